From an optimization exercise on the open Yosys and OpenROAD flow, aimed at small area, a short achievable clock period and few clock cycles; shortcuts taken in it are not production practice. Function was checked by simulation only, so behaviour that the tests miss may differ from the original. The runs stand in the order in which they began. Some may have run side by side, so a run need not build on the results above it, and the first need not be the original design. Some runs may be left out. An edit can pass the tests and still lose a function that they never use. No activity file was given, so power comes from the tool's default toggle rates.

$ cat config.mk
export PLATFORM = sky130hd
export DESIGN_NAME = cpu
export DESIGN_NICKNAME = cpu
export VERILOG_FILES = /design/flow/design.v
export SDC_FILE = /design/flow/constraint.sdc
export NUM_CORES = 4
export LEC_CHECK = 0
export CAP_MARGIN = 20
export CORE_MARGIN = 2
export CORE_UTILIZATION = 40
export SLEW_MARGIN = 20
$ cat constraint.sdc
create_clock -name core_clock -period 10.0 [get_ports {clk}]
set_input_delay 2.0000 -clock core_clock [delete_from_list [all_inputs] [get_ports {clk}]]
set_output_delay 2.0000 -clock core_clock [all_outputs]
set_load 0.01 [all_outputs]
$ cat design.v
module alu(
    input wire [31:0]   opA,
                        opB,
    input wire [3:0]    S,     
    input wire          M,     
                        Cin,
    output reg [31:0]  DO,     
    output reg          C,     
                        V,     
                        N,     
                        Z      
);
    wire [5:0] control = {S, Cin, M};
    parameter   SET_ZERO = 6'b000010,
                NOR      = 6'b000110,
                NOTAND   = 6'b001010,
                NOT_A    = 6'b001110,
                ANDNOT   = 6'b010010,
                NOT_B    = 6'b010110,
                XOR      = 6'b011010,
                NAND     = 6'b011110,
                AND      = 6'b100010,
                XNOR     = 6'b100110,
                PASS_B   = 6'b101010,
                NOTOR    = 6'b101110,
                PASS_A   = 6'b110010,
                ORNOT    = 6'b110110,
                OR       = 6'b111010,
                SET_ONE  = 6'b111110,
                ADD      = 6'b100101,
                SUB      = 6'b011011;
    always @(*) begin
        case(control)
            SET_ZERO: {C,DO} = {1'b0, {32{1'b0}}};
            NOR:      {C,DO} = {1'b0, ~opA & ~opB};
            NOTAND:   {C,DO} = {1'b0, ~opA & opB};
            NOT_A:    {C,DO} = {1'b0, ~opA};
            ANDNOT:   {C,DO} = {1'b0, opA & ~opB};
            NOT_B:    {C,DO} = {1'b0, ~opB};
            XOR:      {C,DO} = {1'b0, opA ^ opB};
            NAND:     {C,DO} = {1'b0, ~(opA & opB)};
            AND:      {C,DO} = {1'b0, opA & opB};
            XNOR:     {C,DO} = {1'b0, ~(opA ^ opB)};
            PASS_B:   {C,DO} = {1'b0, opB};
            NOTOR:    {C,DO} = {1'b0, ~opA | opB};
            PASS_A:   {C,DO} = {1'b0, opA};
            ORNOT:    {C,DO} = {1'b0, opA | ~opB};
            OR:       {C,DO} = {1'b0, opA | opB};
            SET_ONE:  {C,DO} = {1'b0, {32{1'b1}}};
            ADD:      {C,DO} = opA + opB + Cin;
            SUB:      {C,DO} = opA + ~opB + Cin;
            default:  {C,DO} = {1'b0, {32{1'b0}}};
        endcase
    end
    always @(*) begin
        N = DO[31];
        Z = (DO == {32{1'b0}}) ? 1'b1 : 1'b0;
        V = {opA[31], opB[31], DO[31], M} == 4'b0010 || 
            {opA[31], opB[31], DO[31], M} == 4'b1100 ? 1'b1 : 1'b0;
    end
endmodule
module barrel_shifter (
    input  wire [31:0] data_in,
    input  wire [2:0]  shift_op,
    input  wire [4:0]  shift_cnt,
    output wire [31:0] data_out
);
    wire [31:0] lsr, lsl, ror, asr, asl;
    assign lsr = data_in >> shift_cnt;
    assign lsl = data_in << shift_cnt;
    assign ror = ((data_in >> shift_cnt) | (data_in << (6'd32 - shift_cnt)));
    assign asr = $signed(data_in) >>> shift_cnt;
    assign asl = lsl;
    assign data_out = (shift_op == 3'b000) ? data_in :
                      (shift_op == 3'b001) ? lsr     :
                      (shift_op == 3'b010) ? lsl     :
                      (shift_op == 3'b011) ? ror     :
                      (shift_op == 3'b100) ? asr     :
                      (shift_op == 3'b101) ? asl     :
                                             32'bx;
endmodule
module bubble(
    input wire         need_bubble_id,
    input wire         need_bubble_ex,
    output wire        bubble_en,
    output wire [31:0] bubble_instrn
);
    assign bubble_en = need_bubble_id | need_bubble_ex;
    assign bubble_instrn = 32'b000000000000_000_000_000_0010011;  
endmodule
module comparator(
    input  wire [31:0] A,
    input  wire [31:0] B,
    input  wire [2:0]  mode,    
    output reg  [31:0] result 
);
    localparam LT  = 3'b000;
    localparam LTU = 3'b001;
    localparam GE  = 3'b010;
    localparam GEU = 3'b011;
    localparam EQ  = 3'b100;
    localparam NEQ = 3'b101;
    wire lt_signed   = ($signed(A) < $signed(B));
    wire ge_signed   = ($signed(A) >= $signed(B));
    wire lt_unsigned = (A < B);
    wire ge_unsigned = (A >= B);
    wire eq          = (A == B);
    always @(*) begin
        case (mode)
            LT:   result = {31'b0, lt_signed};
            LTU:  result = {31'b0, lt_unsigned};
            GE:   result = {31'b0, ge_signed};
            GEU:  result = {31'b0, ge_unsigned};
            EQ:   result = {31'b0, eq};
            NEQ:  result = {31'b0, ~eq};
            default:  result = 32'b0;
        endcase
    end
endmodule
module forwarding(
    input wire [4:0]  rs1_addr_id,
    input wire [4:0]  rs2_addr_id,
    input wire [4:0]  rd_addr_ex,
    input wire [4:0]  rd_addr_mem,
    input wire        reg_write_en_ex,
    input wire        reg_write_en_mem,
    input wire [31:0] cal_result_ex,
    input wire [31:0] wb_data_mem,
    output reg [31:0] rs1_data_id,
    output reg [31:0] rs2_data_id,
    output reg        rs1_forward_en,
    output reg        rs2_forward_en
);
    wire [1:0] need_forward_rs1;
    wire [1:0] need_forward_rs2;
    wire rs1_match_ex  = reg_write_en_ex  && (rs1_addr_id != 5'd0) && (rd_addr_ex  != 5'd0) && (rs1_addr_id == rd_addr_ex);
    wire rs1_match_mem = reg_write_en_mem && (rs1_addr_id != 5'd0) && (rd_addr_mem != 5'd0) && (rs1_addr_id == rd_addr_mem);
    assign need_forward_rs1 = {rs1_match_mem, rs1_match_ex};
    wire rs2_match_ex  = reg_write_en_ex  && (rs2_addr_id != 5'd0) && (rd_addr_ex  != 5'd0) && (rs2_addr_id == rd_addr_ex);
    wire rs2_match_mem = reg_write_en_mem && (rs2_addr_id != 5'd0) && (rd_addr_mem != 5'd0) && (rs2_addr_id == rd_addr_mem);
    assign need_forward_rs2 = {rs2_match_mem, rs2_match_ex};
    always @(*) begin
        case (need_forward_rs1)
            2'b01: begin rs1_data_id = cal_result_ex; rs1_forward_en = 1'b1; end
            2'b10: begin rs1_data_id = wb_data_mem;   rs1_forward_en = 1'b1; end
            2'b11: begin rs1_data_id = cal_result_ex; rs1_forward_en = 1'b1; end
            default: begin rs1_data_id = 32'b0; rs1_forward_en = 1'b0; end
        endcase
    end
    always @(*) begin
        case (need_forward_rs2)
            2'b01: begin rs2_data_id = cal_result_ex; rs2_forward_en = 1'b1; end
            2'b10: begin rs2_data_id = wb_data_mem;   rs2_forward_en = 1'b1; end
            2'b11: begin rs2_data_id = cal_result_ex; rs2_forward_en = 1'b1; end
            default: begin rs2_data_id = 32'b0; rs2_forward_en = 1'b0; end
        endcase
    end
endmodule
module froze(
    input  wire        ex_is_load,
    input  wire [4:0]  rd_addr_ex,
    input  wire [4:0]  rs1_addr_id,
    input  wire [4:0]  rs2_addr_id,
    output wire        froze_if,
    output wire        froze_id,
    output wire        flush_en,
    output wire [31:0] nop_instr
);
    wire need_froze = ex_is_load && (rd_addr_ex != 5'd0) &&
                       ((rd_addr_ex == rs1_addr_id) || (rd_addr_ex == rs2_addr_id));
    assign froze_if   = need_froze;
    assign froze_id   = need_froze;
    assign flush_en = need_froze;
    assign nop_instr = 32'h00000013;
endmodule
module instruction_decoder(
    input  wire [31:0]  instruction,
    input  wire [31:0]  pc_count,
    output wire [4:0]   rd_addr,
    output wire [4:0]   rs1_addr,
    output wire [4:0]   rs2_addr,
    output reg  [31:0]  imm_value,
    output reg          use_alu,
    output reg          use_shifter,
    output reg          use_comparator,
    output reg          alu_src1,           
    output reg          alu_src2,           
    output reg  [5:0]   alu_mode,
    output reg  [2:0]   shifter_mode,
    output reg  [2:0]   comparator_mode,
    output reg          reg_write_en,
    output reg          mem_read_en,
    output reg          mem_write_en,
    output reg  [1:0]   mem_access_mode,    
    output reg          mem_read_signed,    
    output reg          is_bj               
);
wire [6:0] opcode = instruction[6:0];
wire [2:0] funct3 = instruction[14:12];
wire [6:0] funct7 = instruction[31:25];
wire [4:0] rd  = instruction[11:7];
wire [4:0] rs1 = instruction[19:15];
wire [4:0] rs2 = instruction[24:20];
wire [31:0] imm_i = {{20{instruction[31]}}, instruction[31:20]};
wire [31:0] imm_s = {{20{instruction[31]}}, instruction[31:25], instruction[11:7]};
wire [31:0] imm_b = {{19{instruction[31]}}, instruction[31], instruction[7], instruction[30:25], instruction[11:8], 1'b0};
wire [31:0] imm_u = {instruction[31:12], 12'b0};
wire [31:0] imm_j = {{11{instruction[31]}}, instruction[31], instruction[19:12], instruction[20], instruction[30:21], 1'b0};
wire R_TYPE      = (opcode == 7'b0110011);
wire I_TYPE_CALC = (opcode == 7'b0010011);
wire I_TYPE_LOAD = (opcode == 7'b0000011);
wire I_TYPE_JUMP = (opcode == 7'b1100111) && (funct3 == 3'b000);
wire I_TYPE_SYNC = (opcode == 7'b1110011);
wire I_TYPE_ENV  = (opcode == 7'b1110010) && instruction[31:20] != 12'b000000000000;
wire I_TYPE_CSR  = (opcode == 7'b1110011);
wire S_TYPE      = (opcode == 7'b0100011);
wire B_TYPE      = (opcode == 7'b1100011);
wire U_TYPE      = (opcode == 7'b0110111) || (opcode == 7'b0010111);
wire J_TYPE      = (opcode == 7'b1101111);
parameter ADD  = 10'b0000000000,   
          SUB  = 10'b0100000000,   
          OR   = 10'b0000000110,   
          AND  = 10'b0000000111,   
          XOR  = 10'b0000000100,   
          SLL  = 10'b0000000001,   
          SRL  = 10'b0000000101,   
          SRA  = 10'b0100000101,   
          SLT  = 10'b0000000010,   
          SLTU = 10'b0000000011;   
parameter ADDI = 3'b000,   
          ORI   = 3'b110,   
          ANDI  = 3'b111,   
          XORI  = 3'b100,   
          SLLI  = 7'b0000001,   
          SRLI  = 7'b0000101,   
          SRAI  = 7'b0100101,   
          SLTI  = 3'b010,   
          SLTIU = 3'b011,   
          LB   = 3'b000,   
          LH   = 3'b001,   
          LW   = 3'b010,   
          LBU  = 3'b100,   
          LHU  = 3'b101,   
          JALR  = 7'b0000000,   
          ECALL = 12'b000000000000,   
          EBREAK= 12'b000000000001,   
          FENCE = 3'b000,     
          FENCE_I = 3'b001,   
          CSRRW  = 3'b001,   
          CSRRS  = 3'b010,   
          CSRRC  = 3'b011,   
          CSRRWI = 3'b101,   
          CSRRSI = 3'b110,   
          CSRRCI = 3'b111;   
parameter SB  = 3'b000,   
          SH  = 3'b001,   
          SW  = 3'b010;   
parameter BEQ  = 3'b000,   
          BNE  = 3'b001,   
          BLT  = 3'b100,   
          BGE  = 3'b101,   
          BLTU = 3'b110,   
          BGEU = 3'b111;   
parameter LUI  = 7'b0110111,   
          AUIPC= 7'b0010111;   
parameter JAL  = 7'b1101111;   
assign rd_addr  = rd;
assign rs1_addr = rs1;
assign rs2_addr = rs2;
parameter   ALU_SET_ZERO = 6'b000010,
            ALU_NOR      = 6'b000110,
            ALU_NOTAND   = 6'b001010,
            ALU_NOT_A    = 6'b001110,
            ALU_ANDNOT   = 6'b010010,
            ALU_NOT_B    = 6'b010110,
            ALU_XOR      = 6'b011010,
            ALU_NAND     = 6'b011110,
            ALU_AND      = 6'b100010,
            ALU_XNOR     = 6'b100110,
            ALU_PASS_B   = 6'b101010,
            ALU_NOTOR    = 6'b101110,
            ALU_PASS_A   = 6'b110010,
            ALU_ORNOT    = 6'b110110,
            ALU_OR       = 6'b111010,
            ALU_SET_ONE  = 6'b111110,
            ALU_ADD      = 6'b100101,
            ALU_SUB      = 6'b011011;
parameter SHIFT_NOP = 3'b000,
          SHIFT_LSR = 3'b001,
          SHIFT_LSL = 3'b010,
          SHIFT_ROR = 3'b011,
          SHIFT_ASR = 3'b100,
          SHIFT_ASL = 3'b101;
parameter CMP_LT  = 3'b000,
          CMP_LTU = 3'b001,
          CMP_GE  = 3'b010,
          CMP_GEU = 3'b011,
          CMP_EQ  = 3'b100,
          CMP_NEQ = 3'b101;
always @(*) begin
    imm_value <= 32'b0;
    use_alu   <= 1'b0;
    use_shifter <= 1'b0;
    use_comparator <= 1'b0;
    alu_src1   <= 1'b0;
    alu_src2   <= 1'b0;
    alu_mode  <= ALU_SET_ZERO;
    shifter_mode <= SHIFT_NOP;
    comparator_mode <= 3'b000;
    reg_write_en <= 1'b0;
    mem_read_en  <= 1'b0;
    mem_write_en <= 1'b0;
    mem_access_mode <= 2'b00;
    mem_read_signed <= 1'b1;
    is_bj <= 1'b0;
    if(R_TYPE) begin
        reg_write_en <= 1'b1;
        alu_src2 <= 1'b0;  
        case({funct7, funct3})
            ADD: begin
                alu_mode <= ALU_ADD;
                use_alu  <= 1'b1;
            end 
            SUB: begin
                alu_mode <= ALU_SUB;
                use_alu  <= 1'b1;
            end
            OR: begin
                alu_mode <= ALU_OR;
                use_alu  <= 1'b1;
            end
            AND: begin
                alu_mode <= ALU_AND;
                use_alu  <= 1'b1;
            end
            XOR: begin
                alu_mode <= ALU_XOR;
                use_alu  <= 1'b1;
            end
            SLL: begin
                shifter_mode <= SHIFT_LSL;
                use_shifter  <= 1'b1;
            end
            SRL: begin
                shifter_mode <= SHIFT_LSR;
                use_shifter  <= 1'b1;
            end
            SRA: begin
                shifter_mode <= SHIFT_ASR;
                use_shifter  <= 1'b1;
            end
            SLT: begin
                comparator_mode <= CMP_LT;
                use_comparator <= 1'b1;
            end
            SLTU: begin
                comparator_mode <= CMP_LTU;
                use_comparator <= 1'b1;
            end
            default: ;
        endcase
    end else if(I_TYPE_CALC) begin
        reg_write_en <= 1'b1;
        alu_src2 <= 1'b1;  
        imm_value <= imm_i;
        case(funct3)
            ADDI: begin
                alu_mode <= ALU_ADD;
                use_alu  <= 1'b1;
            end
            ORI: begin
                alu_mode <= ALU_OR;
                use_alu  <= 1'b1;
            end
            ANDI: begin
                alu_mode <= ALU_AND;
                use_alu  <= 1'b1;
            end
            XORI: begin
                alu_mode <= ALU_XOR;
                use_alu  <= 1'b1;
            end
            SLTI: begin
                comparator_mode <= CMP_LT;
                use_comparator <= 1'b1;
            end
            SLTIU: begin
                comparator_mode <= CMP_LTU;
                use_comparator <= 1'b1;
            end
            3'b001: begin
                if({funct7, funct3} == {7'b0000000, 3'b001}) begin
                    shifter_mode <= SHIFT_LSL;
                    use_shifter  <= 1'b1;
                end
            end
            3'b101: begin
                if({funct7, funct3} == {7'b0000000, 3'b101}) begin
                    shifter_mode <= SHIFT_LSR;
                    use_shifter  <= 1'b1;
                end else if({funct7, funct3} == {7'b0100000, 3'b101}) begin
                    shifter_mode <= SHIFT_ASR;
                    use_shifter  <= 1'b1;
                end
            end
            default: ;
        endcase
    end else if(S_TYPE) begin
        use_alu <= 1'b1;
        alu_src2 <= 1'b1;  
        imm_value <= imm_s;
        alu_mode <= ALU_ADD;
        mem_write_en <= 1'b1;
        case(funct3)
            SB: mem_access_mode <= 2'b00;  
            SH: mem_access_mode <= 2'b01;  
            SW: mem_access_mode <= 2'b10;  
            default: ;
        endcase
    end else if(I_TYPE_LOAD) begin
        use_alu <= 1'b1;
        alu_src2 <= 1'b1;  
        imm_value <= imm_i;
        alu_mode <= ALU_ADD;
        mem_read_en <= 1'b1;
        reg_write_en <= 1'b1;
        case(funct3)
            LB: mem_access_mode <= 2'b00;
            LH: mem_access_mode <= 2'b01;
            LW: mem_access_mode <= 2'b10;
            LBU: begin
                mem_access_mode <= 2'b00;
                mem_read_signed <= 1'b0;
            end
            LHU: begin
                mem_access_mode <= 2'b01;
                mem_read_signed <= 1'b0;
            end
            default: ;
        endcase
    end else if(U_TYPE) begin
        case(opcode)
            LUI: begin
                reg_write_en <= 1'b1;
                imm_value <= imm_u;
                alu_src2 <= 1'b1;  
                alu_mode <= ALU_PASS_B;
                use_alu <= 1'b1;
            end
            AUIPC: begin
                reg_write_en <= 1'b1;
                imm_value <= imm_u;
                alu_src1 <= 1'b1;  
                alu_src2 <= 1'b1;  
                alu_mode <= ALU_ADD;
                use_alu <= 1'b1;
            end
            default: ; 
        endcase 
    end else if(J_TYPE) begin
        reg_write_en <= 1'b1;
        imm_value <= 32'd4;
        alu_src1 <= 1'b1;  
        alu_src2 <= 1'b1;  
        alu_mode <= ALU_ADD;
        use_alu <= 1'b1;
        is_bj <= 1'b1;
    end else if(I_TYPE_JUMP) begin
        reg_write_en <= 1'b1;
        imm_value <= 32'd4;
        alu_src1 <= 1'b1;  
        alu_src2 <= 1'b1;  
        alu_mode <= ALU_ADD;
        use_alu <= 1'b1;
        is_bj <= 1'b1;
    end else if(B_TYPE) begin
        use_comparator <= 1'b1;
        imm_value <= imm_b;
        is_bj <= 1'b1;
        case(funct3)
            BEQ: begin
                comparator_mode <= CMP_EQ;
            end
            BNE: begin
                comparator_mode <= CMP_NEQ;
            end
            BLT: begin
                comparator_mode <= CMP_LT;
            end
            BGE: begin
                comparator_mode <= CMP_GE;
            end
            BLTU: begin
                comparator_mode <= CMP_LTU;
            end
            BGEU: begin
                comparator_mode <= CMP_GEU;
            end
            default: ;
        endcase
    end
end
endmodule
module program_counter (
    input  wire         clk,
    input  wire         rstn,
    input  wire [1:0]   pc_src,   
    input  wire [31:0]  rs1,
    input  wire [31:0]  offset,
    output reg  [31:0]  pc_cnt
);
    always @(posedge clk or negedge rstn) begin
        if (!rstn) begin
            pc_cnt <= 32'b0;
        end else begin
            case (pc_src)
                2'b00: pc_cnt <= pc_cnt + 4;
                2'b01: pc_cnt <= pc_cnt + offset;
                2'b10: pc_cnt <= (rs1 + offset) & ~32'b1;
                default: pc_cnt <= pc_cnt + 4;
            endcase
        end
    end
endmodule
module reg_file(
    input  wire        clk,
    input  wire        rstn,
    input  wire        write_en,
    input  wire [4:0]  write_addr,
    input  wire [31:0] write_data,
    input  wire [4:0]  rd1_addr,
    input  wire [4:0]  rd2_addr,
    output wire [31:0] rd1_data,
    output wire [31:0] rd2_data
);
    wire [32*32-1:0] q_all;
    wire [31:0]      v_all;
    assign q_all[31:0] = 32'b0;
    assign v_all[0]    = 1'b0;
    genvar i;
    generate
        for (i = 1; i < 32; i = i + 1) begin : g_reg
            reg        valid;
            reg [31:0] q;
            wire       we = write_en && (write_addr == i);
            always @(posedge clk or negedge rstn)
                if (!rstn)
                    valid <= 1'b0;
                else if (we)
                    valid <= 1'b1;
            always @(posedge clk)
                if (we)
                    q <= write_data;
            assign q_all[32*i +: 32] = q;
            assign v_all[i] = valid;
        end
    endgenerate
    reg [31:0] r1, r2;
    integer k;
    always @(*) begin
        r1 = 32'b0;
        r2 = 32'b0;
        for (k = 1; k < 32; k = k + 1) begin
            r1 = r1 | ({32{v_all[k] & (rd1_addr == k)}} & q_all[32*k +: 32]);
            r2 = r2 | ({32{v_all[k] & (rd2_addr == k)}} & q_all[32*k +: 32]);
        end
    end
    assign rd1_data = r1;
    assign rd2_data = r2;
endmodule
module cpu(
    input  wire         clk,
    input  wire         rstn,
    output wire [31:0]  imem_addr,
    input  wire [31:0]  imem_rdata,
    output wire [31:0]  dmem_addr,
    output wire         dmem_we,
    output wire [1:0]   dmem_mode,    
    output wire [31:0]  dmem_wdata,
    input  wire [31:0]  dmem_rdata
);
    reg  [31:2] pc;
    reg         id_v;
    reg  [31:0] id_ir;
    reg  [31:2] id_pc;
    reg         ex_v;
    reg  [31:0] ex_a, ex_b, ex_sd;
    reg  [31:2] ex_alt;
    reg  [4:0]  ex_rd;
    reg         ex_wr, ex_load, ex_store, ex_br, ex_jalr, ex_pred;
    reg  [2:0]  ex_f3;
    reg         ex_fa, ex_fb, ex_fs;
    reg         ex_sub, ex_sel_sum, ex_sel_lt, ex_sel_xor, ex_sel_or, ex_sel_and;
    reg         ex_sel_sll, ex_sel_sr, ex_sra, ex_link;
    reg  [31:0] mem_res, mem_sd;
    reg  [4:0]  mem_rd;
    reg         mem_wr, mem_load, mem_store;
    reg  [2:0]  mem_f3;
    reg  [31:0] wb_raw;
    reg  [1:0]  wb_lo;
    reg  [2:0]  wb_f3;
    reg  [4:0]  wb_rd;
    reg         wb_wr;
    assign imem_addr = {pc, 2'b00};
    reg [31:0] wb_val;
    always @(*) begin : align
        reg [7:0]  by;
        reg [15:0] hw;
        case (wb_lo)
            2'b00:   by = wb_raw[7:0];
            2'b01:   by = wb_raw[15:8];
            2'b10:   by = wb_raw[23:16];
            default: by = wb_raw[31:24];
        endcase
        hw = wb_lo[1] ? wb_raw[31:16] : wb_raw[15:0];
        case (wb_f3[1:0])
            2'b00:   wb_val = {{24{~wb_f3[2] & by[7]}}, by};
            2'b01:   wb_val = {{16{~wb_f3[2] & hw[15]}}, hw};
            default: wb_val = wb_raw;
        endcase
    end
    wire [4:0] rs1 = id_ir[19:15];
    wire [4:0] rs2 = id_ir[24:20];
    wire [4:0] rd  = id_ir[11:7];
    wire [2:0] f3  = id_ir[14:12];
    wire d_jal   = id_ir[3];
    wire d_jalr  = id_ir[6] & ~id_ir[3] &  id_ir[2];
    wire d_br    = id_ir[6] & ~id_ir[2];
    wire d_u     = ~id_ir[6] & id_ir[2];
    wire d_lui   = d_u &  id_ir[5];
    wire d_auipc = d_u & ~id_ir[5];
    wire d_load  = ~id_ir[6] & ~id_ir[5] & ~id_ir[4];
    wire d_store = ~id_ir[6] &  id_ir[5] & ~id_ir[4] & ~id_ir[2];
    wire d_alu   = ~id_ir[6] &  id_ir[4] & ~id_ir[2];       
    wire d_op    = d_alu & id_ir[5];
    wire use_rs1 = ~d_u & ~d_jal;
    wire use_rs2 = d_br | d_store | d_op;
    wire reg_we  = ~d_br & ~d_store & (rd != 5'd0);
    wire [31:0] imm_i = {{20{id_ir[31]}}, id_ir[31:20]};
    wire [31:0] imm_s = {{20{id_ir[31]}}, id_ir[31:25], id_ir[11:7]};
    wire [31:0] imm_b = {{19{id_ir[31]}}, id_ir[31], id_ir[7], id_ir[30:25], id_ir[11:8], 1'b0};
    wire [31:0] imm_u = {id_ir[31:12], 12'b0};
    wire [31:0] imm_j = {{11{id_ir[31]}}, id_ir[31], id_ir[19:12], id_ir[20], id_ir[30:21], 1'b0};
    wire [31:2] id_target = id_pc + (d_jal ? imm_j[31:2] : imm_b[31:2]);
    wire        id_pred   = d_br & id_ir[31];                  
    wire [31:0] rf1, rf2;
    reg_file u_rf(
        .clk(clk), .rstn(rstn),
        .write_en(wb_wr), .write_addr(wb_rd), .write_data(wb_val),
        .rd1_addr(rs1), .rd2_addr(rs2),
        .rd1_data(rf1), .rd2_data(rf2)
    );
    wire m1 = mem_wr & (mem_rd == rs1);
    wire m2 = mem_wr & (mem_rd == rs2);
    wire w1 = wb_wr  & (wb_rd  == rs1);
    wire w2 = wb_wr  & (wb_rd  == rs2);
    wire [31:0] rv1 = m1 ? mem_res : w1 ? wb_val : rf1;
    wire [31:0] rv2 = m2 ? mem_res : w2 ? wb_val : rf2;
    wire e1 = ex_v & ex_wr & (ex_rd == rs1);
    wire e2 = ex_v & ex_wr & (ex_rd == rs2);
    wire stall = id_v & ((use_rs1 & ((e1 & ex_load) | (m1 & mem_load))) |
                         (use_rs2 & ((e2 & ex_load) | (m2 & mem_load))));
    wire [31:0] A = ex_fa ? mem_res : ex_a;
    wire [31:0] B = ex_fb ? mem_res : ex_b;
    wire [31:0] S = ex_fs ? mem_res : ex_sd;
    wire [31:0] Bx = B ^ {32{ex_sub}};
    wire [32:0] sum33 = {1'b0, A} + {1'b0, Bx} + {32'b0, ex_sub};
    wire [31:0] sum = sum33[31:0];
    wire        ltu = ~sum33[32];
    wire        lt  = (A[31] ^ B[31]) ? A[31] : sum[31];
    wire        eq  = (A == B);
    wire [31:0] a_rev;
    genvar gi;
    generate
        for (gi = 0; gi < 32; gi = gi + 1) begin : g_rev
            assign a_rev[gi] = A[31-gi];
        end
    endgenerate
    wire [31:0] sh_in = ex_sel_sll ? a_rev : A;
    wire [32:0] sh_x  = {ex_sra & A[31], sh_in};
    wire [32:0] sh_r  = $signed(sh_x) >>> B[4:0];
    wire [31:0] sh_o  = sh_r[31:0];
    wire [31:0] sh_rev;
    generate
        for (gi = 0; gi < 32; gi = gi + 1) begin : g_rev2
            assign sh_rev[gi] = sh_o[31-gi];
        end
    endgenerate
    wire [31:0] ex_res = ({32{ex_sel_sum}} & sum) |
                         ({32{ex_sel_lt}}  & {31'b0, ex_f3[0] ? ltu : lt}) |
                         ({32{ex_sel_xor}} & (A ^ B)) |
                         ({32{ex_sel_or}}  & (A | B)) |
                         ({32{ex_sel_and}} & (A & B)) |
                         ({32{ex_sel_sll}} & sh_rev) |
                         ({32{ex_sel_sr}}  & sh_o) |
                         ({32{ex_link}}    & {ex_alt, 2'b00});
    wire br_cond  = ex_f3[2] ? (ex_f3[1] ? ltu : lt) : eq;
    wire br_taken = br_cond ^ ex_f3[0];
    wire ex_redirect = ex_v & (ex_jalr | (ex_br & (br_taken ^ ex_pred)));
    wire [31:2] ex_target = ex_jalr ? sum[31:2] : ex_alt;
    wire id_redirect = id_v & (d_jal | id_pred);
    always @(posedge clk or negedge rstn) begin
        if (!rstn)
            pc <= 30'b0;
        else if (ex_redirect)
            pc <= ex_target;
        else if (stall)
            pc <= pc;
        else if (id_redirect)
            pc <= id_target;
        else
            pc <= pc + 30'd1;
    end
    always @(posedge clk or negedge rstn) begin
        if (!rstn)
            id_v <= 1'b0;
        else if (ex_redirect)
            id_v <= 1'b0;
        else if (!stall)
            id_v <= ~id_redirect;
    end
    always @(posedge clk) begin
        if (!stall) begin
            id_ir <= imem_rdata;
            id_pc <= pc;
        end
    end
    always @(posedge clk or negedge rstn) begin
        if (!rstn)
            ex_v <= 1'b0;
        else
            ex_v <= id_v & ~stall & ~ex_redirect;
    end
    wire alu_f3_0 = d_alu & (f3 == 3'b000);
    always @(posedge clk) begin
        ex_a     <= d_lui ? 32'b0 : d_auipc ? {id_pc, 2'b00} : rv1;
        ex_b     <= (d_op | d_br) ? rv2 : d_store ? imm_s : d_u ? imm_u : imm_i;
        ex_sd    <= rv2;
        ex_alt   <= (d_jal | d_jalr | id_pred) ? pc : id_target;
        ex_rd    <= rd;
        ex_wr    <= reg_we;
        ex_load  <= d_load;
        ex_store <= d_store;
        ex_br    <= d_br;
        ex_jalr  <= d_jalr;
        ex_pred  <= id_pred;
        ex_f3    <= f3;
        ex_fa    <= e1 & ~d_u;
        ex_fb    <= e2 & (d_op | d_br);
        ex_fs    <= e2;
        ex_sub   <= (d_op & id_ir[30] & (f3 == 3'b000)) | (d_alu & (f3[2:1] == 2'b01)) | d_br;
        ex_sel_sum <= alu_f3_0 | d_load | d_store | d_u;
        ex_sel_lt  <= d_alu & (f3[2:1] == 2'b01);
        ex_sel_xor <= d_alu & (f3 == 3'b100);
        ex_sel_or  <= d_alu & (f3 == 3'b110);
        ex_sel_and <= d_alu & (f3 == 3'b111);
        ex_sel_sll <= d_alu & (f3 == 3'b001);
        ex_sel_sr  <= d_alu & (f3 == 3'b101);
        ex_sra     <= id_ir[30];
        ex_link    <= d_jal | d_jalr;
    end
    always @(posedge clk or negedge rstn) begin
        if (!rstn) begin
            mem_wr    <= 1'b0;
            mem_store <= 1'b0;
        end else begin
            mem_wr    <= ex_v & ex_wr;
            mem_store <= ex_v & ex_store;
        end
    end
    always @(posedge clk) begin
        mem_res  <= ex_res;
        mem_sd   <= S;
        mem_rd   <= ex_rd;
        mem_load <= ex_load;
        mem_f3   <= ex_f3;
    end
    assign dmem_addr  = mem_res;
    assign dmem_we    = mem_store;
    assign dmem_mode  = mem_f3[1:0];
    assign dmem_wdata = mem_sd;
    always @(posedge clk or negedge rstn) begin
        if (!rstn)
            wb_wr <= 1'b0;
        else
            wb_wr <= mem_wr;
    end
    always @(posedge clk) begin
        wb_raw <= mem_load ? dmem_rdata : mem_res;
        wb_lo  <= mem_res[1:0];
        wb_f3  <= mem_load ? mem_f3 : 3'b010;
        wb_rd  <= mem_rd;
    end
endmodule
$ cat run.sh
#!/bin/bash
# synth_recipe.tcl (not shown) runs the flow's synth.tcl, then flattens the netlist and writes it again
# the make line also repeats each setting of config.mk as NAME=value (left out here)
make -C /OpenROAD-flow-scripts/flow DESIGN_CONFIG=/design/flow/config.mk WORK_HOME=/design/flow/orfs CLKGATE_MAP_FILE= SYNTH_SCRIPT=/design/flow/synth_recipe.tcl finish
==> summary.txt, run 1 <==
CP arrival - 7.12 ns
DRC - 0
first-pass GRT wire length - 437,000 um
postcts setup bufs - 0
final core utilization - 0.462
Slew headroom - 0.115
Final min period - 6.42 ns
Routed Antenna Nets - 0
Seq pwr share - 0.444
DIE WIDTH - 407 um
RSZ-0062 raised after global routing - no
ys async rst share - 0.0476
I/O Buffers - 160
CTS buffer count - 149
routed wire length - 332,000 um
Worst-path clk slew - 0.06 ns
largest net degree at the start of global routing - 68
Mapped Cells - 5,186
P_sw - 6.35 mW
Post-synth EDFFs - 1,052
Setup crit start kind - register
pins over their slew limit - 0
register bit count reported by yosys - 1,386
combinational share of power - 0.247
crit path kind - reg2reg
FILL cells - 14,400
num ports - 165
Max Fclk - 156 MHz
Core Area - 0.161 mm^2
Clock Skew - 0.0573 ns
antenna violations before repair - 21
Sink Count - 1,386
worst hold path type - reg2reg
WP data required - 10.70 ns
clk latency of the worst-skew pair - 0.83 ns
Synth Flop Type - edfxtp_1
die area - 0.165 mm^2
clock root cell - clkbuf_16
final period utilization - 0.642
Crit. End Element - register
Site Rows - 147
CTS H-tree lvls - 4
YS warnings - 2
DP Cell Count - 7,242
Cell Area, Synth - 0.0649 mm^2
crit-path max FO - 31
vias in the first global route - 51,200
CTS Hold Bufs - 0
post-route setup TNS - 0 ns
DR iter-0 viols - 12,500
Final nets - 5,427
Non-Filler Instances - 7,527
Vias/cell - 7.42
Pwr Total - 18.3 mW
clock power share - 0.309
TritonCTS clock tree - yes
CTS resizes - 0
die height - 407 um
Clock Path Buffers - 3
switching share of power - 0.348
total track usage - 0.389
area overhead of the layout relative to synthesis - 14.5%
worst slew pin tran - 1.32 ns
RePlAce Congestion - 1.05
status - complete, no violations
cell-internal power - 11.9 mW
drt pass-1 iters - 13
post-synthesis sequential area ratio - 0.595
synth unique cells - 82
Mean Syn Cell Area - 12.5 um^2
max_cap viols - 0
maximum VDD drop - 0.000241 V
routed length per instance - 44.1 um
Hold Fails Final Rpt - 0
# setup viols final - 0
total grt overflow - 0
Starting Density - 0.403
DP Wirelength - 198,000 um
DR vias - 55,800
LEAKAGE - 26.0 nW
layout cell share with drive strength beyond 1 - 0.133
Power Dens Cells - 246 mW/mm^2
## power groups by stage
| stage | logic (mW) | clock network (mW) | registers [mW] |
|---|---|---|---|
| floorplan | 2.35 | 0 | 7.72 |
| global placement | 4.28 | 0 | 8.17 |
| detailed placement | 4.30 | 0 | 8.16 |
| CTS | 4.32 | 5.63 | 8.06 |
| global route | 4.69 | 5.84 | 8.10 |
| finish | 4.51 | 5.64 | 8.11 |
## routing by layer
metal  share of wire  wire length, um  track usage  up-vias
li1                -                -            -    21000
met1            0.33           109000        0.450    27000
met2            0.41           136000        0.561     5907
met3            0.16            51700        0.172     1875
met4            0.10            34400        0.299       26
met5          0.0015              495      0.00743        -
## layout make-up
class / instances / area (um^2) / area share
clock buffers: 192 / 3950 / 0.0532
clock inverters: 79 / 930 / 0.0125
diodes: 13 / 32.5 / 0.000438
flip-flops and latches: 1386 / 38600 / 0.520
multi-input cells: 3243 / 24700 / 0.332
well taps: 2160 / 2700 / 0.0364
inverters: 121 / 458 / 0.00616
repair buffers: 333 / 2910 / 0.0392
## sequential cells by signal (all words and copies together), names as in the netlist, 2 cells and up
signal,cells
wb_raw,32
wb_f3,3
ex_rd,5
u_rf.g.valid,31
mem_sd,32
id_ir,30
pc,30
ex_alt,30
ex_a,32
ex_sd,32
wb_lo,2
ex_f3,3
id_pc,30
mem_res,32
wb_rd,5
u_rf.g.q,992
mem_f3,3
ex_b,32
mem_rd,5
## metrics by stage
stage,setup slack (ns),area (um^2),hold slack [ns]
3_5_place_dp,3.67,69300,0.377
4_1_cts,3.64,74200,0.390
6_report,3.58,74300,0.394
3_3_place_gp,3.65,69300,0.372
2_1_floorplan,4.94,64900,0.346
5_1_grt,3.44,74300,0.400
## cells by family (layout without fill, tap and decap cells)
kind of cell | Yosys count | count (layout) | synth area share
simple gates | 1026 | 1026 | 0.0806
flops | 1386 | 1386 | 0.595
compound gates | 1661 | 1661 | 0.195
fa+ha+maj | 127 | 127 | 0.0247
mux | 310 | 310 | 0.0564
buf+inv | 558 | 725 | 0.0331
xor+xnor | 117 | 117 | 0.0158
other cells | 1 | 15 | 0.0000578
## cells in the final DEF (no fill, tap or decap), types with 63 or more instances in the layout
master | Yosys | final
edfxtp_1 | 1052 | 1052
a221oi_1 | 362 | 362
a22o_1 | 357 | 357
dfxtp_1 | 268 | 256
nand2_1 | 238 | 238
a22oi_1 | 234 | 234
a21oi_1 | 216 | 216
buf_4 | 4 | 173
o21ai_0 | 180 | 164
mux2i_1 | 164 | 160
clkdlybuf4s50_1 | 0 | 159
nor2_1 | 183 | 152
clkbuf_16 | 0 | 149
nand4_1 | 145 | 145
ha_1 | 125 | 125
inv_1 | 118 | 116
mux2_2 | 113 | 113
nand3_1 | 86 | 85
nor3_1 | 99 | 85
xnor2_1 | 72 | 72
dfrtp_1 | 66 | 66
a222oi_1 | 64 | 64
and3_2 | 0 | 63
## path summary, 6_finish.rpt
path,startpoint,end,slack [ns],cells after the start
max reg2reg,ex_fb,pc[20],3.58,17
min reg2reg,ex_load,mem_load,0.39,0
max,ex_fb,pc[20],3.58,17
max in group asynchronous,rstn,u_rf.g_reg[23].valid,7.86,2
min in group asynchronous,rstn,pc[27],0.98,1
min,ex_load,mem_load,0.39,0
## worst max-delay path, stage by stage, from the launching register on
cell	delay [ns]
dfxtp_2	0.94
buf_4	0.48
mux2i_4	0.28
buf_4	0.35
nand2_1	0.08
and3_1	0.21
fa_1	0.47
nor2b_1	0.31
o31a_1	0.22
o31ai_1	0.14
a2111oi_0	0.93
nor3_1	0.15
nor3_1	0.24
o31ai_1	0.20
mux2i_1	0.22
nor2_4	0.14
buf_4	0.47
mux2_2	0.40
## synth_stat cells, drive strengths merged, types with 64 or more instances
cell       n  area share
nand4    145       0.014
xnor2     72      0.0097
nand3     86      0.0066
buf       67      0.0047
dfrtp     66       0.025
ha       125       0.024
a21oi    217       0.017
mux2     115       0.020
nand2    238       0.014
mux2i    165       0.026
a22o     357       0.048
clkbuf   370       0.021
dfxtp    268       0.083
nor3      99      0.0076
inv      119      0.0069
nor2     184       0.011
a221oi   362       0.049
o21ai    181       0.014
edfxtp  1052        0.49
a222oi    64      0.0099
a22oi    234       0.027
and3      88      0.0085
Testbench counts, summed over its fixed seeds: cycles 45,361.
==> run 2, diff against run 1 <==
--- a/design.v
+++ b/design.v
@@ -591,3 +591,2 @@
     reg  [2:0]  ex_f3;
-    reg         ex_fa, ex_fb, ex_fs;
     reg         ex_sub, ex_sel_sum, ex_sel_lt, ex_sel_xor, ex_sel_or, ex_sel_and;
@@ -662,5 +661,5 @@
                          (use_rs2 & ((e2 & ex_load) | (m2 & mem_load))));
-    wire [31:0] A = ex_fa ? mem_res : ex_a;
-    wire [31:0] B = ex_fb ? mem_res : ex_b;
-    wire [31:0] S = ex_fs ? mem_res : ex_sd;
+    wire [31:0] A = ex_a;
+    wire [31:0] B = ex_b;
+    wire [31:0] S = ex_sd;
     wire [31:0] Bx = B ^ {32{ex_sub}};
@@ -735,5 +734,6 @@
     always @(posedge clk) begin
-        ex_a     <= d_lui ? 32'b0 : d_auipc ? {id_pc, 2'b00} : rv1;
-        ex_b     <= (d_op | d_br) ? rv2 : d_store ? imm_s : d_u ? imm_u : imm_i;
-        ex_sd    <= rv2;
+        ex_a     <= (e1 & ~d_u) ? ex_res : d_lui ? 32'b0 : d_auipc ? {id_pc, 2'b00} : rv1;
+        ex_b     <= (e2 & (d_op | d_br)) ? ex_res :
+                    (d_op | d_br) ? rv2 : d_store ? imm_s : d_u ? imm_u : imm_i;
+        ex_sd    <= e2 ? ex_res : rv2;
         ex_alt   <= (d_jal | d_jalr | id_pred) ? pc : id_target;
@@ -747,5 +747,2 @@
         ex_f3    <= f3;
-        ex_fa    <= e1 & ~d_u;
-        ex_fb    <= e2 & (d_op | d_br);
-        ex_fs    <= e2;
         ex_sub   <= (d_op & id_ir[30] & (f3 == 3'b000)) | (d_alu & (f3[2:1] == 2'b01)) | d_br;
--- a/config.mk
+++ b/config.mk
@@ -9,3 +9,4 @@
 export CORE_MARGIN = 2
-export CORE_UTILIZATION = 40
+export CORE_UTILIZATION = 60
+export SETUP_SLACK_MARGIN = 5
 export SLEW_MARGIN = 20
==> summary.txt, run 2 <==
status - complete, no violations (unchanged)
worst hold stages - 0 (unchanged)
cell taking the most area after synthesis - edfxtp_1 (unchanged)
Sink Count - 1,383 (was 1,386)
hold endpoint - mem_sd[30] (was mem_load)
DP Wirelength - 188,000 um (was 198,000 um)
Vias/cell - 8.37 (was 7.42)
Setup crit start kind - register (unchanged)
pins over their slew limit - 0 (unchanged)
TritonCTS clock tree - yes (unchanged)
antenna violations before repair - 33 (was 21)
final core utilization - 0.685 (was 0.462)
crit path buf inv count - 1 (was 3)
maximum VDD drop - 0.000248 V (was 0.000241 V)
Routed Antenna Nets - 0 (unchanged)
Cell Area, Synth - 0.0653 mm^2 (was 0.0649 mm^2)
clk latency of the worst-skew pair - 0.82 ns (was 0.83 ns)
Mean Syn Cell Area - 12.2 um^2 (was 12.5 um^2)
synth unique cells - 84 (was 82)
max reg flops - 992 (unchanged)
DRC - 0 (unchanged)
Commonest cells post-synth - edfxtp_1 (1,052), a22oi_1 (504), clkbuf_1 (376) (was edfxtp_1 (1,052), clkbuf_1 (370), a221oi_1 (362))
register bit count reported by yosys - 1,383 (was 1,386)
register area - 0.0386 mm^2 (about the same)
Post-synth EDFFs - 1,052 (unchanged)
Max Fclk - 191 MHz (was 156 MHz)
Starting Density - 0.607 (was 0.403)
DR vias - 58,300 (was 55,800)
DIE WIDTH - 334 um (was 407 um)
Worst-path clk slew - 0.06 ns (about the same)
DP Worst Slack - 4.33 ns (was 3.67 ns)
drt pass-1 iters - 15 (was 13)
final period utilization - 0.524 (was 0.642)
LEAKAGE - 25.9 nW (was 26.0 nW)
Most flops, register - u_rf.g.q (unchanged)
WP data required - 10.60 ns (was 10.70 ns)
footprint of the multi-input gates - 0.0250 mm^2 (was 0.0247 mm^2)
num ports - 165 (unchanged)
Clock Path Buffers - 3 (unchanged)
Synth Flop Type - edfxtp_1 (unchanged)
FF-to-FF End - ex_b[16] (was pc[20])
YS warnings - 2 (unchanged)
Core Area - 0.108 mm^2 (was 0.161 mm^2)
Final min period - 5.24 ns (was 6.42 ns)
most frequent cells in the layout - edfxtp_1 (1,052), a22oi_1 (504), nand2_1 (288) (was edfxtp_1 (1,052), a221oi_1 (362), a22o_1 (357))
total track usage - 0.547 (was 0.389)
CP arrival - 5.84 ns (was 7.12 ns)
Reg2Reg Depth - 10 (was 17)
crit path kind - reg2reg (unchanged)
slowest stage delay, CP - 0.91 ns (was 0.94 ns)
layout cell share with drive strength beyond 1 - 0.130 (was 0.133)
largest net degree at the start of global routing - 86 (was 68)
slowest cell on the critical path - and3_2 (was dfxtp_2)
clock root cell - clkbuf_16 (unchanged)
die area - 0.111 mm^2 (was 0.165 mm^2)
CTS H-tree lvls - 4 (unchanged)
I/O Buffers - 160 (unchanged)
crit path cell chain - nor3b_1 > and3_2 > buf_4 > a221oi_1 > nand3_1 > nor3_1 > a31oi_1 > mux2i_1 > o21a_1 > o32ai_1 (was buf_4 > mux2i_4 > buf_4 > nand2_1 > and3_1 > fa_1 > nor2b_1 > o31a_1 > o31ai_1 > a2111oi_0 > nor3_1 > nor3_1 > o31ai_1 > mux2i_1 > nor2_4 > buf_4 > mux2_2)
Slew headroom - 0.0981 (was 0.115)
Clock Skew - 0.0429 ns (was 0.0573 ns)
FILL cells - 7,876 (was 14,400)
RSZ-0062 raised after global routing - no (unchanged)
critical hold path startpoint - ex_sd[30] (was ex_load)
first-pass GRT wire length - 422,000 um (was 437,000 um)
routed wire length - 312,000 um (was 332,000 um)
RePlAce Congestion - 1.10 (was 1.05)
post-route setup TNS - 0 ns (unchanged)
Mapped Cells - 5,367 (was 5,186)
r2r setup slk - 4.76 ns (was 3.58 ns)
ys async rst share - 0.0477 (was 0.0476)
Hold Fails Final Rpt - 0 (unchanged)
max_cap viols - 0 (unchanged)
routed length per instance - 44.8 um (was 44.1 um)
setup ws final - 4.76 ns (was 3.58 ns)
cell family with most CP delay - compound AO/OA/AOI/OAI gates (unchanged)
Crit. End Element - register (unchanged)
Yosys top cell area share - 0.484 (was 0.487)
post-synthesis sequential area ratio - 0.591 (was 0.595)
Site Rows - 120 (was 147)
area overhead of the layout relative to synthesis - 12.8% (was 14.5%)
die height - 334 um (was 407 um)
worst hold path type - reg2reg (unchanged)
most common cell after layout, fill and taps aside - edfxtp_1 (unchanged)
# setup viols final - 0 (unchanged)
total grt overflow - 0 (unchanged)
r2r startpoint - id_ir[20] (was ex_fb)
DR iter-0 viols - 13,700 (was 12,500)
crit-path max FO - 18 (was 31)
Area contributors post-synth - edfxtp_1 (48%), dfxtp_1 (8.1%), a22oi_1 (5.8%) (was edfxtp_1 (49%), dfxtp_1 (8.3%), a221oi_1 (4.9%))
worst slew pin tran - 1.35 ns (was 1.32 ns)
vias in the first global route - 53,900 (was 51,200)
CTS buffer count - 143 (was 149)
Power Dens Cells - 248 mW/mm^2 (was 246 mW/mm^2)
count leader, synth - edfxtp_1 (unchanged)
Final nets - 5,614 (was 5,427)
## run 2: changes by cell type after synthesis, moves of 20 or more
cell      change
a221oi_1    -124
a222oi_1     -21
a22o_1      -124
a22oi_1     +270
inv_1        +22
mux2_2       -37
mux2i_1      -78
mux4_2       +20
nand2_1      +50
nand3_1      +65
nand3b_1     -28
nor2_1       +29
o21a_1       +35
## run 2: worst max-delay path by stage
stage | from | to | slack, ns | depth (start not counted)
3_5_place_dp | ex_sub | pc[21] | 4.33 | 14
2_1_floorplan | id_ir[21] | pc[18] | 5.54 | 13
5_1_grt | id_ir[20] | ex_b[16] | 4.98 | 10
6_report | id_ir[20] | ex_b[16] | 4.76 | 10
4_1_cts | ex_sub | pc[21] | 5.06 | 14
3_3_place_gp | ex_sub | pc[21] | 4.34 | 14
## run 2: stage by stage
stage | power [mW] | cells | area, um^2 | hold WS, ns
2_1_floorplan | 10.2 | 5368 | 65300 | 0.310
3_3_place_gp | 12.5 | 6667 | 68800 | 0.313
3_5_place_dp | 12.6 | 6668 | 68800 | 0.312
4_1_cts | 17.8 | 6927 | 73400 | 0.326
5_1_grt | 18.5 | 6940 | 73600 | 0.331
6_report | 18.2 | 6961 | 73600 | 0.326
## run 2: where the power goes
group | leakage, nW | internal [mW] | total (mW) | switching (mW)
clock network | 2.25 | 3.00 | 5.39 | 2.40
registers | 12.6 | 7.21 | 8.13 | 0.922
logic | 11.1 | 1.63 | 4.70 | 3.07
## run 2: cells by family after synthesis
family | after synthesis | synth area share
AO/OA/AOI/OAI | 1777 | 0.203
XOR/XNOR | 115 | 0.0154
adder cells (fa/ha/maj) | 127 | 0.0246
buffers and inverters | 590 | 0.0345
flip-flops | 1383 | 0.591
multiplexers | 209 | 0.0424
other | 1 | 0.0000575
AND/OR/NAND/NOR | 1165 | 0.0891
## run 2: timing repair
item | CTS | global route
hold buffers | 0 | 0
resized for setup | 6 | 3
endpoints found under the setup margin | 26 | 4
setup buffers | 0 | 10
pin swaps | 1 | 0
gates cloned | 0 | 0
## run 2: metal layers
metal	vias up	GRT usage	part of all wire	wire length, um
li1	21600	-	-	-
met1	27300	0.620	0.30	93600
met2	6956	0.748	0.39	122000
met3	2394	0.285	0.18	56900
met4	37	0.482	0.12	38800
met5	-	0.0126	0.0019	596
## run 2: area by class of cell
class / count / share of cell area
repair buffers: 353 / 0.0416
flip-flops and latches: 1383 / 0.524
multi-input cells: 3395 / 0.340
well taps: 1403 / 0.0238
diodes: 23 / 0.000782
clock buffers: 181 / 0.0514
inverters: 145 / 0.00741
clock inverters: 78 / 0.0116
Testbench counts for the RTL of run 2, summed over its fixed seeds: cycles 45,361.
==> run 3, diff against run 2 <==
--- a/design.v
+++ b/design.v
@@ -81,10 +81,18 @@
 endmodule
-module bubble(
-    input wire         need_bubble_id,
-    input wire         need_bubble_ex,
-    output wire        bubble_en,
-    output wire [31:0] bubble_instrn
+module sel3(
+    input  wire sa, a,
+    input  wire sb, b,
+    input  wire sc, c,
+    output wire y
 );
-    assign bubble_en = need_bubble_id | need_bubble_ex;
-    assign bubble_instrn = 32'b000000000000_000_000_000_0010011;  
+    assign y = (sa & a) | (sb & b) | (sc & c);
+endmodule
+module sel4(
+    input  wire sa, a,
+    input  wire sb, b,
+    input  wire sc, c,
+    input  wire sd, d,
+    output wire y
+);
+    assign y = (sa & a) | (sb & b) | (sc & c) | (sd & d);
 endmodule
@@ -524,2 +532,26 @@
 endmodule
+module rf_aoi222(input wire [2:0] s, input wire [2:0] d, output wire y_n);
+    assign y_n = ~|(s & d);
+endmodule
+module rf_rdbit(input wire [31:1] sel, input wire [31:1] d, output wire y);
+    wire [10:0] n;
+    genvar j;
+    generate
+        for (j = 0; j < 10; j = j + 1) begin : g_a
+            rf_aoi222 u(.s(sel[3*j+3:3*j+1]), .d(d[3*j+3:3*j+1]), .y_n(n[j]));
+        end
+    endgenerate
+    assign n[10] = ~(sel[31] & d[31]);
+    wire [2:0] g;
+    rf_nand4 u_g0(.a(n[3:0]),  .y(g[0]));
+    rf_nand4 u_g1(.a(n[7:4]),  .y(g[1]));
+    rf_nand4 u_g2(.a({1'b1, n[10:8]}), .y(g[2]));
+    rf_or3   u_o(.a(g), .y(y));
+endmodule
+module rf_nand4(input wire [3:0] a, output wire y);
+    assign y = ~&a;
+endmodule
+module rf_or3(input wire [2:0] a, output wire y);
+    assign y = |a;
+endmodule
 module reg_file(
@@ -557,14 +589,18 @@
     endgenerate
-    reg [31:0] r1, r2;
-    integer k;
-    always @(*) begin
-        r1 = 32'b0;
-        r2 = 32'b0;
-        for (k = 1; k < 32; k = k + 1) begin
-            r1 = r1 | ({32{v_all[k] & (rd1_addr == k)}} & q_all[32*k +: 32]);
-            r2 = r2 | ({32{v_all[k] & (rd2_addr == k)}} & q_all[32*k +: 32]);
+    wire [31:1] sel1, sel2;
+    genvar b;
+    generate
+        for (i = 1; i < 32; i = i + 1) begin : g_sel
+            assign sel1[i] = v_all[i] & (rd1_addr == i);
+            assign sel2[i] = v_all[i] & (rd2_addr == i);
         end
-    end
-    assign rd1_data = r1;
-    assign rd2_data = r2;
+        for (b = 0; b < 32; b = b + 1) begin : g_bit
+            wire [31:1] col;
+            for (i = 1; i < 32; i = i + 1) begin : g_col
+                assign col[i] = q_all[32*i + b];
+            end
+            rf_rdbit u_r1(.sel(sel1), .d(col), .y(rd1_data[b]));
+            rf_rdbit u_r2(.sel(sel2), .d(col), .y(rd2_data[b]));
+        end
+    endgenerate
 endmodule
@@ -581,6 +617,10 @@
 );
-    reg  [31:2] pc;
+    reg  [11:2] fpc;         
     reg         id_v;
     reg  [31:0] id_ir;
-    reg  [31:2] id_pc;
+    reg  [31:2] id_pc;       
+    reg         id_pred;     
+    reg  [11:2] id_tlo;      
+    reg         id_tc;       
+    reg  [7:0]  id_offh;     
     reg         ex_v;
@@ -602,3 +642,3 @@
     reg         wb_wr;
-    assign imem_addr = {pc, 2'b00};
+    assign imem_addr = {20'b0, fpc, 2'b00};
     reg [31:0] wb_val;
@@ -642,4 +682,2 @@
     wire [31:0] imm_j = {{11{id_ir[31]}}, id_ir[31], id_ir[19:12], id_ir[20], id_ir[30:21], 1'b0};
-    wire [31:2] id_target = id_pc + (d_jal ? imm_j[31:2] : imm_b[31:2]);
-    wire        id_pred   = d_br & id_ir[31];                  
     wire [31:0] rf1, rf2;
@@ -655,4 +693,2 @@
     wire w2 = wb_wr  & (wb_rd  == rs2);
-    wire [31:0] rv1 = m1 ? mem_res : w1 ? wb_val : rf1;
-    wire [31:0] rv2 = m2 ? mem_res : w2 ? wb_val : rf2;
     wire e1 = ex_v & ex_wr & (ex_rd == rs1);
@@ -665,6 +701,6 @@
     wire [31:0] Bx = B ^ {32{ex_sub}};
-    wire [32:0] sum33 = {1'b0, A} + {1'b0, Bx} + {32'b0, ex_sub};
-    wire [31:0] sum = sum33[31:0];
-    wire        ltu = ~sum33[32];
-    wire        lt  = (A[31] ^ B[31]) ? A[31] : sum[31];
+    wire [32:0] sum33 = {A, 1'b1} + {Bx, ex_sub};
+    wire [31:0] sum = sum33[32:1];
+    wire        ltu = A < B;
+    wire        lt  = $signed(A) < $signed(B);
     wire        eq  = (A == B);
@@ -687,4 +723,3 @@
     endgenerate
-    wire [31:0] ex_res = ({32{ex_sel_sum}} & sum) |
-                         ({32{ex_sel_lt}}  & {31'b0, ex_f3[0] ? ltu : lt}) |
+    wire [31:0] ex_oth = ({32{ex_sel_lt}}  & {31'b0, ex_f3[0] ? ltu : lt}) |
                          ({32{ex_sel_xor}} & (A ^ B)) |
@@ -695,2 +730,3 @@
                          ({32{ex_link}}    & {ex_alt, 2'b00});
+    wire [31:0] ex_res = ({32{ex_sel_sum}} & sum) | ex_oth;
     wire br_cond  = ex_f3[2] ? (ex_f3[1] ? ltu : lt) : eq;
@@ -698,15 +734,44 @@
     wire ex_redirect = ex_v & (ex_jalr | (ex_br & (br_taken ^ ex_pred)));
-    wire [31:2] ex_target = ex_jalr ? sum[31:2] : ex_alt;
-    wire id_redirect = id_v & (d_jal | id_pred);
+    reg  r_redir, r_jalr;
+    always @(posedge clk or negedge rstn) begin
+        if (!rstn)
+            r_redir <= 1'b0;
+        else
+            r_redir <= ex_redirect;
+    end
+    always @(posedge clk)
+        r_jalr <= ex_jalr;
+    wire [31:2] r_target = r_jalr ? mem_sd[31:2] : mem_res[31:2];
+    wire [11:0] jalr_lo = ex_a[11:0] + ex_b[11:0];
+    wire [11:2] ex_ftarget = ex_jalr ? jalr_lo[11:2] : ex_alt[11:2];
+    wire [31:0] f_ir    = imem_rdata;
+    wire        f_jal   = f_ir[3];
+    wire        f_br    = f_ir[6] & ~f_ir[2];
+    wire        f_pred  = f_jal | (f_br & f_ir[31]);        
+    wire [10:0] f_tb    = {1'b0, fpc} + {1'b0, f_ir[7], f_ir[30:25], f_ir[11:9]};
+    wire [10:0] f_tj    = {1'b0, fpc} + {1'b0, f_ir[20], f_ir[30:22]};
+    wire [10:0] f_t     = f_jal ? f_tj : f_tb;
     always @(posedge clk or negedge rstn) begin
         if (!rstn)
-            pc <= 30'b0;
+            fpc <= 10'b0;
         else if (ex_redirect)
-            pc <= ex_target;
+            fpc <= ex_ftarget;
         else if (stall)
-            pc <= pc;
-        else if (id_redirect)
-            pc <= id_target;
+            fpc <= fpc;
+        else if (f_pred)
+            fpc <= f_t[9:0];
         else
-            pc <= pc + 30'd1;
+            fpc <= fpc + 10'd1;
+    end
+    wire [31:2] id_link = id_pc + 30'd1;
+    wire [20:0] id_thi  = {id_pc[31:12], 1'b1} + {{12{id_ir[31]}}, id_offh, id_tc};
+    wire [31:2] id_tgt  = {id_thi[20:1], id_tlo};
+    wire        id_taken = d_jal | id_pred;
+    always @(posedge clk or negedge rstn) begin
+        if (!rstn)
+            id_pc <= 30'b0;
+        else if (r_redir)
+            id_pc <= r_target;
+        else if (id_v & ~stall)
+            id_pc <= id_taken ? id_tgt : id_link;
     end
@@ -718,3 +783,3 @@
         else if (!stall)
-            id_v <= ~id_redirect;
+            id_v <= 1'b1;
     end
@@ -722,4 +787,7 @@
         if (!stall) begin
-            id_ir <= imem_rdata;
-            id_pc <= pc;
+            id_ir   <= imem_rdata;
+            id_pred <= f_br & f_pred;
+            id_tlo  <= f_t[9:0];
+            id_tc   <= f_t[10];
+            id_offh <= f_jal ? f_ir[19:12] : {8{f_ir[31]}};
         end
@@ -732,9 +800,35 @@
     end
+    wire        a_rs  = ~d_u;
+    wire        b_rs  = d_op | d_br;
+    wire        a_ex  = e1 & a_rs;
+    wire        a_rf  = ~e1 & a_rs & ~m1 & ~w1;
+    wire        a_o   = ~a_ex & ~a_rf;
+    wire [31:0] a_oth = (a_rs & m1) ? mem_res : (a_rs & w1) ? wb_val :
+                        d_auipc ? {id_pc, 2'b00} : 32'b0;
+    wire        b_ex  = e2 & b_rs;
+    wire        b_rf  = ~e2 & b_rs & ~m2 & ~w2;
+    wire        b_o   = ~b_ex & ~b_rf;
+    wire [31:0] b_oth = (b_rs & m2) ? mem_res : (b_rs & w2) ? wb_val :
+                        d_store ? imm_s : d_u ? imm_u : imm_i;
+    wire        s_rf  = ~e2 & ~m2 & ~w2;
+    wire        s_o   = ~e2 & ~s_rf;
+    wire [31:0] s_oth = m2 ? mem_res : wb_val;
+    wire [31:0] ex_a_d, ex_b_d, ex_sd_d;
+    genvar gk;
+    generate
+        for (gk = 0; gk < 32; gk = gk + 1) begin : g_opsel
+            sel4 u_a(.sa(a_ex & ex_sel_sum), .a(sum[gk]), .sb(a_ex), .b(ex_oth[gk]),
+                     .sc(a_rf), .c(rf1[gk]), .sd(a_o), .d(a_oth[gk]), .y(ex_a_d[gk]));
+            sel4 u_b(.sa(b_ex & ex_sel_sum), .a(sum[gk]), .sb(b_ex), .b(ex_oth[gk]),
+                     .sc(b_rf), .c(rf2[gk]), .sd(b_o), .d(b_oth[gk]), .y(ex_b_d[gk]));
+            sel4 u_s(.sa(e2 & ex_sel_sum),   .a(sum[gk]), .sb(e2),   .b(ex_oth[gk]),
+                     .sc(s_rf), .c(rf2[gk]), .sd(s_o), .d(s_oth[gk]), .y(ex_sd_d[gk]));
+        end
+    endgenerate
     wire alu_f3_0 = d_alu & (f3 == 3'b000);
     always @(posedge clk) begin
-        ex_a     <= (e1 & ~d_u) ? ex_res : d_lui ? 32'b0 : d_auipc ? {id_pc, 2'b00} : rv1;
-        ex_b     <= (e2 & (d_op | d_br)) ? ex_res :
-                    (d_op | d_br) ? rv2 : d_store ? imm_s : d_u ? imm_u : imm_i;
-        ex_sd    <= e2 ? ex_res : rv2;
-        ex_alt   <= (d_jal | d_jalr | id_pred) ? pc : id_target;
+        ex_a     <= ex_a_d;
+        ex_b     <= ex_b_d;
+        ex_sd    <= ex_sd_d;
+        ex_alt   <= (d_br & ~id_pred) ? id_tgt : id_link;
         ex_rd    <= rd;
@@ -756,3 +850,3 @@
         ex_sra     <= id_ir[30];
-        ex_link    <= d_jal | d_jalr;
+        ex_link    <= d_jal | d_jalr | d_br;      
     end
@@ -769,3 +863,3 @@
         mem_res  <= ex_res;
-        mem_sd   <= S;
+        mem_sd   <= ex_jalr ? {sum[31:2], 2'b00} : S;
         mem_rd   <= ex_rd;
==> flow/run.sh (new file) <==
#!/bin/bash
# The standard layout (standard.sh, unchanged synthesis), with a stronger
# setup repair: repair_timing aims for 6.5 ns of slack at the design's 10 ns
# clock and may resize cells across footprints. Ports get buf_2 buffers.
# Each ORFS step writes its own log under orfs/logs/; make's output goes to flow.log.
set -o pipefail
bash standard.sh SETUP_SLACK_MARGIN=6.5 MATCH_CELL_FOOTPRINT=0 \
    "BUFFER_PORTS_ARGS=-buffer_cell sky130_fd_sc_hd__buf_2" finish > flow.log 2>&1
==> standard.sh (new file) <==
#!/bin/bash
# synth_recipe.tcl (not shown) runs the flow's synth.tcl, then flattens the netlist and writes it again
# the make line also repeats each setting of config.mk as NAME=value (left out here)
make -C /OpenROAD-flow-scripts/flow DESIGN_CONFIG=/design/flow/config.mk WORK_HOME=/design/flow/orfs CLKGATE_MAP_FILE= SYNTH_SCRIPT=/design/flow/synth_recipe.tcl "${@:-finish}"
--- a/config.mk
+++ b/config.mk
@@ -9,4 +9,6 @@
 export CORE_MARGIN = 2
-export CORE_UTILIZATION = 60
+export CORE_UTILIZATION = 55
 export SETUP_SLACK_MARGIN = 5
 export SLEW_MARGIN = 20
+export SYNTH_HIERARCHICAL = 1
+export SYNTH_MINIMUM_KEEP_SIZE = 0
removed: run.sh
==> summary.txt, run 3 <==
status - complete, no violations (unchanged)
CTS buffer count - 147 (was 143)
highest metal used - met5 (unchanged)
post-route cell area - 0.0757 mm^2 (was 0.0736 mm^2)
cell taking the most area after synthesis - edfxtp_1 (unchanged)
Cell Area, Synth - 0.0655 mm^2 (was 0.0653 mm^2)
Clock Skew - 0.0270 ns (was 0.0429 ns)
placed cell areas - 0.0690 mm^2 (was 0.0688 mm^2)
r2r setup slk - 6.38 ns (was 4.76 ns)
max reg flops - 992 (unchanged)
Pwr Total - 19.0 mW (was 18.2 mW)
count leader, synth - edfxtp_1 (unchanged)
clk latency of the worst-skew pair - 0.82 ns (about the same)
Most flops, register - u_rf.g.q (unchanged)
drt pass-1 iters - 13 (was 15)
combinational share of power - 0.272 (was 0.258)
# setup viols final - 0 (unchanged)
Starting Density - 0.554 (was 0.607)
crit path kind - in2reg (was reg2reg)
Power Dens Cells - 251 mW/mm^2 (was 248 mW/mm^2)
Met2 Routed Length - 121,000 um (was 122,000 um)
DR vias - 55,400 (was 58,300)
Synth Flop Type - edfxtp_1 (unchanged)
Yosys top cell area share - 0.478 (was 0.484)
Hold Slack - 0.390 ns (was 0.326 ns)
Crit. End Element - register (unchanged)
DP Wirelength - 180,000 um (was 188,000 um)
synth unique cells - 93 (was 84)
DRC - 0 (unchanged)
Commonest cells post-synth - edfxtp_1 (1,042), a222oi_1 (652), nand2_1 (457) (was edfxtp_1 (1,052), a22oi_1 (504), clkbuf_1 (376))
Core Area - 0.118 mm^2 (was 0.108 mm^2)
vias in the first global route - 50,800 (was 53,900)
Sink Count - 1,385 (was 1,383)
Mean Syn Cell Area - 12.6 um^2 (was 12.2 um^2)
Seq pwr share - 0.442 (was 0.446)
clock power share - 0.286 (was 0.296)
area overhead of the layout relative to synthesis - 15.6% (was 12.8%)
RePlAce Congestion - 1.08 (was 1.10)
Setup crit start kind - input port (was register)
max_cap viols - 0 (unchanged)
Vias/cell - 7.68 (was 8.37)
DR iter-0 viols - 11,500 (was 13,700)
Slew headroom - 0.213 (was 0.0981)
antenna violations before repair - 21 (was 33)
Hold Fails Final Rpt - 0 (unchanged)
total grt overflow - 0 (unchanged)
crit-path max FO - 5 (was 18)
layout cell share with drive strength beyond 1 - 0.186 (was 0.130)
YS warnings - 8 (was 2)
Post-Route M1 WL - 94,200 um (was 93,600 um)
Clock Path Buffers - 3 (unchanged)
num ports - 165 (unchanged)
worst slew pin tran - 1.18 ns (was 1.35 ns)
post-route setup TNS - 0 ns (unchanged)
Post-synth EDFFs - 1,042 (was 1,052)
CTS H-tree lvls - 4 (unchanged)
post-synthesis sequential area ratio - 0.589 (was 0.591)
ys async rst share - 0.0556 (was 0.0477)
RSZ-0062 raised after global routing - yes (was no)
clock root cell - clkbuf_16 (unchanged)
final period utilization - 0.367 (was 0.524)
register bit count reported by yosys - 1,385 (was 1,383)
routed length per instance - 39.9 um (was 44.8 um)
die height - 349 um (was 334 um)
die area - 0.122 mm^2 (was 0.111 mm^2)
pins over their slew limit - 0 (unchanged)
P_sw - 6.93 mW (was 6.39 mW)
CP arrival - 4.38 ns (was 5.84 ns)
Final nets - 5,783 (was 5,614)
Max Fclk - 272 MHz (was 191 MHz)
Site Rows - 126 (was 120)
Routed Antenna Nets - 0 (unchanged)
cell-internal power - 12.1 mW (was 11.8 mW)
worst hold path type - reg2reg (unchanged)
most frequent cells in the layout - edfxtp_1 (1,042), a222oi_1 (652), nand2_1 (455) (was edfxtp_1 (1,052), a22oi_1 (504), nand2_1 (288))
Met3 Routed Length - 42,700 um (was 56,900 um)
LEAKAGE - 26.8 nW (was 25.9 nW)
maximum VDD drop - 0.000182 V (was 0.000248 V)
Mapped Cells - 5,192 (was 5,367)
WP data required - 10.71 ns (was 10.60 ns)
most common cell after layout, fill and taps aside - edfxtp_1 (unchanged)
TritonCTS clock tree - yes (unchanged)
switching share of power - 0.364 (was 0.350)
first-pass GRT wire length - 388,000 um (was 422,000 um)
final core utilization - 0.641 (was 0.685)
routed wire length - 288,000 um (was 312,000 um)
DIE WIDTH - 349 um (was 334 um)
largest net degree at the start of global routing - 68 (was 86)
Area contributors post-synth - edfxtp_1 (48%), a222oi_1 (10%), dfxtp_1 (8.1%) (was edfxtp_1 (48%), dfxtp_1 (8.1%), a22oi_1 (5.8%))
Worst-path clk slew - 0.07 ns (was 0.06 ns)
Final min period - 3.67 ns (was 5.24 ns)
I/O Buffers - 140 (was 160)
total track usage - 0.459 (was 0.547)
-- run 3: cell types whose count changed in the layout (fill, tap and decap cells not counted), moves of 66 or more --
cell / change
a22o_1: -230
nand2_1: +167
nor3_1: -66
conb_1: +84
nand4_1: +68
nand3_1: -114
a221oi_1: -226
a22oi_1: -297
buf_2: +136
clkdlybuf4s50_1: -159
a222oi_1: +609
-- run 3: final timing paths --
check	start	to	cells after the start
max	imem_rdata[3]	fpc[11]	13
min	ex_load	mem_load	0
max reg2reg	id_ir[20]	ex_b[3]	9
min reg2reg	ex_load	mem_load	0
max in group asynchronous	rstn	u_rf.g_reg[24].valid	2
min in group asynchronous	rstn	id_pc[30]	1
-- run 3: cells by family after synthesis --
logic type,synth area share
AO/OA/AOI/OAI,0.199
XOR/XNOR,0.0206
adder cells (fa/ha/maj),0.0308
buffers and inverters,0.0219
flip-flops,0.589
multiplexers,0.0383
other,0.00373
AND/OR/NAND/NOR,0.0964
-- run 3: layout make-up --
type | instances | area (um^2)
sequential | 1385 | 38700
clock buffer | 184 | 3890
timing repair inverter | 4 | 20.0
fill | 9162 | 42400
antenna | 2 | 5.00
inverter | 145 | 569
timing repair buffer | 384 | 2910
multi-input combinational | 3490 | 26800
tap | 1536 | 1920
clock inverter | 84 | 821
-- run 3: power by group through the flow --
stage / Sequential, mW / Clock [mW] / Combinational, mW
after floorplan: 7.81 / 0 / 2.71
after global placement: 8.38 / 0 / 4.50
after detailed placement: 8.38 / 0 / 4.56
after CTS: 8.29 / 5.43 / 4.74
after global routing: 8.36 / 5.66 / 5.36
final: 8.41 / 5.43 / 5.17
-- run 3: modules after synthesis (local to each module, per instance) --
module     flip-flops and latches  times used  area, um^2  cells
rf_rdbit                        0          64        7.51      2
rf_nand4                        0         192        6.26      1
cpu                           362           1       23400   2672
sel4                            0          96        18.8      3
reg_file                     1023           1       31700   1208
rf_or3                          0          64        6.26      1
rf_aoi222                       0         640        10.0      1
-- run 3: critical path, cell delays in order --
cell and delay [ns]:
buf_12 0.10, mux2i_4 0.33, inv_2 0.09, ha_4 0.23
a21oi_4 0.15, o211ai_1 0.16, o41ai_2 0.40, o21ai_1 0.14
xor2_1 0.22, nor2_1 0.06, a31oi_1 0.16, o22ai_1 0.10
a221oi_2 0.24
-- run 3: stage by stage --
stage | std cells | setup WS [ns]
floorplan | 5213 | 5.83
global placement | 6855 | 5.13
detailed placement | 6855 | 5.08
CTS | 7172 | 6.41
global route | 7212 | 6.19
finish | 7214 | 6.33
-- run 3: per-layer routing --
layer,vias up,global-route usage
li1,22400,-
met1,27000,0.555
met2,4914,0.661
met3,1098,0.159
met4,16,0.378
met5,-,0.00920
-- run 3: timing repair --
action | 4_1_cts | 5_1_grt
setup endpoints to repair | 316 | 280
setup buffers | 45 | 31
pin swaps | 21 | 55
gates resized for setup | 154 | 173
cloned | 4 | 7
hold buffers | 0 | 0
Testbench counts for the RTL of run 3, summed over its fixed seeds: cycles 42,196.
==> run 4, diff against run 3 <==
==> flow/run.sh (replaced) <==
#!/bin/bash
# The standard layout (standard.sh, unchanged synthesis), with:
# - buf_2 port buffers;
# - clock tree sink clusters of up to 30 flip-flops within 60 um, and no
#   dummy loads.
# Each ORFS step writes its own log under orfs/logs/; make's output goes to flow.log.
set -o pipefail
bash standard.sh SETUP_SLACK_MARGIN=6.5 MATCH_CELL_FOOTPRINT=0 \
    "BUFFER_PORTS_ARGS=-buffer_cell sky130_fd_sc_hd__buf_2" \
    "CTS_ARGS=-sink_clustering_enable -repair_clock_nets -sink_clustering_size 30 -sink_clustering_max_diameter 60 -dont_use_dummy_load" \
    finish > flow.log 2>&1
==> summary.txt, run 4 <==
status - complete, no violations (unchanged)
largest net degree at the start of global routing - 68 (unchanged)
Synth Flop Type - edfxtp_1 (unchanged)
most frequent cells in the layout - edfxtp_1 (1,042), a222oi_1 (652), nand2_1 (455) (unchanged)
Area contributors post-synth - edfxtp_1 (48%), a222oi_1 (10%), dfxtp_1 (8.1%) (unchanged)
post-synthesis sequential area ratio - 0.589 (unchanged)
LEAKAGE - 25.9 nW (was 26.8 nW)
first-pass GRT wire length - 387,000 um (was 388,000 um)
I/O Buffers - 140 (unchanged)
Sink Count - 1,385 (unchanged)
# setup viols final - 0 (unchanged)
routed wire length - 289,000 um (was 288,000 um)
FILL cells - 9,314 (was 9,162)
Post-synth EDFFs - 1,042 (unchanged)
total track usage - 0.457 (was 0.459)
clk latency of the worst-skew pair - 0.79 ns (was 0.82 ns)
CP arrival - 4.37 ns (was 4.38 ns)
maximum VDD drop - 0.000186 V (was 0.000182 V)
Core Area - 0.118 mm^2 (unchanged)
Yosys top cell area share - 0.478 (unchanged)
Power Dens Cells - 236 mW/mm^2 (was 251 mW/mm^2)
Most flops, register - u_rf.g.q (unchanged)
Clock Skew - 0.128 ns (was 0.0270 ns)
CTS Hold Bufs - 0 (unchanged)
synth unique cells - 93 (unchanged)
die area - 0.122 mm^2 (unchanged)
Routed Antenna Nets - 0 (unchanged)
CTS H-tree lvls - 3 (was 4)
Starting Density - 0.554 (unchanged)
WP data required - 10.65 ns (was 10.71 ns)
pins over their slew limit - 0 (unchanged)
RSZ-0062 raised after global routing - yes (unchanged)
total grt overflow - 0 (unchanged)
Site Rows - 126 (unchanged)
Final nets - 5,748 (was 5,783)
Vias/cell - 7.83 (was 7.68)
DP Wirelength - 180,000 um (unchanged)
Mapped Cells - 5,192 (unchanged)
crit-path max FO - 5 (unchanged)
register area - 0.0387 mm^2 (about the same)
footprint of the multi-input gates - 0.0269 mm^2 (was 0.0268 mm^2)
ys async rst share - 0.0556 (unchanged)
clock root cell - clkbuf_16 (unchanged)
TritonCTS clock tree - yes (unchanged)
DIE WIDTH - 349 um (unchanged)
YS warnings - 8 (unchanged)
drt pass-1 iters - 14 (was 13)
Slew headroom - 0.193 (was 0.213)
Hold Fails Final Rpt - 0 (unchanged)
max_cap viols - 0 (unchanged)
worst hold path type - reg2reg (unchanged)
Crit. End Element - register (unchanged)
post-route cell area - 0.0739 mm^2 (was 0.0757 mm^2)
final core utilization - 0.626 (was 0.641)
worst slew pin tran - 1.21 ns (was 1.18 ns)
DP Worst Slack - 5.08 ns (unchanged)
layout cell share with drive strength beyond 1 - 0.174 (was 0.186)
most common cell after layout, fill and taps aside - edfxtp_1 (unchanged)
Max Fclk - 269 MHz (was 272 MHz)
area overhead of the layout relative to synthesis - 12.9% (was 15.6%)
num ports - 165 (unchanged)
Hold Slack - 0.320 ns (was 0.390 ns)
DR iter-0 viols - 11,500 (about the same)
die height - 349 um (unchanged)
antenna violations before repair - 16 (was 21)
final period utilization - 0.372 (was 0.367)
cell taking the most area after synthesis - edfxtp_1 (unchanged)
Final min period - 3.72 ns (was 3.67 ns)
Setup crit start kind - input port (unchanged)
Mean Syn Cell Area - 12.6 um^2 (unchanged)
Clock Path Buffers - 3 (unchanged)
post-route setup TNS - 0 ns (unchanged)
DR vias - 55,400 (about the same)
count leader, synth - edfxtp_1 (unchanged)
Non-Filler Instances - 7,069 (was 7,214)
vias in the first global route - 50,500 (was 50,800)
CTS buffer count - 109 (was 147)
register bit count reported by yosys - 1,385 (unchanged)
max reg flops - 992 (unchanged)
Commonest cells post-synth - edfxtp_1 (1,042), a222oi_1 (652), nand2_1 (457) (unchanged)
routed length per instance - 40.9 um (was 39.9 um)
crit path kind - in2reg (unchanged)
Pwr Total - 17.4 mW (was 19.0 mW)
placed cell areas - 0.0690 mm^2 (unchanged)
DRC - 0 (unchanged)
setup ws final - 6.28 ns (was 6.33 ns)
Cell Area, Synth - 0.0655 mm^2 (unchanged)
DP Cell Count - 6,855 (unchanged)
Worst-path clk slew - 0.09 ns (was 0.07 ns)
RePlAce Congestion - 1.08 (unchanged)
## run 4: cell counts after synthesis
No cell type changed its count.
## run 4: worst paths after layout
path,from,to,slack [ns],cells after the start
worst max-delay path,imem_rdata[3],fpc[11],6.28,13
worst min-delay path,ex_f3[2],mem_f3[2],0.32,0
worst max register to register,id_ir[17],ex_a[16],6.35,9
worst min register to register,ex_f3[2],mem_f3[2],0.32,0
max in group asynchronous,rstn,id_pc[17],7.67,2
min in group asynchronous,rstn,id_pc[22],1.19,1
## run 4: kinds of logic after synthesis
kind of cell	after synthesis	synth area share
buffers and inverters	340	0.0219
AO/OA/AOI/OAI	1628	0.199
AND/OR/NAND/NOR	1277	0.0964
other	65	0.00373
adder cells (fa/ha/maj)	160	0.0308
multiplexers	183	0.0383
flip-flops	1385	0.589
XOR/XNOR	154	0.0206
## run 4: modules after synthesis, one instance, submodules excluded
module / cell area, um^2 / cells
cpu: 23400 / 2672
reg_file: 31700 / 1208
rf_aoi222: 10.0 / 1
rf_nand4: 6.26 / 1
rf_or3: 6.26 / 1
rf_rdbit: 7.51 / 2
sel4: 18.8 / 3
## run 4: timing repair
action	4_1_cts	5_1_grt
endpoints found under the setup margin	356	320
resized for setup	141	224
hold endpoints to repair	0	0
cloned	8	9
pin swaps	27	68
setup buffers	46	29
## run 4: per-layer routing
metal  up-vias  wire (um)  track usage
li1      22200          -            -
met1     27000      94600        0.549
met2      4983     121000        0.663
met3      1147      42600        0.162
met4         6      30200        0.375
met5         -         34            0
## run 4: critical path, cell delays in order
cell	delay, ns
buf_12	0.10
mux2i_4	0.33
inv_2	0.08
ha_4	0.23
a21oi_4	0.15
o211ai_1	0.16
o41ai_2	0.42
o21ai_1	0.14
xor2_1	0.22
nor2_1	0.06
a31oi_1	0.16
o22ai_1	0.10
a221oi_2	0.23
## run 4: layout make-up
class | count | share of cell area
clock buffer | 109 | 0.0369
sequential | 1385 | 0.523
timing repair inverter | 7 | 0.000542
inverter | 145 | 0.00789
timing repair buffer | 383 | 0.0411
antenna | 13 | 0.000440
tap | 1536 | 0.0260
multi-input combinational | 3491 | 0.364
## run 4: report_power, final
group          internal [mW]  total (mW)  switching (mW)
clock network           1.90        3.82            1.92
logic                   1.70        5.18            3.48
registers               7.31        8.40            1.09
total                   10.9        17.4            6.49
==> run 5, diff against run 4 <==
--- a/design.v
+++ b/design.v
@@ -511,22 +511,8 @@
 endmodule
-module program_counter (
-    input  wire         clk,
-    input  wire         rstn,
-    input  wire [1:0]   pc_src,   
-    input  wire [31:0]  rs1,
-    input  wire [31:0]  offset,
-    output reg  [31:0]  pc_cnt
+module fetch_add(
+    input  wire [9:0]  a,
+    input  wire [9:0]  b,
+    output wire [10:0] s
 );
-    always @(posedge clk or negedge rstn) begin
-        if (!rstn) begin
-            pc_cnt <= 32'b0;
-        end else begin
-            case (pc_src)
-                2'b00: pc_cnt <= pc_cnt + 4;
-                2'b01: pc_cnt <= pc_cnt + offset;
-                2'b10: pc_cnt <= (rs1 + offset) & ~32'b1;
-                default: pc_cnt <= pc_cnt + 4;
-            endcase
-        end
-    end
+    assign s = {1'b0, a} + {1'b0, b};
 endmodule
@@ -750,5 +736,20 @@
     wire        f_pred  = f_jal | (f_br & f_ir[31]);        
-    wire [10:0] f_tb    = {1'b0, fpc} + {1'b0, f_ir[7], f_ir[30:25], f_ir[11:9]};
-    wire [10:0] f_tj    = {1'b0, fpc} + {1'b0, f_ir[20], f_ir[30:22]};
+    wire [10:0] f_tb, f_tj;
+    fetch_add u_fab(.a(fpc), .b({f_ir[7], f_ir[30:25], f_ir[11:9]}), .s(f_tb));
+    fetch_add u_faj(.a(fpc), .b({f_ir[20], f_ir[30:22]}), .s(f_tj));
     wire [10:0] f_t     = f_jal ? f_tj : f_tb;
+    wire [9:0]  fpc_inc = fpc + 10'd1;
+    wire        s_ex    = ex_redirect;
+    wire        s_hold  = ~ex_redirect & stall;
+    wire        s_tj    = ~ex_redirect & ~stall & f_pred & f_jal;
+    wire        s_tb    = ~ex_redirect & ~stall & f_pred & ~f_jal;
+    wire        s_inc   = ~ex_redirect & ~stall & ~f_pred;
+    wire [9:0]  fpc_oth = ({10{s_ex}} & ex_ftarget) | ({10{s_hold}} & fpc) | ({10{s_inc}} & fpc_inc);
+    wire [9:0]  fpc_d;
+    genvar gf;
+    generate
+        for (gf = 0; gf < 10; gf = gf + 1) begin : g_fpc
+            sel3 u_f(.sa(s_tj), .a(f_tj[gf]), .sb(s_tb), .b(f_tb[gf]), .sc(1'b1), .c(fpc_oth[gf]), .y(fpc_d[gf]));
+        end
+    endgenerate
     always @(posedge clk or negedge rstn) begin
@@ -756,10 +757,4 @@
             fpc <= 10'b0;
-        else if (ex_redirect)
-            fpc <= ex_ftarget;
-        else if (stall)
-            fpc <= fpc;
-        else if (f_pred)
-            fpc <= f_t[9:0];
         else
-            fpc <= fpc + 10'd1;
+            fpc <= fpc_d;
     end
==> summary.txt, run 5 <==
FF-to-FF End - fpc[10] (was ex_a[16])
worst hold stages - 0 (unchanged)
Clock Skew - 0.134 ns (was 0.128 ns)
WP data required - 10.56 ns (was 10.65 ns)
placed cell areas - 0.0701 mm^2 (was 0.0690 mm^2)
routed length per instance - 39.9 um (was 40.9 um)
crit path kind - reg2reg (was in2reg)
Mapped Cells - 5,273 (was 5,192)
CP arrival - 4.46 ns (was 4.37 ns)
LEAKAGE - 26.5 nW (was 25.9 nW)
total grt overflow - 0 (unchanged)
crit path cell chain - inv_1 > ha_4 > nor4_4 > nand4_1 > or4b_4 > nor4_4 > or2_4 > o2111ai_4 > nor3b_4 > buf_4 > nor2_4 > and3_2 > a222oi_1 > inv_1 (was buf_12 > mux2i_4 > inv_2 > ha_4 > a21oi_4 > o211ai_1 > o41ai_2 > o21ai_1 > xor2_1 > nor2_1 > a31oi_1 > o22ai_1 > a221oi_2)
Final nets - 5,864 (was 5,748)
Area contributors post-synth - edfxtp_1 (47%), a222oi_1 (10%), dfxtp_1 (8.0%) (was edfxtp_1 (48%), a222oi_1 (10%), dfxtp_1 (8.1%))
global route hottest layer - met2 (unchanged)
DR vias - 56,100 (was 55,400)
YS warnings - 8 (unchanged)
Mean Syn Cell Area - 12.6 um^2 (about the same)
r2r startpoint - ex_a[31] (was id_ir[17])
Cell Area, Synth - 0.0662 mm^2 (was 0.0655 mm^2)
ys async rst share - 0.0556 (unchanged)
Non-Filler Instances - 7,249 (was 7,069)
die height - 351 um (was 349 um)
drt pass-1 iters - 14 (unchanged)
cell taking the most area after synthesis - edfxtp_1 (unchanged)
synth unique cells - 100 (was 93)
Starting Density - 0.553 (was 0.554)
Site Rows - 127 (was 126)
most frequent cells in the layout - edfxtp_1 (1,042), a222oi_1 (659), nand2_1 (439) (was edfxtp_1 (1,042), a222oi_1 (652), nand2_1 (455))
clk latency of the worst-skew pair - 0.78 ns (was 0.79 ns)
Power Dens Cells - 233 mW/mm^2 (was 236 mW/mm^2)
DR iter-0 viols - 12,600 (was 11,500)
XOR/XNOR Fraction of Synth Area - 0.0205 (was 0.0206)
Hold Fails Final Rpt - 0 (unchanged)
main combinational cell family by area after synthesis - compound AO/OA/AOI/OAI gates (unchanged)
Reg2Reg Depth - 14 (was 9)
slowest cell on the critical path - or4b_4 (was o41ai_2)
critical hold path startpoint - ex_load (was ex_f3[2])
I/O Buffers - 140 (unchanged)
max_cap viols - 0 (unchanged)
Hold Slack - 0.359 ns (was 0.320 ns)
Post-synth EDFFs - 1,042 (unchanged)
Sink Count - 1,385 (unchanged)
maximum VDD drop - 0.000199 V (was 0.000186 V)
met3 usage - 0.134 (was 0.162)
r2r setup slk - 6.10 ns (was 6.35 ns)
crit-path max FO - 10 (was 5)
vias in the first global route - 51,700 (was 50,500)
final period utilization - 0.390 (was 0.372)
DIE WIDTH - 351 um (was 349 um)
worst slew pin tran - 1.14 ns (was 1.21 ns)
die area - 0.123 mm^2 (was 0.122 mm^2)
Routed Antenna Nets - 0 (unchanged)
post-route cell area - 0.0750 mm^2 (was 0.0739 mm^2)
clock root cell - clkbuf_16 (unchanged)
Synth Flop Type - edfxtp_1 (unchanged)
DRC - 0 (unchanged)
RSZ-0062 raised after global routing - yes (unchanged)
TritonCTS clock tree - yes (unchanged)
Clock Path Buffers - 3 (unchanged)
Synth Area in Simple Gates - 0.0959 (was 0.0964)
Worst-path clk slew - 0.10 ns (was 0.09 ns)
# setup viols final - 0 (unchanged)
CTS H-tree lvls - 3 (unchanged)
num ports - 165 (unchanged)
RePlAce Congestion - 1.08 (about the same)
register bit count reported by yosys - 1,385 (unchanged)
Vias/cell - 7.74 (was 7.83)
crit path buf inv count - 3 (was 2)
Setup crit start kind - register (was input port)
mux share of post-synthesis cell area - 0.0369 (was 0.0383)
count leader, synth - edfxtp_1 (unchanged)
first-pass GRT wire length - 390,000 um (was 387,000 um)
post-synthesis sequential area ratio - 0.582 (was 0.589)
total track usage - 0.452 (was 0.457)
Yosys top cell area share - 0.473 (was 0.478)
Commonest cells post-synth - edfxtp_1 (1,042), a222oi_1 (659), nand2_1 (441) (was edfxtp_1 (1,042), a222oi_1 (652), nand2_1 (457))
post-route setup TNS - 0 ns (unchanged)
antenna violations before repair - 17 (was 16)
Crit. End Element - register (unchanged)
slowest stage delay, CP - 0.61 ns (was 0.42 ns)
most common cell after layout, fill and taps aside - edfxtp_1 (unchanged)
hold endpoint - mem_load (was mem_f3[2])
CTS buffer count - 109 (unchanged)
routed wire length - 289,000 um (about the same)
DP Wirelength - 177,000 um (was 180,000 um)
met1 global-route usage - 0.563 (was 0.549)
Final min period - 3.90 ns (was 3.72 ns)
post-synthesis adder-cell area fraction - 0.0327 (was 0.0308)
largest net degree at the start of global routing - 79 (was 68)
Core Area - 0.120 mm^2 (was 0.118 mm^2)
pins over their slew limit - 0 (unchanged)
layout cell share with drive strength beyond 1 - 0.178 (was 0.174)
post-synthesis compound-gate area fraction - 0.206 (was 0.199)
grt met2 use - 0.664 (was 0.663)
Slew headroom - 0.237 (was 0.193)
max reg flops - 992 (unchanged)
Max Fclk - 256 MHz (was 269 MHz)
Most flops, register - u_rf.g.q (unchanged)
area overhead of the layout relative to synthesis - 13.3% (was 12.9%)
worst hold path type - reg2reg (unchanged)
status - complete, no violations (unchanged)
DP Cell Count - 7,033 (was 6,855)
cell family with most CP delay - simple AND/OR/NAND/NOR gates (was compound AO/OA/AOI/OAI gates)
CTS Hold Bufs - 0 (unchanged)
[run 5: cell type report]
cell class | count | area (um^2)
sequential | 1385 | 38700
tap | 1612 | 2020
fill | 9382 | 44600
inverter | 157 | 637
clock buffer | 109 | 2730
antenna | 12 | 30.0
timing repair inverter | 1 | 5.00
timing repair buffer | 416 | 3290
multi-input combinational | 3557 | 27600
[run 5: metrics by stage]
stage / util / worst slack [ns] / total power, mW
floorplan: - / 6.39 / 10.7
global placement: 0.586 / 5.27 / 13.0
detailed placement: 0.586 / 5.19 / 13.1
CTS: 0.617 / 6.13 / 17.0
global route: 0.627 / 6.03 / 17.9
finish: 0.627 / 6.10 / 17.5
[run 5: layer usage]
metal | vias to the layer above | part of all wire
met5 | - | 0.00080
met4 | 14 | 0.093
met3 | 1118 | 0.14
met2 | 4959 | 0.43
met1 | 27400 | 0.34
li1 | 22600 | -
[run 5: report_power, final]
part	internal (mW)	leakage (nW)	total [mW]	switching (mW)
logic	1.82	12.5	5.42	3.59
clock network	1.90	1.34	3.84	1.94
registers	7.31	12.6	8.19	0.888
total	11.0	26.5	17.5	6.42
[run 5: kinds of logic after synthesis]
family	after synthesis
adders and majority gates	171
buffers and inverters	363
muxes	187
other	66
and+or+nand+nor	1260
xor gates and xnor gates	155
DFF	1385
AOI/OAI and AO/OA	1686
[run 5: worst max-delay path by stage]
| stage | from | endpoint | cells past startpoint |
|---|---|---|---|
| 3_3_place_gp | ex_b[4] | fpc[2] | 15 |
| 4_1_cts | ex_b[30] | fpc[10] | 15 |
| 6_report | ex_a[31] | fpc[10] | 14 |
| 2_1_floorplan | imem_rdata[9] | id_tlo[10] | 9 |
| 3_5_place_dp | ex_b[4] | fpc[6] | 15 |
| 5_1_grt | ex_b[28] | fpc[11] | 16 |
[run 5: repair_timing]
item / CTS / global route
endpoints found under the setup margin: 171 / 393
pin swaps: 27 / 72
buffers inserted: 50 / 31
cloned: 2 / 10
gates resized for setup: 125 / 174
[run 5: worst reg2reg max path: cells and delay by family (launching register included)]
family	cells	cell delay, ns
and+or+nand+nor	8	2.28
AOI/OAI and AO/OA	2	0.46
DFF	1	0.42
buffers and inverters	3	0.32
adders and majority gates	1	0.29
[run 5: modules after synthesis, one instance, submodules excluded, a selection]
module / flip-flops and latches / times used
rf_aoi222: 0 / 640
cpu: 362 / 1
sel4: 0 / 96
rf_rdbit: 0 / 64
reg_file: 1023 / 1
fetch_add: 0 / 2
rf_or3: 0 / 64
rf_nand4: 0 / 192
Testbench counts for the RTL of run 5, summed over its fixed seeds: cycles 42,196.
==> run 6, diff against run 5 <==
--- a/design.v
+++ b/design.v
@@ -511,8 +511,22 @@
 endmodule
-module fetch_add(
-    input  wire [9:0]  a,
-    input  wire [9:0]  b,
-    output wire [10:0] s
+module program_counter (
+    input  wire         clk,
+    input  wire         rstn,
+    input  wire [1:0]   pc_src,   
+    input  wire [31:0]  rs1,
+    input  wire [31:0]  offset,
+    output reg  [31:0]  pc_cnt
 );
-    assign s = {1'b0, a} + {1'b0, b};
+    always @(posedge clk or negedge rstn) begin
+        if (!rstn) begin
+            pc_cnt <= 32'b0;
+        end else begin
+            case (pc_src)
+                2'b00: pc_cnt <= pc_cnt + 4;
+                2'b01: pc_cnt <= pc_cnt + offset;
+                2'b10: pc_cnt <= (rs1 + offset) & ~32'b1;
+                default: pc_cnt <= pc_cnt + 4;
+            endcase
+        end
+    end
 endmodule
@@ -736,20 +750,5 @@
     wire        f_pred  = f_jal | (f_br & f_ir[31]);        
-    wire [10:0] f_tb, f_tj;
-    fetch_add u_fab(.a(fpc), .b({f_ir[7], f_ir[30:25], f_ir[11:9]}), .s(f_tb));
-    fetch_add u_faj(.a(fpc), .b({f_ir[20], f_ir[30:22]}), .s(f_tj));
+    wire [10:0] f_tb    = {1'b0, fpc} + {1'b0, f_ir[7], f_ir[30:25], f_ir[11:9]};
+    wire [10:0] f_tj    = {1'b0, fpc} + {1'b0, f_ir[20], f_ir[30:22]};
     wire [10:0] f_t     = f_jal ? f_tj : f_tb;
-    wire [9:0]  fpc_inc = fpc + 10'd1;
-    wire        s_ex    = ex_redirect;
-    wire        s_hold  = ~ex_redirect & stall;
-    wire        s_tj    = ~ex_redirect & ~stall & f_pred & f_jal;
-    wire        s_tb    = ~ex_redirect & ~stall & f_pred & ~f_jal;
-    wire        s_inc   = ~ex_redirect & ~stall & ~f_pred;
-    wire [9:0]  fpc_oth = ({10{s_ex}} & ex_ftarget) | ({10{s_hold}} & fpc) | ({10{s_inc}} & fpc_inc);
-    wire [9:0]  fpc_d;
-    genvar gf;
-    generate
-        for (gf = 0; gf < 10; gf = gf + 1) begin : g_fpc
-            sel3 u_f(.sa(s_tj), .a(f_tj[gf]), .sb(s_tb), .b(f_tb[gf]), .sc(1'b1), .c(fpc_oth[gf]), .y(fpc_d[gf]));
-        end
-    endgenerate
     always @(posedge clk or negedge rstn) begin
@@ -757,4 +756,10 @@
             fpc <= 10'b0;
+        else if (ex_redirect)
+            fpc <= ex_ftarget;
+        else if (stall)
+            fpc <= fpc;
+        else if (f_pred)
+            fpc <= f_t[9:0];
         else
-            fpc <= fpc_d;
+            fpc <= fpc + 10'd1;
     end
--- a/flow/run.sh
+++ b/flow/run.sh
@@ -7,3 +7,3 @@
 set -o pipefail
-bash standard.sh SETUP_SLACK_MARGIN=6.5 MATCH_CELL_FOOTPRINT=0 \
+bash standard.sh SETUP_SLACK_MARGIN=6.7 MATCH_CELL_FOOTPRINT=0 \
     "BUFFER_PORTS_ARGS=-buffer_cell sky130_fd_sc_hd__buf_2" \
==> summary.txt, run 6 <==
layout cell share with drive strength beyond 1 - 0.221 (was 0.178)
Slew headroom - 0.134 (was 0.237)
post-synthesis sequential area ratio - 0.589 (was 0.582)
Most flops, register - u_rf.g.q (unchanged)
crit path cell chain - buf_12 > mux2i_4 > inv_2 > ha_4 > a21oi_4 > o211ai_1 > o41ai_2 > o21ai_1 > xor2_1 > nor2_1 > a31oi_1 > o22ai_1 > a221oi_2 (was inv_1 > ha_4 > nor4_4 > nand4_1 > or4b_4 > nor4_4 > or2_4 > o2111ai_4 > nor3b_4 > buf_4 > nor2_4 > and3_2 > a222oi_1 > inv_1)
Hold Slack - 0.367 ns (was 0.359 ns)
Crit. End Element - register (unchanged)
DR iter-0 viols - 13,100 (was 12,600)
CTS H-tree lvls - 3 (unchanged)
die height - 349 um (was 351 um)
Power Dens Cells - 235 mW/mm^2 (was 233 mW/mm^2)
DP Cell Count - 6,859 (was 7,033)
Mapped Cells - 5,192 (was 5,273)
cell taking the most area after synthesis - edfxtp_1 (unchanged)
Starting Density - 0.554 (was 0.553)
DRC - 0 (unchanged)
status - complete, no violations (unchanged)
WP data required - 10.62 ns (was 10.56 ns)
post-route setup TNS - 0 ns (unchanged)
clk latency of the worst-skew pair - 0.79 ns (was 0.78 ns)
r2r startpoint - id_ir[16] (was ex_a[31])
total grt overflow - 0 (unchanged)
slowest stage delay, CP - 0.39 ns (was 0.61 ns)
Hold Fails Final Rpt - 0 (unchanged)
Final nets - 5,911 (was 5,864)
max_cap viols - 0 (unchanged)
CTS buffer count - 113 (was 109)
TritonCTS clock tree - yes (unchanged)
Yosys top cell area share - 0.478 (was 0.473)
critical hold path startpoint - ex_rd[0] (was ex_load)
RSZ-0062 raised after global routing - yes (unchanged)
drt pass-1 iters - 13 (was 14)
Worst-path clk slew - 0.09 ns (was 0.10 ns)
die area - 0.122 mm^2 (was 0.123 mm^2)
routed wire length - 301,000 um (was 289,000 um)
crit-path max FO - 6 (was 10)
Core Area - 0.118 mm^2 (was 0.120 mm^2)
DP Wirelength - 181,000 um (was 177,000 um)
Pwr Total - 18.0 mW (was 17.5 mW)
final core utilization - 0.648 (was 0.627)
area overhead of the layout relative to synthesis - 17.0% (was 13.3%)
Mean Syn Cell Area - 12.6 um^2 (about the same)
Synth Flop Type - edfxtp_1 (unchanged)
LEAKAGE - 27.0 nW (was 26.5 nW)
pins over their slew limit - 0 (unchanged)
YS warnings - 8 (unchanged)
clock root cell - clkbuf_16 (unchanged)
worst hold path type - reg2reg (unchanged)
setup ws final - 6.26 ns (was 6.10 ns)
synth unique cells - 93 (was 100)
CP arrival - 4.35 ns (was 4.46 ns)
FF-to-FF End - ex_a[10] (was fpc[10])
Reg2Reg Depth - 9 (was 14)
count leader, synth - edfxtp_1 (unchanged)
Routed Antenna Nets - 0 (unchanged)
Max Fclk - 268 MHz (was 256 MHz)
Cell Area, Synth - 0.0655 mm^2 (was 0.0662 mm^2)
r2r setup slk - 6.32 ns (was 6.10 ns)
final period utilization - 0.374 (was 0.390)
Non-Filler Instances - 7,228 (was 7,249)
DR vias - 56,600 (was 56,100)
Post-synth EDFFs - 1,042 (unchanged)
Sink Count - 1,385 (unchanged)
max reg flops - 992 (unchanged)
DIE WIDTH - 349 um (was 351 um)
first-pass GRT wire length - 392,000 um (was 390,000 um)
Setup crit start kind - input port (was register)
vias in the first global route - 50,800 (was 51,700)
RePlAce Congestion - 1.10 (was 1.08)
slowest cell on the critical path - o41ai_2 (was or4b_4)
most common cell after layout, fill and taps aside - edfxtp_1 (unchanged)
DP Worst Slack - 5.12 ns (was 5.19 ns)
most frequent cells in the layout - edfxtp_1 (1,042), a222oi_1 (652), nand2_1 (453) (was edfxtp_1 (1,042), a222oi_1 (659), nand2_1 (439))
placed cell areas - 0.0690 mm^2 (was 0.0701 mm^2)
maximum VDD drop - 0.000179 V (was 0.000199 V)
hold endpoint - mem_rd[0] (was mem_load)
Final min period - 3.74 ns (was 3.90 ns)
worst slew pin tran - 1.29 ns (was 1.14 ns)
antenna violations before repair - 13 (was 17)
total track usage - 0.464 (was 0.452)
Site Rows - 126 (was 127)
crit path kind - in2reg (was reg2reg)
Clock Path Buffers - 3 (unchanged)
largest net degree at the start of global routing - 68 (was 79)
Vias/cell - 7.83 (was 7.74)
Clock Skew - 0.115 ns (was 0.134 ns)
routed length per instance - 41.6 um (was 39.9 um)
ys async rst share - 0.0556 (unchanged)
register bit count reported by yosys - 1,385 (unchanged)
# setup viols final - 0 (unchanged)
post-route cell area - 0.0766 mm^2 (was 0.0750 mm^2)
I/O Buffers - 140 (unchanged)
num ports - 165 (unchanged)
Commonest cells post-synth - edfxtp_1 (1,042), a222oi_1 (652), nand2_1 (457) (was edfxtp_1 (1,042), a222oi_1 (659), nand2_1 (441))
worst hold stages - 0 (unchanged)
Area contributors post-synth - edfxtp_1 (48%), a222oi_1 (10%), dfxtp_1 (8.1%) (was edfxtp_1 (47%), a222oi_1 (10%), dfxtp_1 (8.0%))
[run 6: cell types whose count changed after synthesis, moves of 13 or more]
cell,previous run,this run
nor2_1,217,233
clkbuf_1,156,136
nand2b_1,14,33
and3_1,89,76
nand2_1,441,457
a21oi_1,200,213
inv_1,155,142
a221oi_1,34,15
[run 6: Yosys stat by module (local to each module, per instance)]
module	flip-flops and latches	copies in the design
rf_or3	0	64
reg_file	1023	1
rf_nand4	0	192
rf_rdbit	0	64
cpu	362	1
sel4	0	96
rf_aoi222	0	640
[run 6: cell type report]
| cell class | count | area [um^2] |
|---|---|---|
| Fill cell | 9119 | 41500 |
| Sequential cell | 1385 | 38800 |
| Multi-Input combinational cell | 3491 | 27400 |
| Timing Repair Buffer | 542 | 4950 |
| Clock buffer | 113 | 2830 |
| Tap cell | 1536 | 1920 |
| Inverter | 145 | 579 |
| Timing Repair inverter | 7 | 50.0 |
| Antenna cell | 9 | 22.5 |
[run 6: logic make-up (layout without fill, tap and decap cells)]
logic type / Yosys count / count (layout) / synth area share
other cells: 65 / 95 / 0.00373
compound gates: 1628 / 1629 / 0.199
mux: 183 / 183 / 0.0383
xor+xnor: 154 / 154 / 0.0206
buf+inv: 340 / 807 / 0.0219
flops: 1385 / 1385 / 0.589
fa+ha+maj: 160 / 160 / 0.0308
simple gates: 1277 / 1279 / 0.0964
[run 6: what timing repair did]
action | 4_1_cts | 5_1_grt
buffers inserted | 115 | 94
gates resized for setup | 327 | 332
cloned | 9 | 27
pin swaps | 92 | 164
setup endpoints to repair | 682 | 388
hold buffers | 0 | 0
[run 6: how the worst max path moves through the flow]
stage                    to  depth (start not counted)           from  slack [ns]
floorplan           fpc[11]                         13  imem_rdata[3]        5.83
detailed placement  fpc[11]                         13  imem_rdata[3]        5.12
finish              fpc[11]                         13  imem_rdata[3]        6.26
CTS                 fpc[11]                         13  imem_rdata[3]        6.34
global route        fpc[11]                         13  imem_rdata[3]        6.13
global placement    fpc[11]                         13  imem_rdata[3]        5.15
[run 6: worst max-delay path, delay by kind of cell]
kind | cells | cell delay, ns
AOI/OAI and AO/OA | 7 | 1.34
xor gates and xnor gates | 1 | 0.20
adders and majority gates | 1 | 0.23
buffers and inverters | 2 | 0.19
muxes | 1 | 0.31
and+or+nand+nor | 1 | 0.06
[run 6: metal layers]
metal,vias to the layer above,GRT usage,part of all wire
li1,22500,-,-
met2,5104,0.674,0.42
met4,14,0.356,0.11
met1,27700,0.567,0.33
met5,-,0.0132,0.0016
met3,1239,0.160,0.15
[run 6: where the power goes]
group          switching (mW)  internal, mW  leakage (nW)
sequential              0.933          7.33          12.6
clock                    1.96          1.97          1.39
combinational            3.85          1.97          13.0
total                    6.74          11.3          27.0
Testbench counts for the RTL of run 6, summed over its fixed seeds: cycles 42,196.
==> run 7, diff against run 6 <==
==> flow/run.sh (replaced) <==
#!/bin/bash
# The standard layout (standard.sh, unchanged synthesis), with a stronger
# setup repair: repair_timing aims for 6.7 ns of slack at the design's 10 ns
# clock and may resize cells across footprints. Ports get buf_2 buffers.
# Each ORFS step writes its own log under orfs/logs/; make's output goes to flow.log.
set -o pipefail
bash standard.sh SETUP_SLACK_MARGIN=6.7 MATCH_CELL_FOOTPRINT=0 \
    "BUFFER_PORTS_ARGS=-buffer_cell sky130_fd_sc_hd__buf_2" finish > flow.log 2>&1
==> summary.txt, run 7 <==
most common cell after layout, fill and taps aside - edfxtp_1 (unchanged)
Reg2Reg Depth - 10 (was 9)
DIE WIDTH - 349 um (unchanged)
num ports - 165 (unchanged)
Worst-path clk slew - 0.06 ns (was 0.09 ns)
DR iter-0 viols - 12,900 (was 13,100)
worst hold stages - 0 (unchanged)
antenna violations before repair - 12 (was 13)
FF-to-FF End - ex_a[10] (unchanged)
post-route setup TNS - 0 ns (unchanged)
die height - 349 um (unchanged)
worst hold path type - reg2reg (unchanged)
Cell Area, Synth - 0.0655 mm^2 (unchanged)
DP Wirelength - 181,000 um (unchanged)
combinational share of power - 0.303 (was 0.323)
status - complete, no violations (unchanged)
Hold Fails Final Rpt - 0 (unchanged)
drt pass-1 iters - 13 (unchanged)
I/O Buffers - 140 (unchanged)
r2r startpoint - id_ir[16] (unchanged)
Post-synth EDFFs - 1,042 (unchanged)
r2r setup slk - 6.54 ns (was 6.32 ns)
crit path cell chain - buf_12 > mux2i_4 > inv_2 > ha_4 > a21oi_4 > o211ai_1 > o41ai_2 > o21ai_1 > xor2_1 > nor2_1 > a31oi_1 > o22ai_1 > a221oi_1 (was buf_12 > mux2i_4 > inv_2 > ha_4 > a21oi_4 > o211ai_1 > o41ai_2 > o21ai_1 > xor2_1 > nor2_1 > a31oi_1 > o22ai_1 > a221oi_2)
first-pass GRT wire length - 391,000 um (was 392,000 um)
crit path kind - in2reg (unchanged)
Slew headroom - 0.171 (was 0.134)
Final min period - 3.64 ns (was 3.74 ns)
YS warnings - 8 (unchanged)
max_cap viols - 0 (unchanged)
Site Rows - 126 (unchanged)
Final nets - 5,924 (was 5,911)
Sink Count - 1,385 (unchanged)
area overhead of the layout relative to synthesis - 20.0% (was 17.0%)
final period utilization - 0.364 (was 0.374)
count leader, synth - edfxtp_1 (unchanged)
post-synthesis sequential area ratio - 0.589 (unchanged)
Crit. End Element - register (unchanged)
post-synthesis compound-gate area fraction - 0.199 (unchanged)
vias in the first global route - 51,300 (was 50,800)
worst slew pin tran - 1.23 ns (was 1.29 ns)
P_sw - 7.11 mW (was 6.74 mW)
die area - 0.122 mm^2 (unchanged)
Non-Filler Instances - 7,364 (was 7,228)
largest net degree at the start of global routing - 68 (unchanged)
Most flops, register - u_rf.g.q (unchanged)
XOR/XNOR Fraction of Synth Area - 0.0206 (unchanged)
Mapped Cells - 5,192 (unchanged)
Clock Skew - 0.0768 ns (was 0.115 ns)
ys async rst share - 0.0556 (unchanged)
cell taking the most area after synthesis - edfxtp_1 (unchanged)
Core Area - 0.118 mm^2 (unchanged)
cell-internal power - 12.5 mW (was 11.3 mW)
Clock Path Buffers - 3 (unchanged)
switching share of power - 0.363 (was 0.374)
main combinational cell family by area after synthesis - compound AO/OA/AOI/OAI gates (unchanged)
DRC - 0 (unchanged)
pins over their slew limit - 0 (unchanged)
CP arrival - 4.35 ns (about the same)
clock root cell - clkbuf_16 (unchanged)
Power Dens Cells - 249 mW/mm^2 (was 235 mW/mm^2)
RePlAce Congestion - 1.10 (unchanged)
clk latency of the worst-skew pair - 0.81 ns (was 0.79 ns)
LEAKAGE - 27.8 nW (was 27.0 nW)
mux share of post-synthesis cell area - 0.0383 (unchanged)
WP data required - 10.70 ns (was 10.62 ns)
Max Fclk - 274 MHz (was 268 MHz)
Synth Flop Type - edfxtp_1 (unchanged)
total track usage - 0.462 (was 0.464)
most frequent cells in the layout - edfxtp_1 (1,042), a222oi_1 (652), nand2_1 (452) (was edfxtp_1 (1,042), a222oi_1 (652), nand2_1 (453))
max reg flops - 992 (unchanged)
Area contributors post-synth - edfxtp_1 (48%), a222oi_1 (10%), dfxtp_1 (8.1%) (unchanged)
post-synthesis adder-cell area fraction - 0.0308 (unchanged)
critical hold path startpoint - ex_load (was ex_rd[0])
TritonCTS clock tree - yes (unchanged)
Synth Area in Simple Gates - 0.0964 (unchanged)
total grt overflow - 0 (unchanged)
routed length per instance - 40.7 um (was 41.6 um)
Seq pwr share - 0.421 (was 0.459)
Vias/cell - 7.73 (was 7.83)
DP Cell Count - 6,859 (unchanged)
RSZ-0062 raised after global routing - yes (unchanged)
register bit count reported by yosys - 1,385 (unchanged)
CTS H-tree lvls - 4 (was 3)
layout cell share with drive strength beyond 1 - 0.230 (was 0.221)
synth unique cells - 93 (unchanged)
routed wire length - 300,000 um (was 301,000 um)
Commonest cells post-synth - edfxtp_1 (1,042), a222oi_1 (652), nand2_1 (457) (unchanged)
maximum VDD drop - 0.000189 V (was 0.000179 V)
slowest stage delay, CP - 0.37 ns (was 0.39 ns)
Starting Density - 0.554 (unchanged)
crit-path max FO - 6 (unchanged)
# setup viols final - 0 (unchanged)
Routed Antenna Nets - 0 (unchanged)
Mean Syn Cell Area - 12.6 um^2 (unchanged)
DR vias - 56,900 (was 56,600)
hold endpoint - mem_load (was mem_rd[0])
slowest cell on the critical path - o41ai_2 (unchanged)
Yosys top cell area share - 0.478 (unchanged)
Setup crit start kind - input port (unchanged)
CTS buffer count - 145 (was 113)
clock power share - 0.276 (was 0.218)
run 7: cell count changes in the layout (fill, tap and decap cells not counted), moves of 9 or more:
cell and delta:
dfxtp_2 -18, clkbuf_16 +36, clkinv_2 +20, buf_2 -35
bufinv_16 +9, clkbuf_8 +13, dfxtp_4 +10, buf_12 -9
buf_4 -10, buf_6 +38, clkinv_1 +21, clkbuf_1 +32
run 7: layout make-up:
| class | instances | area, um^2 |
|---|---|---|
| Sequential cell | 1385 | 38800 |
| Inverter | 145 | 576 |
| Fill cell | 8929 | 39500 |
| Timing Repair inverter | 6 | 40.0 |
| Clock inverter | 70 | 686 |
| Multi-Input combinational cell | 3489 | 27500 |
| Clock buffer | 195 | 4040 |
| Tap cell | 1536 | 1920 |
| Timing Repair Buffer | 526 | 4960 |
| Antenna cell | 12 | 30.0 |
run 7: Yosys stat by module, one instance, submodules excluded:
module,flops+latches,cells,copies in the design,area [um^2]
reg_file,1023,1208,1,31700
sel4,0,3,96,18.8
cpu,362,2672,1,23400
rf_nand4,0,1,192,6.26
rf_rdbit,0,2,64,7.51
rf_or3,0,1,64,6.26
rf_aoi222,0,1,640,10.0
run 7: timing repair:
item / in CTS / in global routing
resized for setup: 332 / 359
gates cloned: 3 / 30
pin swaps: 75 / 145
buffers inserted: 126 / 67
hold buffers: 0 / 0
endpoints found under the setup margin: 683 / 440
run 7: cells by family after synthesis:
family | after synthesis
other cells | 65
mux | 183
buf+inv | 340
compound gates | 1628
flops | 1385
simple gates | 1277
fa+ha+maj | 160
xor+xnor | 154
run 7: worst max-delay path by stage:
stage	start	slack, ns	cells after the start	to
4_1_cts	imem_rdata[3]	6.40	13	fpc[11]
3_5_place_dp	imem_rdata[3]	5.12	13	fpc[11]
5_1_grt	imem_rdata[3]	6.21	13	fpc[11]
6_report	imem_rdata[3]	6.36	13	fpc[11]
3_3_place_gp	imem_rdata[3]	5.15	13	fpc[11]
2_1_floorplan	imem_rdata[3]	5.83	13	fpc[11]
run 7: power groups by stage:
stage / clock [mW] / sequential [mW] / combinational [mW]
2_1_floorplan: 0 / 7.81 / 2.71
4_1_cts: 5.41 / 8.13 / 5.23
5_1_grt: 5.63 / 8.21 / 6.10
3_3_place_gp: 0 / 8.38 / 4.50
6_report: 5.41 / 8.24 / 5.94
3_5_place_dp: 0 / 8.38 / 4.56
run 7: stage by stage:
step           total power [mW]   util  hold WS, ns  area, um^2  setup WS, ns
2_1_floorplan              10.5      -        0.329       65700          5.83
3_3_place_gp               12.9  0.584        0.363       69000          5.15
3_5_place_dp               12.9  0.584        0.360       69000          5.12
4_1_cts                    18.8  0.643        0.369       76000          6.40
5_1_grt                    19.9  0.665        0.382       78500          6.21
6_report                   19.6  0.665        0.374       78600          6.36
run 7: critical path, delay by kind of cell:
family | cells | cell delay [ns]
compound gates | 7 | 1.33
fa+ha+maj | 1 | 0.23
mux | 1 | 0.33
xor+xnor | 1 | 0.20
buf+inv | 2 | 0.19
simple gates | 1 | 0.06
run 7: routing by layer:
| layer | vias to the layer above | global-route usage | wire [um] |
|---|---|---|---|
| met5 | - | 0.0144 | 375 |
| met3 | 1195 | 0.151 | 45700 |
| li1 | 22700 | - | - |
| met1 | 27700 | 0.567 | 97200 |
| met2 | 5251 | 0.666 | 125000 |
| met4 | 12 | 0.376 | 31100 |
==> run 8, diff against run 7 <==
--- a/design.v
+++ b/design.v
@@ -511,22 +511,8 @@
 endmodule
-module program_counter (
-    input  wire         clk,
-    input  wire         rstn,
-    input  wire [1:0]   pc_src,   
-    input  wire [31:0]  rs1,
-    input  wire [31:0]  offset,
-    output reg  [31:0]  pc_cnt
+module fetch_add(
+    input  wire [9:0]  a,
+    input  wire [9:0]  b,
+    output wire [10:0] s
 );
-    always @(posedge clk or negedge rstn) begin
-        if (!rstn) begin
-            pc_cnt <= 32'b0;
-        end else begin
-            case (pc_src)
-                2'b00: pc_cnt <= pc_cnt + 4;
-                2'b01: pc_cnt <= pc_cnt + offset;
-                2'b10: pc_cnt <= (rs1 + offset) & ~32'b1;
-                default: pc_cnt <= pc_cnt + 4;
-            endcase
-        end
-    end
+    assign s = {1'b0, a} + {1'b0, b};
 endmodule
@@ -750,4 +736,5 @@
     wire        f_pred  = f_jal | (f_br & f_ir[31]);        
-    wire [10:0] f_tb    = {1'b0, fpc} + {1'b0, f_ir[7], f_ir[30:25], f_ir[11:9]};
-    wire [10:0] f_tj    = {1'b0, fpc} + {1'b0, f_ir[20], f_ir[30:22]};
+    wire [10:0] f_tb, f_tj;
+    fetch_add u_fab(.a(fpc), .b({f_ir[7], f_ir[30:25], f_ir[11:9]}), .s(f_tb));
+    fetch_add u_faj(.a(fpc), .b({f_ir[20], f_ir[30:22]}), .s(f_tj));
     wire [10:0] f_t     = f_jal ? f_tj : f_tb;
==> flow/run.sh (replaced) <==
#!/bin/bash
# The standard layout (standard.sh, unchanged synthesis), with:
# - buf_2 port buffers;
# - clock tree sink clusters of up to 30 flip-flops within 60 um, and no
#   dummy loads.
# Each ORFS step writes its own log under orfs/logs/; make's output goes to flow.log.
set -o pipefail
bash standard.sh SETUP_SLACK_MARGIN=6.5 MATCH_CELL_FOOTPRINT=0 \
    "BUFFER_PORTS_ARGS=-buffer_cell sky130_fd_sc_hd__buf_2" \
    "CTS_ARGS=-sink_clustering_enable -repair_clock_nets -sink_clustering_size 30 -sink_clustering_max_diameter 60 -dont_use_dummy_load" \
    finish > flow.log 2>&1
==> summary.txt, run 8 <==
Mean Syn Cell Area - 12.5 um^2 (was 12.6 um^2)
Non-Filler Instances - 7,269 (was 7,364)
pins over their slew limit - 0 (unchanged)
total grt overflow - 0 (unchanged)
final period utilization - 0.396 (was 0.364)
Most flops, register - u_rf.g.q (unchanged)
clock power share - 0.218 (was 0.276)
die area - 0.123 mm^2 (was 0.122 mm^2)
crit-path max FO - 28 (was 6)
WP data required - 10.52 ns (was 10.70 ns)
Vias/cell - 7.84 (was 7.73)
Mapped Cells - 5,271 (was 5,192)
Routed Antenna Nets - 0 (unchanged)
drt pass-1 iters - 13 (unchanged)
Final nets - 5,880 (was 5,924)
largest net degree at the start of global routing - 79 (was 68)
post-synthesis sequential area ratio - 0.584 (was 0.589)
num ports - 165 (unchanged)
CTS buffer count - 110 (was 145)
RSZ-0062 raised after global routing - yes (unchanged)
routed wire length - 304,000 um (was 300,000 um)
cell taking the most area after synthesis - edfxtp_1 (unchanged)
switching share of power - 0.379 (was 0.363)
combinational share of power - 0.313 (was 0.303)
DIE WIDTH - 350 um (was 349 um)
P_sw - 6.75 mW (was 7.11 mW)
clock root cell - clkbuf_16 (unchanged)
die height - 350 um (was 349 um)
status - complete, no violations (unchanged)
antenna violations before repair - 17 (was 12)
ys async rst share - 0.0556 (unchanged)
total track usage - 0.456 (was 0.462)
DRC - 0 (unchanged)
Cell Area, Synth - 0.0660 mm^2 (was 0.0655 mm^2)
Crit. End Element - register (unchanged)
Power Dens Cells - 236 mW/mm^2 (was 249 mW/mm^2)
Area contributors post-synth - edfxtp_1 (47%), a222oi_1 (9.8%), dfxtp_1 (8.1%) (was edfxtp_1 (48%), a222oi_1 (10%), dfxtp_1 (8.1%))
TritonCTS clock tree - yes (unchanged)
Slew headroom - 0.0753 (was 0.171)
RePlAce Congestion - 1.07 (was 1.10)
I/O Buffers - 140 (unchanged)
register bit count reported by yosys - 1,385 (unchanged)
maximum VDD drop - 0.000177 V (was 0.000189 V)
most frequent cells in the layout - edfxtp_1 (1,042), a222oi_1 (649), nand2_1 (482) (was edfxtp_1 (1,042), a222oi_1 (652), nand2_1 (452))
layout cell share with drive strength beyond 1 - 0.184 (was 0.230)
Hold Fails Final Rpt - 0 (unchanged)
Worst-path clk slew - 0.07 ns (was 0.06 ns)
cell-internal power - 11.1 mW (was 12.5 mW)
Synth Flop Type - edfxtp_1 (unchanged)
routed length per instance - 41.8 um (was 40.7 um)
synth unique cells - 91 (was 93)
Yosys top cell area share - 0.474 (was 0.478)
post-route setup TNS - 0 ns (unchanged)
Site Rows - 127 (was 126)
Core Area - 0.119 mm^2 (was 0.118 mm^2)
CTS Hold Bufs - 0 (unchanged)
area overhead of the layout relative to synthesis - 14.4% (was 20.0%)
crit path kind - reg2reg (was in2reg)
LEAKAGE - 26.5 nW (was 27.8 nW)
Max Fclk - 253 MHz (was 274 MHz)
Post-synth EDFFs - 1,042 (unchanged)
# setup viols final - 0 (unchanged)
YS warnings - 8 (unchanged)
Commonest cells post-synth - edfxtp_1 (1,042), a222oi_1 (649), nand2_1 (486) (was edfxtp_1 (1,042), a222oi_1 (652), nand2_1 (457))
most common cell after layout, fill and taps aside - edfxtp_1 (unchanged)
Seq pwr share - 0.469 (was 0.421)
max_cap viols - 0 (unchanged)
DP Wirelength - 182,000 um (was 181,000 um)
CP arrival - 4.48 ns (was 4.35 ns)
max reg flops - 992 (unchanged)
vias in the first global route - 50,600 (was 51,300)
DR iter-0 viols - 12,600 (was 12,900)
DP Cell Count - 6,991 (was 6,859)
Final min period - 3.96 ns (was 3.64 ns)
Sink Count - 1,385 (unchanged)
CTS H-tree lvls - 3 (was 4)
count leader, synth - edfxtp_1 (unchanged)
Clock Skew - 0.117 ns (was 0.0768 ns)
clk latency of the worst-skew pair - 0.81 ns (about the same)
Starting Density - 0.552 (was 0.554)
worst hold path type - reg2reg (unchanged)
Clock Path Buffers - 3 (unchanged)
Setup crit start kind - register (was input port)
worst slew pin tran - 1.38 ns (was 1.23 ns)
first-pass GRT wire length - 388,000 um (was 391,000 um)
DR vias - 57,000 (was 56,900)
[run 8: changes by cell type after synthesis, sizes merged, moves of 9 or more]
cell    delta
nand2     +29
nand2b    -16
a221oi    +14
nand3     +13
nor2      -13
mux2i     +12
inv       -11
xnor2     +11
ha        +10
a221o      -9
[run 8: power groups by stage]
stage	Sequential, mW	Clock (mW)	Combinational (mW)
detailed placement	8.31	0	4.91
global placement	8.32	0	4.85
global route	8.31	4.07	5.73
CTS	8.21	3.87	5.08
floorplan	7.82	0	2.92
finish	8.34	3.89	5.58
[run 8: cell families after synthesis]
kind of cell	share of synthesized area
compound gates	0.202
flops	0.584
simple gates	0.0959
buf+inv	0.0219
mux	0.0380
fa+ha+maj	0.0328
xor+xnor	0.0219
other cells	0.00370
[run 8: repair_timing]
item / in CTS / in global routing
setup endpoints to repair: 330 / 364
gates cloned: 5 / 32
resized for setup: 154 / 282
buffers inserted: 22 / 91
pin swaps: 31 / 134
[run 8: metal layers]
layer,track usage,wire length (um),vias up
met5,0.0184,479,-
met4,0.367,32400,26
met3,0.136,47100,1290
met2,0.670,126000,5233
met1,0.558,97600,27900
li1,-,-,22600
[run 8: modules after synthesis, one instance, submodules excluded]
module,copies in the design,flip-flops and latches
cpu,1,362
fetch_add,2,0
reg_file,1,1023
rf_aoi222,640,0
rf_nand4,192,0
rf_or3,64,0
rf_rdbit,64,0
sel4,96,0
[run 8: layout make-up]
cell class | instances | area (um^2)
Antenna cell | 16 | 40.0
Clock buffer | 110 | 2750
Fill cell | 9431 | 44000
Inverter | 133 | 519
Multi-Input combinational cell | 3582 | 27700
Sequential cell | 1385 | 38600
Tap cell | 1612 | 2020
Timing Repair Buffer | 427 | 3770
Timing Repair inverter | 4 | 20.0
[run 8: worst paths after layout]
path                       startpoint                   to  slack [ns]  depth (start not counted)
min in group asynchronous        rstn               fpc[5]        1.19                          1
hold reg to reg               ex_load             mem_load        0.35                          0
hold / removal                ex_load             mem_load        0.35                          0
setup reg to reg            id_ir[15]             ex_a[16]        6.04                          9
setup / recovery            id_ir[15]             ex_a[16]        6.04                          9
max in group asynchronous        rstn  u_rf.g_reg[2].valid        7.49                          2
[run 8: through the flow]
| step | power, mW | setup WS [ns] | util | hold slack (ns) | cell area, um^2 |
|---|---|---|---|---|---|
| 2_1_floorplan | 10.7 | 5.68 | - | 0.329 | 66200 |
| 3_5_place_dp | 13.2 | 5.45 | 0.582 | 0.336 | 69500 |
| 3_3_place_gp | 13.2 | 5.44 | 0.582 | 0.339 | 69500 |
| 5_1_grt | 18.1 | 6.24 | 0.631 | 0.365 | 75400 |
| 6_report | 17.8 | 6.04 | 0.632 | 0.350 | 75500 |
| 4_1_cts | 17.2 | 6.37 | 0.611 | 0.349 | 73000 |
[run 8: critical path, cell delays in order (launching register included)]
cell	delay, ns
edfxtp_1	0.41
buf_12	0.17
buf_4	0.18
xor2_1	0.21
nor4_4	0.77
and2_4	0.51
nor2_2	0.15
buf_4	0.30
a22oi_2	0.91
nand2_1	0.09
Testbench counts for the RTL of run 8, summed over its fixed seeds: cycles 42,196.

[port drivers added, routing unchanged]
In the flow no input, the clock included, has a driving cell. The finished layouts below were timed again as built, in two steps. Step 1 assumes that a clkbuf_16 drives the clock port and a buf_2 every other input. Step 2 moves the port delays by t, midway between the first and last clock arrival at a register: inputs arrive t later, outputs are due t later. That takes back most of the time a late clock gives input paths. a / b / c = no drivers / after step 1 / after step 2; a / b = the first two.
| run | t (ns) | slack for setup (ns) | worst setup path at the end | worst data-port slew with drivers (ns) | cell pins on the clock port's net |
|---|---|---|---|---|---|
| run 1 | 0.889 | 3.578 / 3.578 / 3.578 | register to register | 0.08 | 1 |
| run 2 | 0.869 | 4.760 / 4.760 / 4.760 | register to register | 0.05 | 1 |
| run 3 | 0.879 | 6.329 / 6.333 / 5.454 | input to register | 0.07 | 1 |
| run 4 | 0.797 | 6.279 / 6.281 / 5.484 | input to register | 0.07 | 1 |
| run 5 | 0.794 | 6.099 / 6.099 / 5.971 | input to register | 0.05 | 1 |
| run 6 | 0.810 | 6.264 / 6.280 / 5.470 | input to register | 0.06 | 1 |
| run 7 | 0.849 | 6.357 / 6.372 / 5.524 | input to register | 0.06 | 1 |
| run 8 | 0.821 | 6.044 / 6.044 / 5.583 | input to register | 0.06 | 1 |
After both steps every run listed still meets setup and hold. The setup slack of run 3, which loses most, moves by +0.004 ns with the drivers and by -0.875 ns with both steps.
